From an optimization exercise on the open Yosys and OpenROAD flow, aimed at a short achievable clock period and few clock cycles; shortcuts taken in it are not production practice.
At most, simulation tests tie the RTL to the original design; equivalence was not proved.
Order is by start time. A run may have started before the one above it ended, and the first run may already hold edits.
The series may have gaps, and a smaller design here may also do less where the tests do not look.
No functional check of the RTL was part of run 1.
No activity file was given, so power comes from the tool's default toggle rates.

[flow/design.v]
module adder(output  [31:0] y,input   [31:0] a, b);
     assign y = a + b;
endmodule
module mux2 #(parameter WIDTH = 8)
                      (output [WIDTH-1:0] y,
                       input [WIDTH-1:0] d0, d1,
                       input              s);
     assign y[WIDTH-1:0] = s ? d1 : d0;
endmodule
module mux3 #(parameter WIDTH = 8)
                     (output [WIDTH-1:0] y,
                         input  [WIDTH-1:0] d0, d1, d2,
                         input  [1:0]       s);
     assign y = s[1] ? d2 : (s[0] ? d1 : d0);
endmodule
module pc(output reg [31:0] PC, input clk, reset, input [31:0] PCNext);
    always @(posedge clk ) begin
        if (reset) begin
            PC<=0;
        end
        else begin
            PC <= PCNext;
        end
    end
endmodule
module instruction_fetch(
		output [6:0] opcode, 
		output [11:7] rd, 
		output [14:12] funct3,
		output [19:15] rs1,
		output [24:20] rs2,
		output [31:25] funct7,
		output [31:7] imm,
		input [31:0] Instr);
	assign opcode=Instr[6:0];
	assign rd=Instr[11:7];
	assign funct3=Instr[14:12];
	assign rs1=Instr[19:15];
	assign rs2=Instr[24:20];
	assign funct7=Instr[31:25];
	assign imm=Instr[31:7];
endmodule
module extend(output reg 	[31:0] immext,
               input  		[31:7] instr,
               input  		[2:0]  immsrc);
    always@(*) begin
        case(immsrc)
            3'b000:     immext = {{20{instr[31]}}, instr[31:20]}; 
            3'b001:     immext = {{20{instr[31]}}, instr[31:25], instr[11:7]}; 
            3'b010:     immext = {{20{instr[31]}}, instr[7], instr[30:25], instr[11:8], 1'b0}; 
            3'b011:     immext = {instr[31:12], 12'b0}; 
            3'b100:     immext = {{12{instr[31]}}, instr[19:12],  instr[20], instr[30:21], 1'b0}; 
            default:   immext = 32'b0;  
        endcase
    end
endmodule
module register_file(output reg [31:0] RD1,RD2, input clk, WE3, rst, input [4:0] A1,A2,A3, input [31:0] WD3);
    reg [31:0] reg_file [31:0];
    integer i;
    always @(posedge clk ) begin  
        if(!rst && WE3 && (A3!=0))begin  
            reg_file[A3]<=WD3;
        end
        else if(rst)begin  
            for(i=0;i<32;i=i+1)begin
                reg_file[i]<=32'd0;
            end
        end
        else begin   
            for(i=0;i<32;i=i+1)begin
                reg_file[i]<=reg_file[i];
            end
        end
    end
    always @(*) begin
        RD1<=reg_file[A1];
        RD2<=reg_file[A2];
    end
endmodule
module branch_cond(output reg br_taken, input [0:2] br_type, input [0:31] A, B);
	always @(*) begin	 
		case (br_type)
			3'b000: br_taken = (A==B)? 1:0;	 
			3'b001: br_taken = (A!=B)? 1:0;	 
			3'b010: br_taken = 0;	 
			3'b011: br_taken = 1;	 
			3'b100: br_taken = ($signed(A) < $signed(B))?  1:0;	 
			3'b101: br_taken = ($signed(A) >= $signed(B))? 1:0;	 
			3'b110: br_taken = (A<B)?  1:0;	 
			3'b111: br_taken = (A>=B)? 1:0;	 
			default: br_taken = 0;
		endcase
	end
endmodule
module alu(input [31:0] A,B,   
           input [3:0] ALU_Sel, 
           output [31:0] ALU_Out  
           );
    reg [31:0] ALU_Result;
    wire [32:0] tmp;
    assign ALU_Out = ALU_Result;  
    always @(*)begin
      case(ALU_Sel) 
      4'b0000:  
        ALU_Result <= A + B ;
      4'b0001:  
        ALU_Result <= A - B ;
      4'b0010:  
        ALU_Result <= A * B;
      4'b0100:  
        ALU_Result <= A<<B[4:0]; 
      4'b0101:  
        ALU_Result <= A>>B[4:0]; 
      4'b0110:  
        ALU_Result <= $signed(A)>>>B[4:0];
      4'b1000:  
        ALU_Result <= A & B;
      4'b1001:  
        ALU_Result <= A | B;
      4'b1010:  
        ALU_Result <= A ^ B;
      4'b1100:  
        ALU_Result <= B;
      4'b1101:  
        ALU_Result <= (A < B)?32'd1:32'd0 ;
      4'b1110:  
        ALU_Result <= ($signed(A) < $signed(B))?32'd1:32'd0 ;
      4'b1111:  
        ALU_Result <= (A==B)?32'd1:32'd0 ;
      default: ALU_Result <= A + B ;
      endcase
    end
endmodule
module data_memory(output reg [31:0] ReadData,input clk,rst, input [2:0] ReadControl, WriteControl, input [7:0] Address, input [31:0] WriteData);
    reg [31:0] data_mem_file [31:0]; 
    reg [31:0] store_intermediate, load_intermediate1,load_intermediate2;
    integer i;
    always @(posedge clk ) begin  
        if(!rst)begin
            case(WriteControl) 
                3'b000:begin
                    store_intermediate = {24'h000000,WriteData[7:0]}<<({3'd0,Address[1:0]}<<3) ;
                    data_mem_file[Address[6:2]] = ( (data_mem_file[Address[6:2]]) & ~(32'h000000ff<< ({3'd0,Address[1:0]}<<3) ) ) | store_intermediate;
                 end             
                3'b001:begin
                    store_intermediate = {16'h0000,WriteData[15:0]}<<({3'd0,(Address[1]),1'd0}<<3);
                    data_mem_file[Address[6:2]] = ( (data_mem_file[Address[6:2]]) & ~(32'h0000ffff<< ({3'd0,(Address[1]),1'd0}<<3) )) | store_intermediate; 
                 end
                3'b010: data_mem_file[Address[6:2]] <= WriteData; 
                default: begin
                    for(i=0;i<32;i=i+1)begin     
                        data_mem_file[i] <= data_mem_file[i];
                    end 
                end 
            endcase
        end
        else begin
            for(i=0;i<32;i=i+1)begin     
                data_mem_file[i]<=32'd0;
            end
            store_intermediate <= 0;
        end
    end
    always @(*) begin
        load_intermediate1 = 0;
        load_intermediate2 = 0;
        case (ReadControl) 
            3'b000:begin
                load_intermediate1=((3-{3'd0,Address[1:0]})<<3);
                load_intermediate2=data_mem_file[Address[6:2]]<<load_intermediate1;
                ReadData = $signed(load_intermediate2)>>>24; 
            end
            3'b001:begin
                load_intermediate1=(2-{3'd0,(Address[1]),1'd0})<<3; 
                load_intermediate2=data_mem_file[Address[6:2]]<<load_intermediate1;
                ReadData = $signed(load_intermediate2)>>>16; 
            end
            3'b010: ReadData =  data_mem_file[Address[6:2]]; 
            3'b100:begin
                load_intermediate1=((3-{3'd0,(Address[1:0])})<<3);
                load_intermediate2=data_mem_file[Address[6:2]]<<load_intermediate1;
                ReadData = load_intermediate2>>24; 
            end
            3'b101:begin
                load_intermediate1=((2-{3'd0,(Address[1]),1'd0})<<3);
                load_intermediate2=data_mem_file[Address[6:2]]<<load_intermediate1;
                ReadData = load_intermediate2>>16; 
            end
            default: begin
            ReadData = 0;
            end
        endcase
    end
endmodule
module controller(output reg [2:0] ImmSrc, output reg [3:0] alu_op, output reg [2:0] br_type,ReadControl,WriteControl,
                    output reg reg_wr, sel_A, sel_B,
                    output reg [1:0] wb_sel,
                    input[6:0] opcode,     
                    input [14:12] funct3,  
                    input [31:25] funct7,  
                    input rst);
        reg R,Ii,S,L,B,auipc,lui,jal,jalr;
    always@(*)begin    
        if (!rst) begin  
            case(opcode) 
                3: {R,Ii,S,L,B,auipc,lui,jal,jalr}<= 'b000100000;                          
                19:{R,Ii,S,L,B,auipc,lui,jal,jalr}<= 'b010000000;                          
                23:{R,Ii,S,L,B,auipc,lui,jal,jalr}<= 'b000001000;                          
                35:{R,Ii,S,L,B,auipc,lui,jal,jalr}<= 'b001000000;                          
                51:{R,Ii,S,L,B,auipc,lui,jal,jalr}<= 'b100000000;                          
                55:{R,Ii,S,L,B,auipc,lui,jal,jalr}<= 'b000000100;                          
                99:{R,Ii,S,L,B,auipc,lui,jal,jalr}<= 'b000010000;                          
                103:{R,Ii,S,L,B,auipc,lui,jal,jalr}<='b000000001;                          
                111:{R,Ii,S,L,B,auipc,lui,jal,jalr}<='b000000010;                          
                default:{R,Ii,S,L,B,auipc,lui,jal,jalr}<='b000000000;
            endcase    
        end   
        else begin
            {R,Ii,S,L,B,auipc,lui,jal,jalr}<=0;
        end
    end
    always @(*) begin
        if (R||Ii) begin     
            casex({R,funct7[30],funct7[25],funct3}) 
                6'b100000:alu_op<=0; 
                6'b110000:alu_op<=1; 
                6'b0xx000:alu_op<=0; 
                6'b100001:alu_op<=4; 
                6'b000001:alu_op<=4; 
                6'b100010:alu_op<=14; 
                6'b0xx010:alu_op<=14; 
                6'b100011:alu_op<=13; 
                6'b0xx011:alu_op<=13; 
                6'b100100:alu_op<=10; 
                6'b0xx100:alu_op<=10; 
                6'b100101:alu_op<=5; 
                6'b000101:alu_op<=5; 
                6'b110101:alu_op<=6; 
                6'b010101:alu_op<=6; 
                6'b100110:alu_op<=9; 
                6'b0xx110:alu_op<=9; 
                6'b100111:alu_op<=8; 
                6'b0xx111:alu_op<=8; 
                6'b101000:alu_op<=2; 
                default:alu_op<=0;
            endcase    
        end
        else if(lui)begin
            alu_op<=4'b1100; 
        end
        else begin
            alu_op<=0; 
        end            
    end
    always @(*) begin 
        case ({S})
            1: WriteControl<=funct3;
            default: WriteControl<=7; 
        endcase
    end
    always @(*) begin 
        case ({L})
            1: ReadControl<=funct3;
            default: ReadControl<=7; 
        endcase
    end
    always @(*) begin 
        casex({jal,jalr,B})
            3'b100: br_type <= 3 ;
            3'b010: br_type <= 3 ; 
            3'b001: br_type <= funct3 ; 
            default: br_type<= 2;  
        endcase
    end
    always@(*)begin
        case({R,Ii,S,L,B,auipc,lui,jal,jalr}) 
            10'b100000000:{ImmSrc,sel_A, sel_B,wb_sel,reg_wr}<=8'b00010011; 
            10'b010000000:{ImmSrc,sel_A, sel_B,wb_sel,reg_wr}<=8'b00011011; 
            10'b001000000:{ImmSrc,sel_A, sel_B,wb_sel,reg_wr}<=8'b00111000; 
            10'b000100000:{ImmSrc,sel_A, sel_B,wb_sel,reg_wr}<=8'b00011101; 
            10'b000010000:{ImmSrc,sel_A, sel_B,wb_sel,reg_wr}<=8'b01001000; 
            10'b000001000:{ImmSrc,sel_A, sel_B,wb_sel,reg_wr}<=8'b01101011; 
            10'b000000100:{ImmSrc,sel_A, sel_B,wb_sel,reg_wr}<=8'b01111011; 
            10'b000000010:{ImmSrc,sel_A, sel_B,wb_sel,reg_wr}<=8'b10001001; 
            10'b000000001:{ImmSrc,sel_A, sel_B,wb_sel,reg_wr}<=8'b00011001; 
            default: {ImmSrc,sel_A, sel_B,wb_sel,reg_wr}<=0;
        endcase
    end
endmodule
module datapath(output [6:0] opcode,
                output [14:12] funct3, 
                output [31:25] funct7, 
                output [31:0] Result,
                output [31:0] PC,
                output [11:7] rd,
                input [31:0] Instr,
                input rst,clk, reg_wr,sel_A,sel_B,
                input [1:0] wb_sel,
                input [2:0] ImmSrc,input [3:0] alu_op, input [2:0] br_type, ReadControl, WriteControl);
	wire [31:0] PCNext, PCPlus4_1, PCPlus4_2, ImmExt, SrcA, RD1, RD2, SrcB, rdata, ALUResult;
	wire [24:20] rs2;
	wire [19:15] rs1;
    wire [31:7] imm;
    wire br_taken;
	mux2 #(32) pcnext(PCNext,PCPlus4_1,ALUResult,br_taken);
	pc pc_inst(PC,clk,rst,PCNext);
	adder pc_plus4(PCPlus4_1,PC,32'd4);
	instruction_fetch ins_fetch(opcode,rd,funct3,rs1,rs2,funct7,imm,Instr);
	extend ext(ImmExt,Instr[31:7],ImmSrc);
	register_file reg_file(RD1,RD2,clk, reg_wr, rst, rs1,rs2,rd, Result);
	branch_cond Br_taken(br_taken,br_type,RD1,RD2);
	mux2 #(32) srcA(SrcA,PC,RD1,sel_A);
	mux2 #(32) srcB(SrcB,RD2,ImmExt,sel_B);
	alu aalu(SrcA,SrcB,alu_op, ALUResult);
	data_memory data_mem(rdata,clk,rst,ReadControl,WriteControl,ALUResult[7:0],RD2);
	adder pc_plus4_2(PCPlus4_2,PC,32'd4);
	mux3 #(32) result(Result,PCPlus4_2,ALUResult,rdata,wb_sel);
endmodule
module RV32I(output [31:0] Result,
             output        wb_en,
             output [4:0]  wb_rd,
             output [31:0] imem_addr,
             input  [31:0] imem_data,
             input clk,rst);
    wire [6:0] opcode;
    wire [14:12] funct3; 
    wire [31:25] funct7; 
    wire br_taken,ResultSrc,reg_wr,sel_A,sel_B; 
    wire [3:0] alu_op;
    wire [2:0] ImmSrc, br_type, ReadControl,WriteControl;
    wire [1:0] wb_sel;
    datapath dp(opcode, funct3, funct7, Result, imem_addr, wb_rd, imem_data, rst,clk,reg_wr,sel_A,sel_B, wb_sel, ImmSrc, alu_op,br_type,ReadControl,WriteControl);
    controller con(ImmSrc,alu_op,br_type,ReadControl,WriteControl, reg_wr, sel_A, sel_B, wb_sel, opcode, funct3, funct7,rst);
    assign wb_en = reg_wr;
endmodule
[flow/run.sh]
#!/bin/bash
# synth_recipe.tcl (not shown) runs the flow's synth.tcl, then flattens the netlist and writes it again
# the make line also repeats each setting of config.mk as NAME=value (left out here)
make -C /OpenROAD-flow-scripts/flow DESIGN_CONFIG=/design/flow/config.mk WORK_HOME=/design/flow/orfs CLKGATE_MAP_FILE= SYNTH_SCRIPT=/design/flow/synth_recipe.tcl finish
[flow/config.mk]
export PLATFORM = sky130hd
export DESIGN_NAME = RV32I
export DESIGN_NICKNAME = RV32I
export VERILOG_FILES = /design/flow/design.v
export SDC_FILE = /design/flow/constraint.sdc
export NUM_CORES = 4
export LEC_CHECK = 0
export CAP_MARGIN = 20
export CORE_MARGIN = 2
export CORE_UTILIZATION = 40
export SLEW_MARGIN = 20
[flow/constraint.sdc]
create_clock -name core_clock -period 27.0 [get_ports {clk}]
set_input_delay 5.4000 -clock core_clock [delete_from_list [all_inputs] [get_ports {clk}]]
set_output_delay 5.4000 -clock core_clock [all_outputs]
set_load 0.01 [all_outputs]
==> impl_metrics.toml, run 1 <==
[cts]
postCtsHoldBufs = 0
path_clk_slew_ns = 0.06
postCtsSetupBuffers = 0
tritoncts = "built"
ctsResizeCount = 0
clockBufferDepth = 4
cts_htree_levels = 4
cts_root_buffer = "clkbuf_16"
cts_buffers = 229
insertion_delay_ns = 0.93
clock_sinks = 2080

[worst_setup_path]
cp-start-kind = "primary input"
cp.buffers_inverters = 9
cp_top_family = "adder cells"
slowest_delay_ns = 1.17
r2r_slack_ns = 12.49
r2r-start = "dp.reg_file.reg_file[29][4]$_SDFFE_PP0P_"
reg2reg_depth = 38
crit_type = "in2out"
critPathCaptureType = "output pin"
cp-startpoint = "imem_data[18]"
crit_required_ns = 21.60
critPathMaxFanout = 32
reg2reg_to = "dp.reg_file.reg_file[10][8]$_SDFFE_PP0P_"
crit_arrival_ns = 19.68
crit_path_frequent_cell = "fa_1"
crit_slowest_cell = "clkdlybuf4s50_1"

[floorplan]
dieWidth_um = 564
core_area_um2 = 312000
die_h_um = 564
dieArea_um2 = 318000
num_rows = 205
ios = 104
initial_core_util_pct = 40.2

[timing]
setup_tns_ns = 0
fin_ws_ns = 1.92
slew_headroom_pct = 15.0
finalHoldViolations = 0
fin_worst_skew_ns = 0.112
slew_viol_final = 0
holdWs_ns = 0.455
max_freq_ghz = 0.0399
finalCriticalPeriod_ns = 25.08
min_period_over_period_pct = 92.9
rsz0062_at_grt = "no"
tightest_slew_ns = 1.26
setup_violations = 0

[pwr]
p_total_mw = 7.60
ir_drop_uv = 55.4
p_leak_nw = 49.1
p_per_area_nw_per_um2 = 55.1

[yosys]
ys_seq_area_share_pct = 33.2
postSynthRegisterBits = 2080
synth_edf_count = 0
synth_area_um2 = 125000
avgSynthCellArea_um2 = 8.76
synthArstFlopShare_pct = 0
synth_area_leaders = "dfxtp_1 (33%), nor2_1 (8.2%), a211oi_1 (7.3%)"
syn_inst = 14289
syn_nets = 14986
yosysWarnings = 8
synth_top_cell_by_area = "dfxtp_1"
synth.top_cell.area_share_pct = 33.2
ys.flop_type = "dfxtp_1"
ys_types = 113

[hold_path]
hold_class = "reg2reg"
hold_path_depth = 2
min-delay-start = "dp.data_mem.data_mem_file[1][7]$_SDFFE_PP0P_"
min_to = "dp.data_mem.data_mem_file[1][7]$_SDFFE_PP0P_"

[layout]
final_nets = 14264
mostFrequentLayoutCells = "nor2_1 (2676), dfxtp_1 (2080), a211oi_1 (1214)"
final_util_pct = 44.3
fill_cells = 30324
fin_area_um2 = 138000
area_growth_pct = 10.2
layout-drive-gt1-share_pct = 11.2
final_common_cell = "nor2_1"
stdcell_count = 17902

[drt]
finalWirelength_um = 562000
drt-initial-drc-count = 17354
post-route-drc-count = 0
via_count = 118013
first_pass_iters = 6
postRouteAntennaNets = 0
via_per_inst = 6.59
routedWlPerCell_um = 31.4

[job]
maxCapViolCount = 0

[placed_design]
place_worst_setup_slack_ns = 2.46
hpwl_um = 363000
placed_cells = 17472
io_buffers = 103
dpl_cell_area_um2 = 130000
gp_congestion = 1.07

[grt]
grt_start_max_net_pins = 198
grt.total_usage_pct = 34.1
grt_pass1_vias = 108902
antenna_found_initial = 38
grt_pass1_wl_um = 803000
grt-ovfl-total = 0

[run_status]
status = "timing/DRC/antenna clean"
[sequential cells by signal, indices dropped and copies added, names as in the netlist]
name / flops
dp.data_mem.data_mem_file: 1024
dp.pc_inst.PC: 32
dp.reg_file.reg_file: 1024
[Yosys cell counts (23+ instances only)]
cell and instances:
a31oi_1 62, a32oi_1 65, nand2b_1 38, nor3_1 306, and3_1 112, a221oi_1 72, a311oi_1 598, a22o_1 49
a211oi_1 1218, mux2_2 50, a41oi_1 102, xnor2_1 103, a2111oi_0 23, a21o_1 36, ha_1 253, buf_6 34
a221o_1 26, nor2_1 2741, o21ai_0 151, a22oi_1 394, clkbuf_1 1050, nand2_1 536, a21oi_1 464, buf_1 103
inv_1 566, dfxtp_1 2080, nand3_1 321, xor2_1 26, a32o_1 29, or3_1 29, nor4_1 59, buf_4 63
o221ai_1 27, and2_1 40, or2_2 24, o21bai_1 135, mux2i_1 759, o211ai_1 25, buf_2 283, nand4_1 86
o22ai_1 32, mux4_2 301, nor2b_1 73, fa_1 410
[routing by layer]
metal | GRT usage (%) | up-vias | part of all wire (%)
met5 | 0 | - | 0.036
met3 | 9.59 | 1773 | 13
li1 | - | 50741 | -
met4 | 20.3 | 20 | 7.1
met1 | 45.1 | 57566 | 39
met2 | 49.3 | 7913 | 41
[kinds of logic after synthesis]
| kind of cell | synth area share, % |
|---|---|
| mux | 12.0 |
| buf+inv | 7.03 |
| xor+xnor | 0.902 |
| simple gates | 15.6 |
| fa+ha+maj | 9.08 |
| compound gates | 22.2 |
| flops | 33.2 |
[how the worst max path moves through the flow]
| stage | cells after the start | slack (ns) | to |
|---|---|---|---|
| floorplan | 47 | 5.19 | Result[31] |
| finish | 39 | 1.92 | Result[31] |
| detailed placement | 40 | 2.46 | Result[31] |
| global route | 39 | 1.86 | Result[31] |
| global placement | 38 | 2.54 | Result[28] |
| CTS | 38 | 2.44 | Result[31] |
[final cells by class]
cell class / count / area, um^2 / area share (%)
multi-input combinational: 10090 / 76400 / 55.4
sequential: 2080 / 41600 / 30.2
clock buffer: 340 / 6790 / 4.92
tap: 4140 / 5180 / 3.75
timing repair buffer: 580 / 4890 / 3.54
inverter: 586 / 2200 / 1.60
clock inverter: 67 / 841 / 0.609
antenna: 19 / 47.5 / 0.0344
[power breakdown]
part / total [mW] / internal, mW / leakage, nW / switching (mW)
sequential: 3.08 / 3.07 / 16.7 / 0.00413
combinational: 1.27 / 0.298 / 28.6 / 0.970
clock: 3.26 / 1.89 / 3.77 / 1.37
total: 7.60 / 5.26 / 49.1 / 2.34
[worst register-to-register path: cells and delay by family, from the launching register on]
| kind | cells | cell delay [ns] |
|---|---|---|
| buf+inv | 11 | 4.95 |
| mux | 5 | 1.59 |
| simple gates | 7 | 2.22 |
| flops | 1 | 0.33 |
| compound gates | 7 | 2.43 |
| fa+ha+maj | 7 | 2.60 |
| xor+xnor | 1 | 0.20 |
## Run 2: large edit since run 1, in outline
flow/design.v: 335 -> 1911 lines; modules unchanged: 0
  mul_stage1: new, 1409 lines, shown in part
  mul_stage2: new, 233 lines
  RV32I: edited, 17 -> 269 lines
  removed: adder, mux2, mux3, pc, instruction_fetch, extend, register_file, branch_cond, alu, data_memory, controller, datapath
==> module mul_stage1 as of run 2, first 56 of 1409 lines <==
module mul_stage1(input [31:0] a, input [31:0] b, output [176:0] p);
    wire pp0_0 = a[0] & b[0];
    wire pp0_1 = a[1] & b[0];
    wire pp0_2 = a[2] & b[0];
    wire pp0_3 = a[3] & b[0];
    wire pp0_4 = a[4] & b[0];
    wire pp0_5 = a[5] & b[0];
    wire pp0_6 = a[6] & b[0];
    wire pp0_7 = a[7] & b[0];
    wire pp0_8 = a[8] & b[0];
    wire pp0_9 = a[9] & b[0];
    wire pp0_10 = a[10] & b[0];
    wire pp0_11 = a[11] & b[0];
    wire pp0_12 = a[12] & b[0];
    wire pp0_13 = a[13] & b[0];
    wire pp0_14 = a[14] & b[0];
    wire pp0_15 = a[15] & b[0];
    wire pp0_16 = a[16] & b[0];
    wire pp0_17 = a[17] & b[0];
    wire pp0_18 = a[18] & b[0];
    wire pp0_19 = a[19] & b[0];
    wire pp0_20 = a[20] & b[0];
    wire pp0_21 = a[21] & b[0];
    wire pp0_22 = a[22] & b[0];
    wire pp0_23 = a[23] & b[0];
    wire pp0_24 = a[24] & b[0];
    wire pp0_25 = a[25] & b[0];
    wire pp0_26 = a[26] & b[0];
    wire pp0_27 = a[27] & b[0];
    wire pp0_28 = a[28] & b[0];
    wire pp0_29 = a[29] & b[0];
    wire pp0_30 = a[30] & b[0];
    wire pp0_31 = a[31] & b[0];
    wire pp1_0 = a[0] & b[1];
    wire pp1_1 = a[1] & b[1];
    wire pp1_2 = a[2] & b[1];
    wire pp1_3 = a[3] & b[1];
    wire pp1_4 = a[4] & b[1];
    wire pp1_5 = a[5] & b[1];
    wire pp1_6 = a[6] & b[1];
    wire pp1_7 = a[7] & b[1];
    wire pp1_8 = a[8] & b[1];
    wire pp1_9 = a[9] & b[1];
    wire pp1_10 = a[10] & b[1];
    wire pp1_11 = a[11] & b[1];
    wire pp1_12 = a[12] & b[1];
    wire pp1_13 = a[13] & b[1];
    wire pp1_14 = a[14] & b[1];
    wire pp1_15 = a[15] & b[1];
    wire pp1_16 = a[16] & b[1];
    wire pp1_17 = a[17] & b[1];
    wire pp1_18 = a[18] & b[1];
    wire pp1_19 = a[19] & b[1];
    wire pp1_20 = a[20] & b[1];
    wire pp1_21 = a[21] & b[1];
    wire pp1_22 = a[22] & b[1];
==> module mul_stage2 as of run 2 <==
module mul_stage2(input [176:0] p, output [31:0] y);
    wire t0 = p[10] ^ p[11];
    wire t1 = p[10] & p[11];
    wire t2 = p[15] ^ p[16] ^ p[17];
    wire t3 = (p[15] & p[16]) | (p[15] & p[17]) | (p[16] & p[17]);
    wire t4 = p[18] ^ p[19];
    wire t5 = p[18] & p[19];
    wire t6 = p[21] ^ p[22] ^ p[23];
    wire t7 = (p[21] & p[22]) | (p[21] & p[23]) | (p[22] & p[23]);
    wire t8 = p[24] ^ p[25] ^ p[26];
    wire t9 = (p[24] & p[25]) | (p[24] & p[26]) | (p[25] & p[26]);
    wire t10 = p[27] ^ p[28] ^ p[29];
    wire t11 = (p[27] & p[28]) | (p[27] & p[29]) | (p[28] & p[29]);
    wire t12 = p[30] ^ p[31] ^ p[32];
    wire t13 = (p[30] & p[31]) | (p[30] & p[32]) | (p[31] & p[32]);
    wire t14 = p[33] ^ p[34] ^ p[35];
    wire t15 = (p[33] & p[34]) | (p[33] & p[35]) | (p[34] & p[35]);
    wire t16 = p[36] ^ p[37] ^ p[38];
    wire t17 = (p[36] & p[37]) | (p[36] & p[38]) | (p[37] & p[38]);
    wire t18 = p[39] ^ p[40] ^ p[41];
    wire t19 = (p[39] & p[40]) | (p[39] & p[41]) | (p[40] & p[41]);
    wire t20 = p[42] ^ p[43] ^ p[44];
    wire t21 = (p[42] & p[43]) | (p[42] & p[44]) | (p[43] & p[44]);
    wire t22 = p[45] ^ p[46] ^ p[47];
    wire t23 = (p[45] & p[46]) | (p[45] & p[47]) | (p[46] & p[47]);
    wire t24 = p[48] ^ p[49] ^ p[50];
    wire t25 = (p[48] & p[49]) | (p[48] & p[50]) | (p[49] & p[50]);
    wire t26 = p[51] ^ p[52] ^ p[53];
    wire t27 = (p[51] & p[52]) | (p[51] & p[53]) | (p[52] & p[53]);
    wire t28 = p[54] ^ p[55] ^ p[56];
    wire t29 = (p[54] & p[55]) | (p[54] & p[56]) | (p[55] & p[56]);
    wire t30 = p[57] ^ p[58] ^ p[59];
    wire t31 = (p[57] & p[58]) | (p[57] & p[59]) | (p[58] & p[59]);
    wire t32 = p[60] ^ p[61] ^ p[62];
    wire t33 = (p[60] & p[61]) | (p[60] & p[62]) | (p[61] & p[62]);
    wire t34 = p[63] ^ p[64] ^ p[65];
    wire t35 = (p[63] & p[64]) | (p[63] & p[65]) | (p[64] & p[65]);
    wire t36 = p[66] ^ p[67] ^ p[68];
    wire t37 = (p[66] & p[67]) | (p[66] & p[68]) | (p[67] & p[68]);
    wire t38 = p[69] ^ p[70] ^ p[71];
    wire t39 = (p[69] & p[70]) | (p[69] & p[71]) | (p[70] & p[71]);
    wire t40 = p[72] ^ p[73] ^ p[74];
    wire t41 = (p[72] & p[73]) | (p[72] & p[74]) | (p[73] & p[74]);
    wire t42 = p[75] ^ p[76] ^ p[77];
    wire t43 = (p[75] & p[76]) | (p[75] & p[77]) | (p[76] & p[77]);
    wire t44 = p[78] ^ p[79] ^ p[80];
    wire t45 = (p[78] & p[79]) | (p[78] & p[80]) | (p[79] & p[80]);
    wire t46 = p[81] ^ p[82] ^ p[83];
    wire t47 = (p[81] & p[82]) | (p[81] & p[83]) | (p[82] & p[83]);
    wire t48 = p[84] ^ p[85] ^ p[86];
    wire t49 = (p[84] & p[85]) | (p[84] & p[86]) | (p[85] & p[86]);
    wire t50 = p[87] ^ p[88] ^ p[89];
    wire t51 = (p[87] & p[88]) | (p[87] & p[89]) | (p[88] & p[89]);
    wire t52 = p[90] ^ p[91] ^ p[92];
    wire t53 = (p[90] & p[91]) | (p[90] & p[92]) | (p[91] & p[92]);
    wire t54 = p[93] ^ p[94] ^ p[95];
    wire t55 = (p[93] & p[94]) | (p[93] & p[95]) | (p[94] & p[95]);
    wire t56 = p[96] ^ p[97] ^ p[98];
    wire t57 = (p[96] & p[97]) | (p[96] & p[98]) | (p[97] & p[98]);
    wire t58 = p[99] ^ p[100] ^ p[101];
    wire t59 = (p[99] & p[100]) | (p[99] & p[101]) | (p[100] & p[101]);
    wire t60 = p[102] ^ p[103] ^ p[104];
    wire t61 = (p[102] & p[103]) | (p[102] & p[104]) | (p[103] & p[104]);
    wire t62 = p[105] ^ p[106] ^ p[107];
    wire t63 = (p[105] & p[106]) | (p[105] & p[107]) | (p[106] & p[107]);
    wire t64 = p[108] ^ p[109] ^ p[110];
    wire t65 = (p[108] & p[109]) | (p[108] & p[110]) | (p[109] & p[110]);
    wire t66 = p[111] ^ p[112] ^ p[113];
    wire t67 = (p[111] & p[112]) | (p[111] & p[113]) | (p[112] & p[113]);
    wire t68 = p[114] ^ p[115] ^ p[116];
    wire t69 = (p[114] & p[115]) | (p[114] & p[116]) | (p[115] & p[116]);
    wire t70 = p[117] ^ p[118] ^ p[119];
    wire t71 = (p[117] & p[118]) | (p[117] & p[119]) | (p[118] & p[119]);
    wire t72 = p[120] ^ p[121] ^ p[122];
    wire t73 = (p[120] & p[121]) | (p[120] & p[122]) | (p[121] & p[122]);
    wire t74 = p[123] ^ p[124] ^ p[125];
    wire t75 = (p[123] & p[124]) | (p[123] & p[125]) | (p[124] & p[125]);
    wire t76 = p[126] ^ p[127] ^ p[128];
    wire t77 = (p[126] & p[127]) | (p[126] & p[128]) | (p[127] & p[128]);
    wire t78 = p[129] ^ p[130] ^ p[131];
    wire t79 = (p[129] & p[130]) | (p[129] & p[131]) | (p[130] & p[131]);
    wire t80 = p[132] ^ p[133] ^ p[134];
    wire t81 = (p[132] & p[133]) | (p[132] & p[134]) | (p[133] & p[134]);
    wire t82 = p[135] ^ p[136] ^ p[137];
    wire t83 = (p[135] & p[136]) | (p[135] & p[137]) | (p[136] & p[137]);
    wire t84 = p[138] ^ p[139] ^ p[140];
    wire t85 = (p[138] & p[139]) | (p[138] & p[140]) | (p[139] & p[140]);
    wire t86 = p[141] ^ p[142] ^ p[143];
    wire t87 = (p[141] & p[142]) | (p[141] & p[143]) | (p[142] & p[143]);
    wire t88 = p[144] ^ p[145] ^ p[146];
    wire t89 = (p[144] & p[145]) | (p[144] & p[146]) | (p[145] & p[146]);
    wire t90 = p[147] ^ p[148] ^ p[149];
    wire t91 = (p[147] & p[148]) | (p[147] & p[149]) | (p[148] & p[149]);
    wire t92 = p[150] ^ p[151] ^ p[152];
    wire t93 = (p[150] & p[151]) | (p[150] & p[152]) | (p[151] & p[152]);
    wire t94 = p[153] ^ p[154] ^ p[155];
    wire t95 = (p[153] & p[154]) | (p[153] & p[155]) | (p[154] & p[155]);
    wire t96 = p[156] ^ p[157] ^ p[158];
    wire t97 = (p[156] & p[157]) | (p[156] & p[158]) | (p[157] & p[158]);
    wire t98 = p[159] ^ p[160] ^ p[161];
    wire t99 = (p[159] & p[160]) | (p[159] & p[161]) | (p[160] & p[161]);
    wire t100 = p[162] ^ p[163] ^ p[164];
    wire t101 = (p[162] & p[163]) | (p[162] & p[164]) | (p[163] & p[164]);
    wire t102 = p[165] ^ p[166] ^ p[167];
    wire t103 = (p[165] & p[166]) | (p[165] & p[167]) | (p[166] & p[167]);
    wire t104 = p[168] ^ p[169] ^ p[170];
    wire t105 = (p[168] & p[169]) | (p[168] & p[170]) | (p[169] & p[170]);
    wire t106 = p[171] ^ p[172] ^ p[173];
    wire t107 = (p[171] & p[172]) | (p[171] & p[173]) | (p[172] & p[173]);
    wire t108 = p[174] ^ p[175] ^ p[176];
    wire t109 = (p[174] & p[175]) | (p[174] & p[176]) | (p[175] & p[176]);
    wire t110 = p[6] ^ p[7];
    wire t111 = p[6] & p[7];
    wire t112 = p[12] ^ p[13] ^ p[14];
    wire t113 = (p[12] & p[13]) | (p[12] & p[14]) | (p[13] & p[14]);
    wire t114 = p[20] ^ t2 ^ t4;
    wire t115 = (p[20] & t2) | (p[20] & t4) | (t2 & t4);
    wire t116 = t6 ^ t8 ^ t3;
    wire t117 = (t6 & t8) | (t6 & t3) | (t8 & t3);
    wire t118 = t10 ^ t12 ^ t7;
    wire t119 = (t10 & t12) | (t10 & t7) | (t12 & t7);
    wire t120 = t14 ^ t16 ^ t11;
    wire t121 = (t14 & t16) | (t14 & t11) | (t16 & t11);
    wire t122 = t18 ^ t20 ^ t15;
    wire t123 = (t18 & t20) | (t18 & t15) | (t20 & t15);
    wire t124 = t22 ^ t24 ^ t19;
    wire t125 = (t22 & t24) | (t22 & t19) | (t24 & t19);
    wire t126 = t26 ^ t28 ^ t23;
    wire t127 = (t26 & t28) | (t26 & t23) | (t28 & t23);
    wire t128 = t30 ^ t32 ^ t27;
    wire t129 = (t30 & t32) | (t30 & t27) | (t32 & t27);
    wire t130 = t34 ^ t36 ^ t31;
    wire t131 = (t34 & t36) | (t34 & t31) | (t36 & t31);
    wire t132 = t38 ^ t40 ^ t35;
    wire t133 = (t38 & t40) | (t38 & t35) | (t40 & t35);
    wire t134 = t42 ^ t44 ^ t39;
    wire t135 = (t42 & t44) | (t42 & t39) | (t44 & t39);
    wire t136 = t46 ^ t48 ^ t43;
    wire t137 = (t46 & t48) | (t46 & t43) | (t48 & t43);
    wire t138 = t50 ^ t52 ^ t47;
    wire t139 = (t50 & t52) | (t50 & t47) | (t52 & t47);
    wire t140 = t54 ^ t56 ^ t51;
    wire t141 = (t54 & t56) | (t54 & t51) | (t56 & t51);
    wire t142 = t58 ^ t60 ^ t55;
    wire t143 = (t58 & t60) | (t58 & t55) | (t60 & t55);
    wire t144 = t62 ^ t64 ^ t59;
    wire t145 = (t62 & t64) | (t62 & t59) | (t64 & t59);
    wire t146 = t66 ^ t68 ^ t63;
    wire t147 = (t66 & t68) | (t66 & t63) | (t68 & t63);
    wire t148 = t70 ^ t72 ^ t67;
    wire t149 = (t70 & t72) | (t70 & t67) | (t72 & t67);
    wire t150 = t74 ^ t76 ^ t71;
    wire t151 = (t74 & t76) | (t74 & t71) | (t76 & t71);
    wire t152 = t78 ^ t80 ^ t75;
    wire t153 = (t78 & t80) | (t78 & t75) | (t80 & t75);
    wire t154 = t82 ^ t84 ^ t79;
    wire t155 = (t82 & t84) | (t82 & t79) | (t84 & t79);
    wire t156 = t86 ^ t88 ^ t83;
    wire t157 = (t86 & t88) | (t86 & t83) | (t88 & t83);
    wire t158 = t90 ^ t92 ^ t87;
    wire t159 = (t90 & t92) | (t90 & t87) | (t92 & t87);
    wire t160 = t94 ^ t96 ^ t91;
    wire t161 = (t94 & t96) | (t94 & t91) | (t96 & t91);
    wire t162 = t98 ^ t100 ^ t95;
    wire t163 = (t98 & t100) | (t98 & t95) | (t100 & t95);
    wire t164 = t102 ^ t104 ^ t99;
    wire t165 = (t102 & t104) | (t102 & t99) | (t104 & t99);
    wire t166 = t106 ^ t108 ^ t103;
    wire t167 = (t106 & t108) | (t106 & t103) | (t108 & t103);
    wire t168 = p[3] ^ p[4];
    wire t169 = p[3] & p[4];
    wire t170 = p[8] ^ p[9] ^ t110;
    wire t171 = (p[8] & p[9]) | (p[8] & t110) | (p[9] & t110);
    wire t172 = t0 ^ t112 ^ t111;
    wire t173 = (t0 & t112) | (t0 & t111) | (t112 & t111);
    wire t174 = t1 ^ t114 ^ t113;
    wire t175 = (t1 & t114) | (t1 & t113) | (t114 & t113);
    wire t176 = t5 ^ t116 ^ t115;
    wire t177 = (t5 & t116) | (t5 & t115) | (t116 & t115);
    wire t178 = t9 ^ t118 ^ t117;
    wire t179 = (t9 & t118) | (t9 & t117) | (t118 & t117);
    wire t180 = t13 ^ t120 ^ t119;
    wire t181 = (t13 & t120) | (t13 & t119) | (t120 & t119);
    wire t182 = t17 ^ t122 ^ t121;
    wire t183 = (t17 & t122) | (t17 & t121) | (t122 & t121);
    wire t184 = t21 ^ t124 ^ t123;
    wire t185 = (t21 & t124) | (t21 & t123) | (t124 & t123);
    wire t186 = t25 ^ t126 ^ t125;
    wire t187 = (t25 & t126) | (t25 & t125) | (t126 & t125);
    wire t188 = t29 ^ t128 ^ t127;
    wire t189 = (t29 & t128) | (t29 & t127) | (t128 & t127);
    wire t190 = t33 ^ t130 ^ t129;
    wire t191 = (t33 & t130) | (t33 & t129) | (t130 & t129);
    wire t192 = t37 ^ t132 ^ t131;
    wire t193 = (t37 & t132) | (t37 & t131) | (t132 & t131);
    wire t194 = t41 ^ t134 ^ t133;
    wire t195 = (t41 & t134) | (t41 & t133) | (t134 & t133);
    wire t196 = t45 ^ t136 ^ t135;
    wire t197 = (t45 & t136) | (t45 & t135) | (t136 & t135);
    wire t198 = t49 ^ t138 ^ t137;
    wire t199 = (t49 & t138) | (t49 & t137) | (t138 & t137);
    wire t200 = t53 ^ t140 ^ t139;
    wire t201 = (t53 & t140) | (t53 & t139) | (t140 & t139);
    wire t202 = t57 ^ t142 ^ t141;
    wire t203 = (t57 & t142) | (t57 & t141) | (t142 & t141);
    wire t204 = t61 ^ t144 ^ t143;
    wire t205 = (t61 & t144) | (t61 & t143) | (t144 & t143);
    wire t206 = t65 ^ t146 ^ t145;
    wire t207 = (t65 & t146) | (t65 & t145) | (t146 & t145);
    wire t208 = t69 ^ t148 ^ t147;
    wire t209 = (t69 & t148) | (t69 & t147) | (t148 & t147);
    wire t210 = t73 ^ t150 ^ t149;
    wire t211 = (t73 & t150) | (t73 & t149) | (t150 & t149);
    wire t212 = t77 ^ t152 ^ t151;
    wire t213 = (t77 & t152) | (t77 & t151) | (t152 & t151);
    wire t214 = t81 ^ t154 ^ t153;
    wire t215 = (t81 & t154) | (t81 & t153) | (t154 & t153);
    wire t216 = t85 ^ t156 ^ t155;
    wire t217 = (t85 & t156) | (t85 & t155) | (t156 & t155);
    wire t218 = t89 ^ t158 ^ t157;
    wire t219 = (t89 & t158) | (t89 & t157) | (t158 & t157);
    wire t220 = t93 ^ t160 ^ t159;
    wire t221 = (t93 & t160) | (t93 & t159) | (t160 & t159);
    wire t222 = t97 ^ t162 ^ t161;
    wire t223 = (t97 & t162) | (t97 & t161) | (t162 & t161);
    wire t224 = t101 ^ t164 ^ t163;
    wire t225 = (t101 & t164) | (t101 & t163) | (t164 & t163);
    wire t226 = t105 ^ t166 ^ t165;
    wire t227 = (t105 & t166) | (t105 & t165) | (t166 & t165);
    wire [31:0] r0 = {t226, t224, t222, t220, t218, t216, t214, t212, t210, t208, t206, t204, t202, t200, t198, t196, t194, t192, t190, t188, t186, t184, t182, t180, t178, t176, t174, t172, t170, p[5], p[1], p[0]};
    wire [31:0] r1 = {t225, t223, t221, t219, t217, t215, t213, t211, t209, t207, t205, t203, t201, t199, t197, t195, t193, t191, t189, t187, t185, t183, t181, t179, t177, t175, t173, t171, t169, t168, p[2], 1'b0};
    assign y = r0 + r1;
endmodule
==> module RV32I as of run 2 <==
module RV32I(output [31:0] Result,
             output        wb_en,
             output [4:0]  wb_rd,
             output [31:0] imem_addr,
             input  [31:0] imem_data,
             input clk,rst);
    localparam MULB = 177;    
    localparam BTBN = 16;     
    reg rst_q;
    always @(posedge clk) rst_q <= rst;
    reg  [31:0] pc_f, pc_on;
    assign imem_addr = ~pc_on;
    reg         btb_v   [0:BTBN-1];
    reg  [7:0]  btb_tag [0:BTBN-1];
    reg  [11:0] btb_tgt [0:BTBN-1];
    wire [3:0]  f_idx  = pc_f[5:2];
    wire        f_hit  = btb_v[f_idx] & (btb_tag[f_idx] == pc_f[13:6]);
    wire [31:0] f_next = f_hit ? {pc_f[31:14], btb_tgt[f_idx], 2'b00} : pc_f + 32'd4;
    wire [6:0]  f_op = imem_data[6:0];
    wire [4:0]  f_rs1 = imem_data[19:15];
    wire [4:0]  f_rs2 = imem_data[24:20];
    wire        f_load   = f_op == 7'b0000011;
    wire        f_opimm  = f_op == 7'b0010011;
    wire        f_auipc  = f_op == 7'b0010111;
    wire        f_store  = f_op == 7'b0100011;
    wire        f_rop    = f_op == 7'b0110011;
    wire        f_lui    = f_op == 7'b0110111;
    wire        f_branch = f_op == 7'b1100011;
    wire        f_jalr   = f_op == 7'b1100111;
    wire        f_jal    = f_op == 7'b1101111;
    wire        f_use1   = f_load | f_opimm | f_store | f_rop | f_branch | f_jalr;
    wire        f_use2   = f_store | f_rop | f_branch;
    wire [31:0] f_sel1   = 32'd1 << f_rs1;
    wire [31:0] f_sel2   = 32'd1 << f_rs2;
    reg  [31:0] ir;
    reg  [31:0] pc_x;
    reg         v_x;
    reg  [31:0] sel1, sel2;     
    reg         use1, use2;     
    reg         is_load, is_opimm, is_auipc, is_store, is_op, is_lui,
                is_branch, is_jalr, is_jal;
    wire [4:0] rd     = ir[11:7];
    wire [2:0] f3     = ir[14:12];
    wire [4:0] rs1    = ir[19:15];
    wire [4:0] rs2    = ir[24:20];
    wire       f7_30  = ir[30];
    wire       f7_25  = ir[25];
    wire       is_mul = is_op & f7_25;
    wire [31:0] imm_i = {{20{ir[31]}}, ir[31:20]};
    wire [31:0] imm_s = {{20{ir[31]}}, ir[31:25], ir[11:7]};
    wire [31:0] imm_b = {{20{ir[31]}}, ir[7], ir[30:25], ir[11:8], 1'b0};
    wire [31:0] imm_u = {ir[31:12], 12'b0};
    wire [31:0] imm_j = {{12{ir[31]}}, ir[19:12], ir[20], ir[30:21], 1'b0};
    reg  [31:0] rf [1:31];
    reg  [31:0] a_rf, b_rf;
    integer r;
    always @(*) begin
        a_rf = 32'd0;
        b_rf = 32'd0;
        for (r = 1; r < 32; r = r + 1) begin
            a_rf = a_rf | (rf[r] & {32{sel1[r]}});
            b_rf = b_rf | (rf[r] & {32{sel2[r]}});
        end
    end
    reg         w_en;       
    reg  [4:0]  w_rd;
    reg  [31:0] w_rdoh;     
    reg         w_mul;      
    reg         w_load;     
    reg  [31:0] w_val;
    reg  [MULB-1:0] w_mp;
    reg         m_we;       
    reg  [6:0]  m_addr;
    reg  [2:0]  m_f3;
    reg  [31:0] m_sdata;
    wire stall = v_x & ((use1 & |(w_rdoh & sel1)) | (use2 & |(w_rdoh & sel2)));
    wire go    = v_x & ~stall;
    wire [31:0] opb = is_op ? b_rf : imm_i;
    wire        sub = is_op & f7_30;
    wire [31:0] sum = a_rf + (sub ? ~opb : opb) + {31'd0, sub};
    wire        lt  = ($signed(a_rf) < $signed(opb));
    wire        ltu = (a_rf < opb);
    wire [4:0]  sh  = opb[4:0];
    wire [31:0] sra_r = $signed(a_rf) >>> sh;
    reg  [31:0] alu;
    always @(*) begin
        case (f3)
            3'd0: alu = sum;
            3'd1: alu = a_rf << sh;
            3'd2: alu = {31'd0, lt};
            3'd3: alu = {31'd0, ltu};
            3'd4: alu = a_rf ^ opb;
            3'd5: alu = f7_30 ? sra_r : (a_rf >> sh);
            3'd6: alu = a_rf | opb;
            default: alu = a_rf & opb;
        endcase
    end
    wire beq  = (a_rf == b_rf);
    wire blt  = ($signed(a_rf) < $signed(b_rf));
    wire bltu = (a_rf < b_rf);
    reg  bcond;
    always @(*) begin
        case (f3)
            3'd0: bcond = beq;
            3'd1: bcond = ~beq;
            3'd4: bcond = blt;
            3'd5: bcond = ~blt;
            3'd6: bcond = bltu;
            3'd7: bcond = ~bltu;
            default: bcond = 1'b0;
        endcase
    end
    wire [31:0] pc_imm  = pc_x + (is_jal ? imm_j : imm_b);
    wire [31:0] jalr_t  = a_rf + imm_i;
    wire [31:0] pc4_x   = pc_x + 32'd4;
    wire        taken   = is_jal | is_jalr | (is_branch & bcond);
    wire [31:0] target  = is_jalr ? {jalr_t[31:1], 1'b0} : pc_imm;
    wire [31:0] actual  = taken ? target : pc4_x;
    wire [31:0] jr_need = pc_f - imm_i;
    wire        ok_t    = (pc_imm == pc_f);
    wire        ok_4    = (pc4_x == pc_f);
    wire        ok_jr   = ~imm_i[0] & (a_rf[31:1] == jr_need[31:1]);
    wire        ok_next = is_jalr ? ok_jr : (taken ? ok_t : ok_4);
    wire        redirect = go & ~ok_next;
    wire        cti     = is_jal | is_jalr | is_branch;
    wire [6:0]  daddr = a_rf[6:0] + (is_store ? imm_s[6:0] : imm_i[6:0]);
    wire [31:0] pc_imm_u = pc_x + imm_u;
    reg [31:0] xres;
    always @(*) begin
        if (is_lui)                 xres = imm_u;
        else if (is_auipc)          xres = pc_imm_u;
        else if (is_jal | is_jalr)  xres = pc4_x;
        else                        xres = alu;
    end
    wire        x_wr  = go & (rd != 5'd0) &
                        (is_lui | is_auipc | is_jal | is_jalr | is_load | is_opimm | is_op);
    wire        x_late = is_mul | is_load;    
    wire        x_rfw = x_wr & ~x_late;
    wire [MULB-1:0] mp;
    mul_stage1 m1(.a(a_rf), .b(b_rf), .p(mp));
    wire [31:0] mres;
    mul_stage2 m2(.p(w_mp), .y(mres));
    reg  [31:0] dmem [0:31];
    wire [31:0] dword = dmem[m_addr[6:2]];
    wire [15:0] dhalf = m_addr[1] ? dword[31:16] : dword[15:0];
    wire [7:0]  dbyte = m_addr[0] ? dhalf[15:8] : dhalf[7:0];
    reg  [31:0] ldata;
    always @(*) begin
        case (m_f3[1:0])
            2'd0: ldata = {{24{dbyte[7] & ~m_f3[2]}}, dbyte};
            2'd1: ldata = {{16{dhalf[15] & ~m_f3[2]}}, dhalf};
            default: ldata = dword;
        endcase
    end
    wire [3:0] lanes = (m_f3[1:0] == 2'd0) ? (4'b0001 << m_addr[1:0]) :
                       (m_f3[1:0] == 2'd1) ? (m_addr[1] ? 4'b1100 : 4'b0011) : 4'b1111;
    wire [31:0] late_res = w_mul ? mres : ldata;
    wire        w_late   = w_mul | w_load;
    wire [31:0] w_res    = w_late ? late_res : w_val;
    reg         o_en;
    reg  [4:0]  o_rd;
    reg  [31:0] o_res;
    assign wb_en  = o_en;
    assign wb_rd  = o_rd;
    assign Result = o_res;
    always @(posedge clk) begin
        if (rst) begin
            pc_f   <= 32'd0;
            pc_on  <= 32'hffffffff;
            v_x    <= 1'b0;
            w_en   <= 1'b0;
            w_mul  <= 1'b0;
            w_load <= 1'b0;
            w_rdoh <= 32'd0;
            m_we   <= 1'b0;
            o_en   <= 1'b0;
        end else begin
            if (redirect) begin
                pc_f <= actual;
                v_x  <= 1'b0;
            end else if (!stall) begin
                pc_f <= f_next;
                v_x  <= 1'b1;
            end
            pc_on <= ~(redirect ? actual : stall ? pc_f : f_next);
            w_en   <= x_wr;
            w_mul  <= x_wr & is_mul;
            w_load <= x_wr & is_load;
            w_rdoh <= (x_wr & x_late) ? (32'd1 << rd) : 32'd0;
            m_we   <= go & is_store;
            o_en   <= w_en;
        end
    end
    always @(posedge clk) begin
        if (!stall) begin
            ir        <= imem_data;
            pc_x      <= pc_f;
            sel1      <= f_sel1;
            sel2      <= f_sel2;
            use1      <= f_use1;
            use2      <= f_use2;
            is_load   <= f_load;
            is_opimm  <= f_opimm;
            is_auipc  <= f_auipc;
            is_store  <= f_store;
            is_op     <= f_rop;
            is_lui    <= f_lui;
            is_branch <= f_branch;
            is_jalr   <= f_jalr;
            is_jal    <= f_jal;
        end
        w_rd    <= rd;
        w_val   <= xres;
        w_mp    <= mp;
        m_addr  <= daddr;
        m_f3    <= f3;
        m_sdata <= (f3[1:0] == 2'd0) ? {4{b_rf[7:0]}} :
                   (f3[1:0] == 2'd1) ? {2{b_rf[15:0]}} : b_rf;
        o_rd    <= w_rd;
        o_res   <= w_res;
    end
    reg         bu_en, bu_taken;
    reg  [3:0]  bu_idx;
    reg  [7:0]  bu_tag;
    reg  [11:0] bu_tgt;
    always @(posedge clk) begin
        if (rst)
            bu_en <= 1'b0;
        else
            bu_en <= go & cti;
        bu_taken <= taken;
        bu_idx   <= pc_x[5:2];
        bu_tag   <= pc_x[13:6];
        bu_tgt   <= target[13:2];
    end
    integer n;
    always @(posedge clk) begin
        for (n = 0; n < BTBN; n = n + 1) begin
            if (rst)
                btb_v[n] <= 1'b0;
            else if (bu_en && bu_idx == n)
                btb_v[n] <= bu_taken;
            if (bu_en && bu_taken && bu_idx == n) begin
                btb_tag[n] <= bu_tag;
                btb_tgt[n] <= bu_tgt;
            end
        end
    end
    integer i;
    always @(posedge clk) begin
        for (i = 1; i < 32; i = i + 1) begin
            if (rst_q)
                rf[i] <= 32'd0;
            else if (x_rfw && rd == i)
                rf[i] <= xres;
            else if (w_rdoh[i])
                rf[i] <= late_res;
        end
    end
    integer j, k;
    always @(posedge clk) begin
        for (j = 0; j < 32; j = j + 1)
            for (k = 0; k < 4; k = k + 1)
                if (rst_q)
                    dmem[j][8*k +: 8] <= 8'd0;
                else if (m_we && m_addr[6:2] == j && lanes[k])
                    dmem[j][8*k +: 8] <= m_sdata[8*k +: 8];
    end
endmodule
removed: flow/run.sh
==> flow/flow/run.sh (new file) <==
#!/bin/bash
# Layout: the standard flow (standard synthesis unchanged), with repair_timing
# asked to keep a setup margin so that it sizes and buffers the critical paths
# (the design's 27 ns clock alone leaves them untouched). The SDC is not changed.
set -uo pipefail
bash standard.sh SETUP_SLACK_MARGIN=20.5 finish > flow_make.log 2>&1
status=$?
exit $status
==> flow/standard.sh (new file) <==
#!/bin/bash
# synth_recipe.tcl (not shown) runs the flow's synth.tcl, then flattens the netlist and writes it again
# the make line also repeats each setting of config.mk as NAME=value (left out here)
make -C /OpenROAD-flow-scripts/flow DESIGN_CONFIG=/design/flow/config.mk WORK_HOME=/design/flow/orfs CLKGATE_MAP_FILE= SYNTH_SCRIPT=/design/flow/synth_recipe.tcl "${@:-finish}"
--- a/flow/config.mk
+++ b/flow/config.mk
@@ -7,4 +7,6 @@
 export LEC_CHECK = 0
 export CAP_MARGIN = 20
+export CELL_PAD_IN_SITES_DETAIL_PLACEMENT = 1
+export CELL_PAD_IN_SITES_GLOBAL_PLACEMENT = 2
 export CORE_MARGIN = 2
 export CORE_UTILIZATION = 40
==> impl_metrics.toml, run 2 <==
[timing]
slew_headroom_pct = -50.9
max_freq_ghz = 0.138
tightest_slew_ns = 2.26
min_period_over_period_pct = 26.8
fin_worst_skew_ns = 0.0734
setup_violations = 0
rsz0062_at_grt = "yes"
finalCriticalPeriod_ns = 7.24
slew_viol_final = 6
setup_tns_ns = 0
finalHoldViolations = 0

[cts]
cts_htree_levels = 5
clock_sinks = 2906
cts_root_buffer = "clkbuf_16"
cts_buffers = 340
insertion_delay_ns = 1.03
postCtsHoldBufs = 0
clockBufferDepth = 4
tritoncts = "built"
path_clk_slew_ns = 0.06

[hold_path]
hold_class = "reg2reg"
min-delay-start = "w_rd[1]$_DFF_P_"

[drt]
routedWlPerCell_um = 42.4
finalWirelength_um = 1020000
drt-initial-drc-count = 24772
postRouteAntennaNets = 0
first_pass_iters = 10
via_per_inst = 7.00
post-route-drc-count = 0
via_count = 168824

[yosys]
synth_top_family_by_area = "compound AO/OA/AOI/OAI gates"
synth_area_um2 = 158000
synth-simple-area-share_pct = 16.7
yosysWarnings = 6
synth_area_leaders = "dfxtp_1 (31%), edfxtp_1 (8.6%), nand2_1 (7.7%)"
muxShareOfSynthArea_pct = 3.30
synth_edf_count = 452
ys_types = 99
yosysMostFrequentCell = "nand2_1"
synth_common_cells = "nand2_1 (3259), dfxtp_1 (2454), a21oi_1 (1955)"
ys_seq_area_share_pct = 39.6
syn_inst = 18794
ys.flop_type = "dfxtp_1"
syn_nets = 19594
synth_top_cell_by_area = "dfxtp_1"
synthXorXnorAreaFrac_pct = 1.71
avgSynthCellArea_um2 = 8.41
synthArstFlopShare_pct = 0
synth.top_cell.area_share_pct = 31.1
synthAdderAreaFrac_pct = 8.02
postSynthRegisterBits = 2906
synth_compound_area_share_pct = 25.1

[run_status]
so.violations = "max-capacitance violations, max-slew violations"
status = "complete, but fails checks"

[worst_setup_path]
crit_arrival_ns = 8.16
r2r-start = "sel2[5]$_SDFFCE_PP0N_"
cp-startpoint = "sel2[5]$_SDFFCE_PP0N_"
critPathMaxFanout = 8
crit_path_frequent_cell = "buf_12"
crit_type = "reg2reg"
crit_slowest_cell = "nor3_4"
slowest_delay_ns = 0.71
crit_required_ns = 27.91
cp-start-kind = "register"
critPathCaptureType = "register"

[grt]
grt.total_usage_pct = 48.9
antenna_found_initial = 83
grt-ovfl-total = 0
grt_start_max_net_pins = 186
grt_pass1_vias = 160768
grt_pass1_wl_um = 1370000

[floorplan]
dieWidth_um = 633
dieArea_um2 = 400000
core_area_um2 = 393000
ios = 104
num_rows = 230
die_h_um = 633
initial_core_util_pct = 40.2

[layout]
mostFrequentLayoutCells = "nand2_1 (3246), dfxtp_1 (2342), a21oi_1 (1926)"
reg_top3 = "dmem (1024), rf (992), btb_tgt (192)"
final_nets = 19312
max_flop_register = "dmem"
layout-drive-gt1-share_pct = 11.6
final_common_cell = "nand2_1"
largest_reg_flops = 1024
stdcell_count = 24125
area_growth_pct = 15.7

[pwr]
ir_drop_uv = 60.4
p_leak_nw = 65.8
p_total_mw = 10.6
p_per_area_nw_per_um2 = 57.7

[placed_design]
hpwl_um = 680000
gp_congestion = 1.05
placed_cells = 23167
io_buffers = 103

[job]
maxCapViolCount = 2
-- run 2: changes by cell type after synthesis, sizes merged, moves of 467 or more --
| cell | before | now |
|---|---|---|
| a211oi | 1220 | 753 |
| nor2 | 2744 | 1415 |
| a311oi | 598 | 71 |
| a22oi | 395 | 1053 |
| nand2 | 538 | 3260 |
| a21oi | 465 | 1955 |
-- run 2: what timing repair did --
| item | CTS | global route |
|---|---|---|
| cloned | 26 | 10 |
| pin swaps | 63 | 59 |
| setup endpoints to repair | 1163 | 845 |
| setup buffers | 123 | 60 |
| gates resized for setup | 786 | 205 |
-- run 2: cells by family after synthesis --
logic type | Yosys count
DFF | 2906
buffers and inverters | 2305
and+or+nand+nor | 6149
xor gates and xnor gates | 300
AOI/OAI and AO/OA | 5874
muxes | 493
adders and majority gates | 766
other | 1
-- run 2: path summary, 6_finish.rpt --
kind / end / slack [ns] / depth (start not counted)
setup / recovery: pc_on[14]$_SDFF_PP1_ / 19.76 / 25
hold / removal: o_rd[1]$_DFF_P_ / 0.33 / 0
setup reg to reg: pc_on[14]$_SDFF_PP1_ / 19.76 / 25
hold reg to reg: o_rd[1]$_DFF_P_ / 0.33 / 0
-- run 2: power breakdown --
part	internal, mW	switching, mW	leakage [nW]
registers	4.44	0.0746	24.3
logic	0.334	0.829	35.9
clock network	2.82	2.06	5.65
total	7.60	2.96	65.8
-- run 2: layer usage --
| metal | vias to the layer above | global-route usage [%] | wire length, um |
|---|---|---|---|
| met5 | - | 0.278 | 701 |
| met4 | 43 | 38.4 | 100000 |
| met3 | 3917 | 15.8 | 122000 |
| met2 | 12450 | 70.7 | 419000 |
| met1 | 85126 | 59.9 | 381000 |
| li1 | 67288 | - | - |
-- run 2: area by class of cell --
| type | instances | area [um^2] |
|---|---|---|
| fillers | 45241 | 210000 |
| multi-input cells | 13594 | 89400 |
| flip-flops and latches | 2906 | 62900 |
| clock buffers | 490 | 9920 |
| repair buffers | 946 | 9510 |
| well taps | 5220 | 6530 |
| inverters | 723 | 2850 |
| clock inverters | 122 | 1550 |
| diodes | 123 | 308 |
| repair inverters | 1 | 6.26 |
-- run 2: worst max-delay path: cells and delay by family, from the launching register on --
kind	cells	cell delay [ns]
AO/OA/AOI/OAI	7	1.57
XOR/XNOR	1	0.15
adder cells (fa/ha/maj)	1	0.25
buffers and inverters	7	1.12
flip-flops	1	0.43
multiplexers	1	0.22
AND/OR/NAND/NOR	8	3.33
-- run 2: through the flow --
step	utilization, %	setup slack [ns]	hold WS (ns)	instance area [um^2]
final	46.5	19.76	0.329	183000
after global routing	46.5	19.82	0.337	183000
after detailed placement	42.3	17.74	0.315	166000
after floorplan	-	20.50	0.310	158000
after global placement	42.3	17.76	0.312	166000
after CTS	46.0	20.06	0.330	181000
Testbench counts for the RTL of run 2, summed over its fixed seeds: cycles 63,625.
==> run 3, diff against run 2 <==
==> flow/run.sh (new file) <==
#!/bin/bash
# synth_recipe.tcl (not shown) runs the flow's synth.tcl, then flattens the netlist and writes it again
# the make line also repeats each setting of config.mk as NAME=value (left out here)
make -C /OpenROAD-flow-scripts/flow DESIGN_CONFIG=/design/flow/config.mk WORK_HOME=/design/flow/orfs CLKGATE_MAP_FILE= SYNTH_SCRIPT=/design/flow/synth_recipe.tcl finish
--- a/flow/config.mk
+++ b/flow/config.mk
@@ -10,4 +10,4 @@
 export CELL_PAD_IN_SITES_GLOBAL_PLACEMENT = 2
 export CORE_MARGIN = 2
-export CORE_UTILIZATION = 40
+export CORE_UTILIZATION = 30
 export SLEW_MARGIN = 20
removed: flow/flow/run.sh
removed: flow/standard.sh
==> impl_metrics.toml, run 3 <==
[grt]
grt.total_usage_pct = 38.9
grt_pass1_vias = 156880
grt_start_max_net_pins = 203
grt_pass1_wl_um = 1430000
antenna_found_initial = 99
grt-ovfl-total = 0

[timing]
setup_tns_ns = 0
finalCriticalPeriod_ns = 9.64
holdWs_ns = 0.320
min_period_over_period_pct = 35.7
rsz0062_at_grt = "no"
max_freq_ghz = 0.104
slew_headroom_pct = 15.1
slew_viol_final = 0
finalHoldViolations = 0
fin_worst_skew_ns = 0.142
tightest_slew_ns = 1.27
setup_violations = 0

[pwr]
power_frac_comb_pct = 9.8
p_per_area_nw_per_um2 = 59.1
ir_drop_uv = 60.3
p_sw_share_pct = 28.8
clock_power_share_pct = 48.0
power_switching_mw = 3.09
p_leak_nw = 64.3
seqPwrFrac_pct = 42.2
p_int_mw = 7.64

[floorplan]
die_h_um = 730
initial_core_util_pct = 30.1
ios = 104
core_area_um2 = 525000
dieArea_um2 = 533000
dieWidth_um = 730
num_rows = 266

[yosys]
ys.flop_type = "dfxtp_1"
postSynthRegisterBits = 2906
yosysMostFrequentCell = "nand2_1"
synth_area_um2 = 158000
syn_nets = 19594
ys_types = 99
synth.top_cell.area_share_pct = 31.1
avgSynthCellArea_um2 = 8.41
synth_edf_count = 452
yosysWarnings = 6
syn_inst = 18794
synth_top_cell_by_area = "dfxtp_1"
ys_seq_area_share_pct = 39.6
synth_area_leaders = "dfxtp_1 (31%), edfxtp_1 (8.6%), nand2_1 (7.7%)"
synthArstFlopShare_pct = 0
synth_common_cells = "nand2_1 (3259), dfxtp_1 (2454), a21oi_1 (1955)"

[cts]
cts_root_buffer = "clkbuf_16"
tritoncts = "built"
clock_sinks = 2906
cts_buffers = 364
insertion_delay_ns = 1.08
cts_htree_levels = 5
postCtsHoldBufs = 0
clockBufferDepth = 4
postCtsSetupBuffers = 0
path_clk_slew_ns = 0.06
ctsResizeCount = 0

[worst_setup_path]
cp.buffers_inverters = 5
crit_cells = 23
r2r_slack_ns = 17.36
slowest_delay_ns = 0.82
reg2reg_to = "pc_f[3]$_SDFF_PP0_"
cp_top_family = "simple AND/OR/NAND/NOR gates"
crit_arrival_ns = 10.51
crit_type = "reg2reg"
critPathMaxFanout = 44
crit_required_ns = 27.87
path_cells = "buf_4 > buf_4 > a22o_1 > a221oi_1 > nand4_1 > nor3_2 > buf_4 > clkinv_1 > ha_1 > nor4_1 > nand3_1 > o221a_2 > a31oi_1 > nor3_1 > nor2_8 > inv_4 > o21ai_2 > xnor2_1 > or4b_1 > or4_4 > or4_4 > nand2_8 > mux2_2"
crit_slowest_cell = "nor3_2"
reg2reg_depth = 23
crit_end = "pc_f[3]$_SDFF_PP0_"
crit_path_frequent_cell = "buf_4"
r2r-start = "sel2[1]$_SDFFCE_PP0N_"
critPathCaptureType = "register"
cp-start-kind = "register"
cp-startpoint = "sel2[1]$_SDFFCE_PP0N_"

[layout]
largest_reg_flops = 1024
final_nets = 19182
area_growth_pct = 14.7
final_util_pct = 34.6
mostFrequentLayoutCells = "nand2_1 (3258), dfxtp_1 (2391), a21oi_1 (1927)"
layout-drive-gt1-share_pct = 9.53
final_common_cell = "nand2_1"
max_flop_register = "dmem"
reg_top3 = "dmem (1024), rf (992), btb_tgt (192)"
fin_area_um2 = 181000

[drt]
postRouteAntennaNets = 0
wl_met1_um = 445000
drt-initial-drc-count = 22919
via_per_inst = 6.39
post-route-drc-count = 0
wl_met2_um = 456000
wl_met3_um = 104000
routedWlPerCell_um = 41.9
first_pass_iters = 10
finalWirelength_um = 1080000
via_count = 164367
top_layer_used = "met5"

[placed_design]
dpl_cell_area_um2 = 169000
hpwl_um = 745000
io_buffers = 103
gp_congestion = 1.06

[job]
maxCapViolCount = 0

[hold_path]
hold_class = "reg2reg"

[run_status]
status = "timing/DRC/antenna clean"
-- run 3: worst min path at each step --
stage          slack (ns)            start         endpoint  cells past startpoint
2_1_floorplan        0.31  w_rd[0]$_DFF_P_  o_rd[0]$_DFF_P_                      0
3_3_place_gp         0.31  w_rd[0]$_DFF_P_  o_rd[0]$_DFF_P_                      0
3_5_place_dp         0.31  w_rd[4]$_DFF_P_  o_rd[4]$_DFF_P_                      0
4_1_cts              0.32  w_rd[4]$_DFF_P_  o_rd[4]$_DFF_P_                      0
5_1_grt              0.33  w_rd[4]$_DFF_P_  o_rd[4]$_DFF_P_                      0
6_report             0.32  w_rd[4]$_DFF_P_  o_rd[4]$_DFF_P_                      0
-- run 3: layer usage --
metal  GRT usage (%)  vias to the layer above
met2            58.1                    10086
li1                -                    66908
met3            9.48                     2670
met5               0                        -
met1            51.3                    84683
met4            21.6                       20
-- run 3: per-stage QoR --
step | setup slack (ns) | power (mW) | cells
global route | 17.33 | 11.0 | 25652
finish | 17.36 | 10.7 | 25704
floorplan | 20.08 | 5.13 | 18794
global placement | 17.90 | 5.65 | 24976
CTS | 17.74 | 10.8 | 25644
detailed placement | 17.78 | 5.64 | 24983
-- run 3: cells by family (layout without fill, tap and decap cells) --
family                   count (synthesis)  in the layout  share of synthesized area (%)
AO/OA/AOI/OAI                         5874           5874                           25.1
XOR/XNOR                               300            300                           1.71
adder cells (fa/ha/maj)                766            766                           8.02
buffers and inverters                 2305           2188                           5.52
flip-flops                            2906           2906                           39.6
multiplexers                           493            493                           3.30
other                                    1             60                        0.00237
AND/OR/NAND/NOR                       6149           6149                           16.7
-- run 3: layout make-up --
type                            instances  area [um^2]
Clock inverter                        133         1690
Tap cell                             6968         8720
Antenna cell                           59          148
Inverter                              723         2720
Multi-Input combinational cell      13583        88300
Fill cell                           60623       343000
Clock buffer                          528        10500
Timing Repair Buffer                  804         6470
Sequential cell                      2906        62900
-- run 3: power groups by stage --
stage                     Combinational (mW)  Sequential [mW]  Clock [mW]
after floorplan                        0.554             4.57           0
after global placement                  1.02             4.62           0
after detailed placement                1.02             4.62           0
after CTS                               1.02             4.53        5.20
final                                   1.05             4.53        5.14
after global routing                    1.08             4.53        5.36
-- run 3: worst reg2reg max path: cells and delay by family (launching register included) --
kind	cells	cell delay, ns
AND/OR/NAND/NOR	10	4.59
buffers and inverters	5	2.02
AO/OA/AOI/OAI	5	1.59
multiplexers	1	0.45
adder cells (fa/ha/maj)	1	0.41
flip-flops	1	0.35
XOR/XNOR	1	0.07
==> run 4, diff against run 3 <==
==> flow/flow/run.sh (new file) <==
#!/bin/bash
# Layout: the standard flow (standard synthesis unchanged), with repair_timing
# asked to keep a setup margin so that it sizes and buffers the critical paths
# (the design's 27 ns clock alone leaves them untouched), without gate cloning (its
# clones were left with max-slew violations). The SDC is not changed.
set -uo pipefail
bash standard.sh SETUP_SLACK_MARGIN=20.5 SKIP_GATE_CLONING=1 finish > flow_make.log 2>&1
status=$?
exit $status
==> flow/standard.sh (new file) <==
#!/bin/bash
# synth_recipe.tcl (not shown) runs the flow's synth.tcl, then flattens the netlist and writes it again
# the make line also repeats each setting of config.mk as NAME=value (left out here)
make -C /OpenROAD-flow-scripts/flow DESIGN_CONFIG=/design/flow/config.mk WORK_HOME=/design/flow/orfs CLKGATE_MAP_FILE= SYNTH_SCRIPT=/design/flow/synth_recipe.tcl "${@:-finish}"
removed: flow/run.sh
==> impl_metrics.toml, run 4 <==
[yosys]
synth_top_cell_by_area = "dfxtp_1"
ys_types = 99
ys.flop_type = "dfxtp_1"
yosysMostFrequentCell = "nand2_1"
synth_edf_count = 452
yosysWarnings = 6
syn_nets = 19594
synth_common_cells = "nand2_1 (3259), dfxtp_1 (2454), a21oi_1 (1955)"
synthArstFlopShare_pct = 0
postSynthRegisterBits = 2906
ys_seq_area_share_pct = 39.6
syn_inst = 18794
synth_area_um2 = 158000
synth.top_cell.area_share_pct = 31.1
avgSynthCellArea_um2 = 8.41
synth_area_leaders = "dfxtp_1 (31%), edfxtp_1 (8.6%), nand2_1 (7.7%)"

[grt]
grt_util_met2_pct = 59.2
grt_pass1_wl_um = 1450000
antenna_found_initial = 118
use_met1_pct = 50.5
grt_start_max_net_pins = 200
met3_usage_pct = 10.3
grt-ovfl-total = 0
grt_pass1_vias = 158230
top_usage_layer = "met2"
grt.total_usage_pct = 39.5

[hold_path]
hold_class = "reg2reg"
min_to = "o_rd[0]$_DFF_P_"
min-delay-start = "w_rd[0]$_DFF_P_"
hold_path_depth = 0

[layout]
reg_top3 = "dmem (1024), rf (992), btb_tgt (192)"
max_flop_register = "dmem"
final_util_pct = 35.8
final_common_cell = "nand2_1"
area_growth_pct = 18.9
largest_reg_flops = 1024
layout-drive-gt1-share_pct = 12.7
fin_area_um2 = 188000
multiInputGateArea_um2 = 89400
mostFrequentLayoutCells = "nand2_1 (3248), dfxtp_1 (2329), a21oi_1 (1918)"
fill_cells = 60222
regArea_um2 = 63000
final_nets = 19470

[floorplan]
dieArea_um2 = 533000
ios = 104
num_rows = 266
dieWidth_um = 730
die_h_um = 730
initial_core_util_pct = 30.1
core_area_um2 = 525000

[drt]
routedWlPerCell_um = 42.3
post-route-drc-count = 0
drt-initial-drc-count = 23796
first_pass_iters = 10
postRouteAntennaNets = 0
finalWirelength_um = 1100000
via_count = 166799
via_per_inst = 6.41

[timing]
setup_tns_ns = 0
rsz0062_at_grt = "yes"
slew_viol_final = 0
max_freq_ghz = 0.137
finalCriticalPeriod_ns = 7.28
tightest_slew_ns = 1.33
finalHoldViolations = 0
setup_violations = 0
fin_worst_skew_ns = 0.106
min_period_over_period_pct = 27.0
slew_headroom_pct = 11.6

[worst_setup_path]
slowest_delay_ns = 0.61
reg2reg_depth = 30
reg2reg_to = "pc_on[16]$_SDFF_PP1_"
crit_arrival_ns = 8.19
cp-start-kind = "register"
crit_required_ns = 27.91
r2r_slack_ns = 19.72
critPathCaptureType = "register"
crit_slowest_cell = "or4_4"
critPathMaxFanout = 21
r2r-start = "sel2[6]$_SDFFCE_PP0N_"
crit_type = "reg2reg"

[cts]
cts_buffers = 366
path_clk_slew_ns = 0.06
cts_htree_levels = 5
cts_root_buffer = "clkbuf_16"
clock_sinks = 2906
postCtsHoldBufs = 0
insertion_delay_ns = 1.09
tritoncts = "built"
clockBufferDepth = 4

[pwr]
p_leak_nw = 67.1
ir_drop_uv = 59.2
p_total_mw = 11.0
p_per_area_nw_per_um2 = 58.4

[placed_design]
gp_congestion = 1.03
dpl_cell_area_um2 = 169000
io_buffers = 103
hpwl_um = 734000

[job]
maxCapViolCount = 0

[run_status]
status = "timing/DRC/antenna clean"
## run 4: cell count changes in the layout (fill, tap and decap cells not counted), sizes merged, moves of 8 or more
cell | previous run | this run
inv | 719 | 701
bufinv | 20 | 28
diode | 59 | 87
clkinvlp | 14 | 34
clkbuf | 529 | 539
clkdlybuf4s50 | 102 | 29
buf | 701 | 1051
## run 4: final cells by class
| class | instances | share of cell area (%) |
|---|---|---|
| well taps | 6968 | 4.64 |
| diodes | 87 | 0.116 |
| clock buffers | 532 | 5.73 |
| clock inverters | 139 | 0.999 |
| multi-input cells | 13583 | 47.6 |
| inverters | 723 | 1.52 |
| repair buffers | 1090 | 5.96 |
| flip-flops and latches | 2906 | 33.5 |
## run 4: repair_timing
item / in CTS / in global routing
resized for setup: 842 / 238
pin swaps: 77 / 74
buffers inserted: 180 / 128
endpoints found under the hold margin: 0 / 0
setup endpoints to repair: 1141 / 962
## run 4: kinds of logic after synthesis
| kind of cell | after synthesis | synth area share, % |
|---|---|---|
| buf+inv | 2305 | 5.52 |
| compound gates | 5874 | 25.1 |
| simple gates | 6149 | 16.7 |
| fa+ha+maj | 766 | 8.02 |
| xor+xnor | 300 | 1.71 |
| flops | 2906 | 39.6 |
| mux | 493 | 3.30 |
| other cells | 1 | 0.00237 |
## run 4: worst max-delay path by stage
stage	start	end	slack, ns	depth (start not counted)
detailed placement	sel2[29]$_SDFFCE_PN0N_	pc_f[3]$_SDFF_PP0_	17.86	22
CTS	o_res[2]$_DFF_P_	Result[2]	20.00	1
global route	sel1[26]$_SDFFCE_PN0N_	pc_on[7]$_SDFF_PP1_	19.75	27
global placement	sel2[10]$_SDFFCE_PP0N_	pc_f[3]$_SDFF_PP0_	17.79	22
floorplan	sel1[8]$_SDFFCE_PP0N_	pc_f[11]$_SDFF_PP0_	20.50	23
finish	sel2[6]$_SDFFCE_PP0N_	pc_on[16]$_SDFF_PP1_	19.72	30
## run 4: per-stage QoR
stage          worst slack (ns)  hold WS, ns  instances
3_5_place_dp              17.86        0.313      24960
6_report                  19.72        0.326      26028
4_1_cts                   20.00        0.328      25811
2_1_floorplan             20.50        0.310      18794
3_3_place_gp              17.79        0.310      24951
5_1_grt                   19.75        0.329      25962
## run 4: critical path: cells and delay by family (launching register included)
family                     cells  cell delay, ns
and+or+nand+nor               10            2.75
buffers and inverters         12            1.79
AOI/OAI and AO/OA              4            1.11
muxes                          2            0.42
DFF                            1            0.37
adders and majority gates      1            0.35
xor gates and xnor gates       1            0.14
## run 4: power breakdown
group / switching, mW / total [mW] / internal (mW)
combinational: 0.814 / 1.17 / 0.357
clock: 2.22 / 5.27 / 3.05
sequential: 0.0845 / 4.53 / 4.44
total: 3.12 / 11.0 / 7.86
## run 4: metal layers
metal	part of all wire [%]	vias up	wire (um)
li1	-	67559	-
met2	42	10692	466000
met4	7.7	52	84800
met1	40	85248	441000
met5	0.055	-	607
met3	9.9	3248	109000

==> what the ideal ports hide <==
No port has a modelled driver above. Below, the same layouts with a new extraction and two added sets of constraints. Step 1: set_driving_cell puts a clkbuf_16 on clk and a buf_2 on each other input, an assumption about the parent block. Step 2 also shifts input and output timing later by t, the mid clock arrival at the registers, as if the neighbouring blocks saw the same clock. Slacks: no drivers / after step 1 / after step 2; pairs: no drivers / after step 1.
| run | shift t [ns] | setup slack, ns | clock arrival spread, ns | worst slew at a driven data input, ns |
|---|---|---|---|---|
| run 1 | 0.980 | 1.925 / 1.725 / 1.725 | 0.112 / 0.112 | 0.21 |
| run 2 | 1.122 | 19.758 / 19.758 / 19.411 | 0.076 / 0.076 | 0.16 |
| run 3 | 1.157 | 17.361 / 17.361 / 17.361 | 0.142 / 0.141 | 0.11 |
| run 4 | 1.164 | 19.715 / 19.716 / 19.328 | 0.105 / 0.106 | 0.12 |
The setup slack of run 4, which loses most, moves by +0.001 ns with the drivers and by -0.387 ns with both steps.
